This design comes from an exercise in tuning for small area, a short achievable clock period and few clock cycles on the open sky130 flow, not from production work. Only simulation tests tie the RTL to the original design; equivalence was not proved. Order is by start time. A run may have started before the one above it ended, and the first run may already hold edits. Not every run is shown, and edits may drop behaviour that the tests do not exercise. Power is estimated from default activity; no workload was simulated.

$ cat run.sh
#!/bin/bash
# synth_recipe.tcl (not shown) runs the flow's synth.tcl, then flattens the netlist and writes it again
# the make line also repeats each setting of config.mk as NAME=value (left out here)
make -C /OpenROAD-flow-scripts/flow DESIGN_CONFIG=/design/flow/config.mk WORK_HOME=/design/flow/orfs CLKGATE_MAP_FILE= SYNTH_SCRIPT=/design/flow/synth_recipe.tcl finish
$ cat config.mk
export PLATFORM = sky130hd
export DESIGN_NAME = cache
export DESIGN_NICKNAME = cache
export VERILOG_FILES = /design/flow/design.v
export SDC_FILE = /design/flow/constraint.sdc
export NUM_CORES = 4
export LEC_CHECK = 0
export CAP_MARGIN = 20
export CORE_MARGIN = 2
export CORE_UTILIZATION = 40
export SLEW_MARGIN = 20
$ cat constraint.sdc
create_clock -name core_clock -period 8.0 [get_ports {clk}]
set_input_delay 1.6000 -clock core_clock [delete_from_list [all_inputs] [get_ports {clk}]]
set_output_delay 1.6000 -clock core_clock [all_outputs]
set_load 0.01 [all_outputs]
$ cat design.v
module Ram (
    input  wire        clka,
    input  wire        ena,
    input  wire [ 3:0] wea,
    input  wire [ 2:0] addra,
    input  wire [31:0] dina,
    output reg  [31:0] douta
);
reg [31:0] mem [0:7];
integer b;
always @(posedge clka) begin
    if (ena) begin
        for (b = 0; b < 4; b = b + 1) begin
            if (wea[b])
                mem[addra][b*8 +: 8] <= dina[b*8 +: 8];
        end
        douta <= {wea[3] ? dina[31:24] : mem[addra][31:24],
                  wea[2] ? dina[23:16] : mem[addra][23:16],
                  wea[1] ? dina[15: 8] : mem[addra][15: 8],
                  wea[0] ? dina[ 7: 0] : mem[addra][ 7: 0]};
    end
end
endmodule
module tagv_ram (
    input  wire        clka,
    input  wire        resetn,
    input  wire        ena,
    input  wire        wea,
    input  wire [ 2:0] addra,
    input  wire [25:0] dina,
    output reg  [25:0] douta
);
reg [24:0] tag_mem [0:7];
reg [ 7:0] v_mem;
always @(posedge clka) begin
    if (ena & wea)
        tag_mem[addra] <= dina[25:1];
end
always @(posedge clka) begin
    if (!resetn)
        v_mem <= 8'b0;
    else if (ena & wea)
        v_mem[addra] <= dina[0];
end
always @(posedge clka) begin
    if (ena)
        douta <= wea ? dina : {tag_mem[addra], v_mem[addra]};
end
endmodule
module cache(
    input  wire         clk,
    input  wire         resetn,
    input  wire         valid,
    input  wire         op,
    input  wire [ 2: 0] index,
    input  wire [24: 0] tag,
    input  wire [ 3: 0] offset,
    input  wire [ 3: 0] wstrb,
    input  wire [31: 0] wdata,
    output wire         addr_ok,
    output wire         data_ok,
    output wire [31: 0] rdata,
    output wire         rd_req,
    output wire [ 2: 0] rd_type,
    output wire [31: 0] rd_addr,
    input  wire         rd_rdy,
    input  wire         ret_valid,
    input  wire         ret_last,
    input  wire [31: 0] ret_data,
    output wire         wr_req,
    output wire [ 2: 0] wr_type,
    output wire [31: 0] wr_addr,
    output wire [ 3: 0] wr_wstrb,
    output wire [127:0] wr_data,
    input  wire         wr_rdy
);
parameter idle = 3'b000,lookup = 3'b001,miss = 3'b010,replace = 3'b011,refill = 3'b100;
reg op_reg; 
reg [ 2:0] index_reg;
reg [24:0] tag_reg;
reg [ 3:0] offset_reg;
reg [ 3:0] wstrb_reg;
reg [31:0] wdata_reg;
reg [2:0] state_main;
wire way0_hit;
wire way1_hit;
wire cache_hit;
wire [31:0] way0_load_word;
wire [31:0] way1_load_word;
wire load_res;
wire random; 
wire replace_data;
wire replace_tag;
wire replace_v;
wire replace_d;
reg [1:0] return_num;
reg w_way_reg;
reg [2:0] w_index_reg;
reg [3:0] w_offset_reg;
reg [3:0] w_wstrb_reg;
reg [31:0] w_data_reg;
wire [24:0] way0_tag;
wire way0_v;
wire wea_tagv0;
wire [2:0] addra_tagv0;
wire [25:0] dina_tagv0;
assign wea_tagv0 = ret_valid & ret_last & ~replace_way;
assign addra_tagv0 = ({3{state_main == lookup  || state_main == idle}} & index)
                 | ({3{state_main == miss || state_main == replace || state_main == refill}} & index_reg);
assign dina_tagv0 = {tag_reg,1'b1};                 
tagv_ram tagv_ram_way0 (
  .clka(clk),     
  .resetn(resetn),
  .ena(1'b1),       
  .wea(wea_tagv0),       
  .addra(addra_tagv0),   
  .dina(dina_tagv0),     
  .douta({way0_tag,way0_v})   
);
reg [7:0] way0_d_reg;
wire way0_d;
assign way0_d = way0_d_reg[index_reg];
always@(posedge clk)begin
    if(!resetn)
        way0_d_reg <= 8'b0;
    else if(wr_state & ~w_way_reg)
        way0_d_reg[w_index_reg] <= 1'b1;
    else if(state_main == refill & ret_valid & ret_last &~replace_way)
        way0_d_reg[index_reg] <= op_reg;    
end
wire [127:0] way0_data;
wire [2:0] addra_way0_bank0;
wire [3:0] wea_way0_bank0;
wire [31:0] dina_way0_bank0;
wire [2:0] addra_way0_bank1;
wire [3:0] wea_way0_bank1;
wire [31:0] dina_way0_bank1;
wire [2:0] addra_way0_bank3;
wire [3:0] wea_way0_bank3;
wire [31:0] dina_way0_bank3;
wire [2:0] addra_way0_bank2;
wire [3:0] wea_way0_bank2;
wire [31:0] dina_way0_bank2;
assign addra_way0_bank0 = (wr_state & ~w_offset_reg[3]&~w_offset_reg[2]) ? w_index_reg : 
                        addr_ok ? index : index_reg ;
assign wea_way0_bank0 = ({4{wr_state & ~w_offset_reg[3]&~w_offset_reg[2] & ~w_way_reg}} & w_wstrb_reg ) 
                     |({4{state_main == refill & (return_num == 2'd0) & ret_valid & ~replace_way}}); 
assign dina_way0_bank0 = ({32{wr_state}} & w_data_reg)  
                      | ({32{state_main == refill}})& (
                       ~offset_reg[3]&~offset_reg[2] & op_reg ? {
                                        wstrb_reg[3] ? wdata_reg[31:24] : ret_data[31:24],
                                        wstrb_reg[2] ? wdata_reg[23:16] : ret_data[23:16],
                                        wstrb_reg[1] ? wdata_reg[15: 8] : ret_data[15: 8],
                                        wstrb_reg[0] ? wdata_reg[ 7: 0] : ret_data[ 7: 0]
                                    } : ret_data);
Ram bank0_ram_way0 (  
  .clka(clk),     
  .ena(1'b1),       
  .wea(wea_way0_bank0),       
  .addra(addra_way0_bank0),   
  .dina(dina_way0_bank0),     
  .douta(way0_data[31:0])   
);
assign addra_way0_bank1 = (wr_state & ~w_offset_reg[3]&w_offset_reg[2]) ? w_index_reg : 
                        addr_ok ? index : index_reg ;
assign wea_way0_bank1 = ({4{wr_state & ~w_offset_reg[3]&w_offset_reg[2] & ~w_way_reg}} & w_wstrb_reg ) 
                     |({4{state_main == refill & (return_num == 2'd1) & ret_valid & ~replace_way}}); 
assign dina_way0_bank1 = ({32{wr_state}} & w_data_reg)  
                      | ({32{state_main == refill}})& (
                       ~offset_reg[3]& offset_reg[2] & op_reg ? {
                                        wstrb_reg[3] ? wdata_reg[31:24] : ret_data[31:24],
                                        wstrb_reg[2] ? wdata_reg[23:16] : ret_data[23:16],
                                        wstrb_reg[1] ? wdata_reg[15: 8] : ret_data[15: 8],
                                        wstrb_reg[0] ? wdata_reg[ 7: 0] : ret_data[ 7: 0]
                                    } : ret_data);
Ram bank1_ram_way0 (
  .clka(clk),     
  .ena(1'b1),       
  .wea(wea_way0_bank1),       
  .addra(addra_way0_bank1),   
  .dina(dina_way0_bank1),     
  .douta(way0_data[63:32])   
);
assign addra_way0_bank2 = (wr_state & w_offset_reg[3]&~w_offset_reg[2]) ? w_index_reg : 
                        addr_ok ? index : index_reg ;
assign wea_way0_bank2 = ({4{wr_state & w_offset_reg[3]&~w_offset_reg[2] & ~w_way_reg}} & w_wstrb_reg ) 
                     |({4{state_main == refill & (return_num == 2'd2) & ret_valid & ~replace_way}}); 
assign dina_way0_bank2 = ({32{wr_state}} & w_data_reg)  
                      | ({32{state_main == refill}})& (
                       offset_reg[3]&~offset_reg[2] & op_reg ? {
                                        wstrb_reg[3] ? wdata_reg[31:24] : ret_data[31:24],
                                        wstrb_reg[2] ? wdata_reg[23:16] : ret_data[23:16],
                                        wstrb_reg[1] ? wdata_reg[15: 8] : ret_data[15: 8],
                                        wstrb_reg[0] ? wdata_reg[ 7: 0] : ret_data[ 7: 0]
                                    } : ret_data);
Ram bank2_ram_way0 (
  .clka(clk),     
  .ena(1'b1),       
  .wea(wea_way0_bank2),       
  .addra(addra_way0_bank2),   
  .dina(dina_way0_bank2),     
  .douta(way0_data[95:64])   
);
assign addra_way0_bank3 = (wr_state & w_offset_reg[3]&w_offset_reg[2]) ? w_index_reg : 
                        addr_ok ? index : index_reg ;
assign wea_way0_bank3 = ({4{wr_state & w_offset_reg[3]&w_offset_reg[2] & ~w_way_reg}} & w_wstrb_reg ) 
                     |({4{state_main == refill & (return_num ==2'd3) & ret_valid & ~replace_way}}); 
assign dina_way0_bank3 = ({32{wr_state}} & w_data_reg)  
                      | (({32{state_main == refill}})& (
                       offset_reg[3]&offset_reg[2] & op_reg ? {
                                        wstrb_reg[3] ? wdata_reg[31:24] : ret_data[31:24],
                                        wstrb_reg[2] ? wdata_reg[23:16] : ret_data[23:16],
                                        wstrb_reg[1] ? wdata_reg[15: 8] : ret_data[15: 8],
                                        wstrb_reg[0] ? wdata_reg[ 7: 0] : ret_data[ 7: 0]
                                    } : ret_data));
Ram bank3_ram_way0 (
  .clka(clk),     
  .ena(1'b1),       
  .wea(wea_way0_bank3),       
  .addra(addra_way0_bank3),   
  .dina(dina_way0_bank3),     
  .douta(way0_data[127:96])   
);
wire [24:0] way1_tag;
wire way1_v;
wire wea_tagv1;
wire [2:0] addra_tagv1;
wire [25:0] dina_tagv1;
assign wea_tagv1 = ret_valid & ret_last & replace_way;
assign addra_tagv1 = ({3{state_main == lookup  || state_main == idle}} & index)
                 | ({3{state_main == miss || state_main == replace || state_main == refill}} & index_reg);
assign dina_tagv1 = {tag_reg,1'b1};                 
tagv_ram tagv_ram_way1 (
  .clka(clk),     
  .resetn(resetn),
  .ena(1'b1),       
  .wea(wea_tagv1),       
  .addra(addra_tagv1),   
  .dina(dina_tagv1),     
  .douta({way1_tag,way1_v})   
);
reg [7:0] way1_d_reg;
wire way1_d;
assign way1_d = way1_d_reg[index_reg];
always@(posedge clk)begin
    if(!resetn)
        way1_d_reg <= 8'b0;
    else if(wr_state & w_way_reg)
        way1_d_reg[w_index_reg] <= 1'b1;
    else if(state_main == refill & ret_valid & ret_last & replace_way)
        way1_d_reg[index_reg] <= op_reg;    
end
wire [127:0] way1_data;
wire [2:0] addra_way1_bank0;
wire [3:0] wea_way1_bank0;
wire [31:0] dina_way1_bank0;
wire [2:0] addra_way1_bank1;
wire [3:0] wea_way1_bank1;
wire [31:0] dina_way1_bank1;
wire [2:0] addra_way1_bank3;
wire [3:0] wea_way1_bank3;
wire [31:0] dina_way1_bank3;
wire [2:0] addra_way1_bank2;
wire [3:0] wea_way1_bank2;
wire [31:0] dina_way1_bank2;
assign addra_way1_bank0 = (wr_state & ~w_offset_reg[3]&~w_offset_reg[2]) ? w_index_reg : 
                        addr_ok ? index : index_reg ;
assign wea_way1_bank0 = ({4{wr_state & ~w_offset_reg[3]&~w_offset_reg[2] & w_way_reg}} & w_wstrb_reg ) 
                     |({4{state_main == refill & (return_num == 2'd0) & ret_valid & replace_way}}); 
assign dina_way1_bank0 = ({32{wr_state}} & w_data_reg)  
                      | ({32{state_main == refill}})& (
                       ~offset_reg[3]&~offset_reg[2] & op_reg ? {
                                        wstrb_reg[3] ? wdata_reg[31:24] : ret_data[31:24],
                                        wstrb_reg[2] ? wdata_reg[23:16] : ret_data[23:16],
                                        wstrb_reg[1] ? wdata_reg[15: 8] : ret_data[15: 8],
                                        wstrb_reg[0] ? wdata_reg[ 7: 0] : ret_data[ 7: 0]
                                    } : ret_data);
Ram bank0_ram_way1 (  
  .clka(clk),     
  .ena(1'b1),       
  .wea(wea_way1_bank0),       
  .addra(addra_way1_bank0),   
  .dina(dina_way1_bank0),     
  .douta(way1_data[31:0])   
);
assign addra_way1_bank1 = (wr_state & ~w_offset_reg[3]&w_offset_reg[2]) ? w_index_reg : 
                        addr_ok ? index : index_reg ;
assign wea_way1_bank1 = ({4{wr_state & ~w_offset_reg[3]&w_offset_reg[2] & w_way_reg}} & w_wstrb_reg ) 
                     |({4{state_main == refill & (return_num == 2'd1) & ret_valid & replace_way}}); 
assign dina_way1_bank1 = ({32{wr_state}} & w_data_reg)  
                      | ({32{state_main == refill}})& (
                       ~offset_reg[3]&offset_reg[2] & op_reg ? {
                                        wstrb_reg[3] ? wdata_reg[31:24] : ret_data[31:24],
                                        wstrb_reg[2] ? wdata_reg[23:16] : ret_data[23:16],
                                        wstrb_reg[1] ? wdata_reg[15: 8] : ret_data[15: 8],
                                        wstrb_reg[0] ? wdata_reg[ 7: 0] : ret_data[ 7: 0]
                                    } : ret_data);
Ram bank1_ram_way1 (
  .clka(clk),     
  .ena(1'b1),       
  .wea(wea_way1_bank1),       
  .addra(addra_way1_bank1),   
  .dina(dina_way1_bank1),     
  .douta(way1_data[63:32])   
);
assign addra_way1_bank2 = (wr_state & w_offset_reg[3]&~w_offset_reg[2]) ? w_index_reg : 
                        addr_ok ? index : index_reg ;
assign wea_way1_bank2 = ({4{wr_state & w_offset_reg[3]&~w_offset_reg[2] & w_way_reg}} & w_wstrb_reg ) 
                     |({4{state_main == refill & (return_num == 2'd2) & ret_valid & replace_way}}); 
assign dina_way1_bank2 = ({32{wr_state}} & w_data_reg)  
                      | ({32{state_main == refill}})& (
                       offset_reg[3]&~offset_reg[2] & op_reg ? {
                                        wstrb_reg[3] ? wdata_reg[31:24] : ret_data[31:24],
                                        wstrb_reg[2] ? wdata_reg[23:16] : ret_data[23:16],
                                        wstrb_reg[1] ? wdata_reg[15: 8] : ret_data[15: 8],
                                        wstrb_reg[0] ? wdata_reg[ 7: 0] : ret_data[ 7: 0]
                                    } : ret_data);
Ram bank2_ram_way1 (
  .clka(clk),     
  .ena(1'b1),       
  .wea(wea_way1_bank2),       
  .addra(addra_way1_bank2),   
  .dina(dina_way1_bank2),     
  .douta(way1_data[95:64])   
);
assign addra_way1_bank3 = (wr_state & w_offset_reg[3]&w_offset_reg[2]) ? w_index_reg : 
                        addr_ok ? index : index_reg ;
assign wea_way1_bank3 = ({4{wr_state & w_offset_reg[3]&w_offset_reg[2] & w_way_reg}} & w_wstrb_reg ) 
                     |({4{state_main == refill & (return_num == 2'd3) & ret_valid & replace_way}}); 
assign dina_way1_bank3 = ({32{wr_state}} & w_data_reg)  
                      | ({32{state_main == refill}})& (
                       (offset_reg[3]&offset_reg[2] & op_reg) ? {
                                        wstrb_reg[3] ? wdata_reg[31:24] : ret_data[31:24],
                                        wstrb_reg[2] ? wdata_reg[23:16] : ret_data[23:16],
                                        wstrb_reg[1] ? wdata_reg[15: 8] : ret_data[15: 8],
                                        wstrb_reg[0] ? wdata_reg[ 7: 0] : ret_data[ 7: 0]
                                    } : ret_data);
Ram bank3_ram_way1 (
  .clka(clk),     
  .ena(1'b1),       
  .wea(wea_way1_bank3),       
  .addra(addra_way1_bank3),   
  .dina(dina_way1_bank3),     
  .douta(way1_data[127:96])   
);
always@(posedge clk)begin
    if(!resetn)begin
        op_reg <= 1'b0; 
        index_reg <= 3'b0; 
        tag_reg <= 25'b0; 
        offset_reg <= 4'b0; 
        wstrb_reg <= 4'b0; 
        wdata_reg   <= 32'b0; 
    end
    else if((state_main == idle & valid & !hit_write_cf) |
            (state_main == lookup & (cache_hit & valid & (op | (!op & !hit_write_cf) ))))begin
        op_reg <= op; 
        index_reg <= index; 
        tag_reg <= tag; 
        offset_reg <= offset; 
        wstrb_reg <= wstrb; 
        wdata_reg   <= wdata;         
    end
end
assign way0_hit = way0_v && {way0_tag == tag_reg};
assign way1_hit = way1_v && {way1_tag == tag_reg};
assign cache_hit = way0_hit || way1_hit;
assign way0_load_word = way0_data[offset_reg[3:2]*32 +: 32];
assign way1_load_word = way1_data[offset_reg[3:2]*32 +: 32];
assign load_res = {32{way0_hit}} & way0_load_word
                | {32{way1_hit}} & way1_load_word
                | {32{~cache_hit}} & ret_data;
LFSR u_lfsr(
    .clk(clk),
    .reset(!resetn),
    .lfsr_bit(random)
);                
reg replace_way; 
always@(posedge clk)begin
    if(!resetn)begin
        replace_way <= 1'b0;
    end
    else if(state_main == miss & wr_rdy)begin
        replace_way <= random;
    end
end
always@(posedge clk)begin
    if(!resetn | (state_main == replace && rd_rdy))
        return_num <= 2'b0;
    else if(ret_valid)begin
        return_num <= return_num + 2'b1;
    end
end
always@(posedge clk)begin
    if(!resetn)begin
        state_main <= idle;
    end
    else if(state_main == idle)begin
        if(valid & !hit_write_cf)begin
            state_main <= lookup;       
        end
    end
    else if(state_main == lookup)begin
        if(cache_hit & (!valid | (valid & hit_write_cf)))begin
            state_main <= idle;
        end    
        else if(!cache_hit)begin
            state_main <= miss;
        end 
    end
    else if(state_main == miss)begin
        if(wr_rdy)begin
            state_main <= replace;
        end
    end
    else if(state_main == replace)begin
        if(rd_rdy)begin
            state_main <= refill;
        end
    end
    else if(state_main == refill)begin
        if(ret_valid & ret_last)begin
            state_main <= idle;
        end
    end
    else 
        state_main <= idle;
end
reg wr_state;
wire hit_write_sign;
wire hit_write_cf;
assign hit_write_sign = (state_main == lookup) & op_reg & cache_hit;
assign hit_write_cf = ( (state_main == lookup) & op_reg & (!op & valid) & ({tag,index,offset} == {tag_reg,index_reg,offset_reg}) ) 
                    | ( wr_state & (!op & valid) & (offset[3:2] == w_offset_reg[3:2]));
always@(posedge clk)begin
    if(!resetn)begin
        wr_state <= 1'b0;
        w_way_reg <= 1'b0;
        w_index_reg <= 3'b0;
        w_offset_reg <= 4'b0;
        w_wstrb_reg <= 4'b0;
        w_data_reg <= 32'b0;
    end
    else if(~wr_state)begin
        if(hit_write_sign)begin
            wr_state <= 1'b1;
            w_way_reg <= way1_hit;
            w_index_reg <= index_reg;
            w_offset_reg <= offset_reg;
            w_wstrb_reg <= wstrb_reg;
            w_data_reg <= wdata_reg; 
        end 
    end
    else if(wr_state)begin
        if(hit_write_sign)begin
            w_way_reg <= way1_hit;
            w_index_reg <= index_reg;
            w_offset_reg <= offset_reg;
            w_wstrb_reg <= wstrb_reg;
            w_data_reg <= wdata_reg; 
        end
        else begin
            wr_state <= 1'b0;
        end    
    end
    else 
        wr_state <= 1'b0;
end
assign addr_ok = ((state_main == idle) & !hit_write_cf) || 
                 (state_main == lookup & (cache_hit & valid & (op | (!op & !hit_write_cf) ))); 
assign data_ok = (state_main == lookup & (cache_hit)) ||
                 (state_main == refill && ret_valid && return_num == offset_reg[3:2]);
assign rdata = ({32{state_main == lookup & way0_hit}} & way0_load_word)
             | ({32{state_main == lookup & way1_hit}} & way1_load_word)
             | ({32{state_main == refill}} & ret_data);                  
assign rd_req = (state_main == replace);
assign rd_type = 3'b100;
assign rd_addr = {tag_reg,index_reg,4'd0};
reg wr_req_reg;
assign wr_req = wr_req_reg & 
            ((replace_way) ? (way1_d & way1_v) : (way0_d & way0_v));
assign wr_type = 3'b100;
assign wr_addr = {(replace_way ? way1_tag : way0_tag),index_reg,4'd0};
assign wr_wstrb = 4'b1111;
assign wr_data = replace_way ? way1_data : way0_data;
always@(posedge clk)begin
    if(!resetn)
        wr_req_reg <= 1'b0;
    else if(state_main == miss & wr_rdy)
        wr_req_reg <= 1'b1;
    else if(wr_rdy)
        wr_req_reg <= 1'b0;
end                 
endmodule
module LFSR (
    input wire clk,
    input wire reset,
    output reg lfsr_bit
);
    reg [7:0] lfsr;
    always @(posedge clk) begin
        if (reset) begin
            lfsr <= 8'h1;  
        end else begin
            lfsr <= {lfsr[6:0], lfsr[7] ^ lfsr[5]};  
        end
    end
    always @(posedge clk) begin
        if (reset) begin
            lfsr_bit <= 1'b0;
        end else begin
            lfsr_bit <= lfsr[0];  
        end
    end
endmodule
==> results of run 1 <==
==> metal layers <==
| layer | up-vias | GRT usage, % | wire length, microns |
|---|---|---|---|
| met2 | 2627 | 36.9 | 154000 |
| li1 | 25200 | - | - |
| met4 | 8 | 8.74 | 13700 |
| met5 | - | 0 | 53 |
| met1 | 31600 | 31.1 | 129000 |
| met3 | 466 | 4.56 | 26100 |
==> cell type report <==
| cell class | count | area [sq um] | area share (%) |
|---|---|---|---|
| clock inverter | 136 | 1240 | 0.967 |
| sequential | 2624 | 77100 | 60.3 |
| multi-input combinational | 2774 | 29900 | 23.4 |
| inverter | 27 | 114 | 0.0890 |
| clock buffer | 379 | 7830 | 6.12 |
| tap | 3570 | 4470 | 3.49 |
| timing repair buffer | 805 | 7140 | 5.58 |
| antenna | 18 | 45.0 | 0.0352 |
==> kinds of logic after synthesis <==
family	count (synthesis)	share of synthesized area (%)
other	2	0.00694
XOR/XNOR	65	0.526
buffers and inverters	419	1.66
AND/OR/NAND/NOR	816	3.64
AO/OA/AOI/OAI	466	2.81
flip-flops	2624	71.2
multiplexers	1395	20.0
adder cells (fa/ha/maj)	14	0.162
==> worst max-delay path: cells and delay by family, from the launching register on <==
kind	cells	cell delay (ps)
simple gates	2	1170
mux	2	890
xor+xnor	1	180
flops	1	630
compound gates	2	710
buf+inv	3	1550
==> path summary, 6_finish.rpt <==
check | startpoint | end | slack (ps) | cells after the start
max | flip-flop | rdata[4] | 280 | 10
min | u_lfsr.lfsr[2] | u_lfsr.lfsr[3] | 440 | 1
max reg2reg | flip-flop | bank3_ram_way0.mem[5][2] | 950 | 12
min reg2reg | u_lfsr.lfsr[2] | u_lfsr.lfsr[3] | 440 | 1
==> power by group <==
group / switching, uW / internal [uW] / leakage (uW)
Combinational: 4830 / 3560 / 0.0152
Sequential: 657 / 15100 / 0.0223
Clock: 5450 / 7420 / 0.00445
==> placed cells by master (no fill, tap or decap), types with 136 or more instances in the layout <==
cell / netlist / layout
sky130_fd_sc_hd__buf_4: 37 / 456
sky130_fd_sc_hd__clkdlybuf4s50_1: 0 / 327
sky130_fd_sc_hd__nand2_1: 138 / 136
sky130_fd_sc_hd__nor3_1: 289 / 281
sky130_fd_sc_hd__clkbuf_16: 0 / 296
sky130_fd_sc_hd__mux2i_1: 737 / 733
sky130_fd_sc_hd__mux4_2: 614 / 614
sky130_fd_sc_hd__nor2_1: 198 / 188
sky130_fd_sc_hd__edfxtp_1: 2448 / 2448
sky130_fd_sc_hd__dfxtp_1: 176 / 157
==> stage by stage <==
| step | cell area (sq um) | utilization (%) | worst slack [ps] |
|---|---|---|---|
| after floorplan | 108000 | - | 2450 |
| after global placement | 118000 | 43.8 | 395 |
| after detailed placement | 118000 | 43.8 | 850 |
| after CTS | 127000 | 47.2 | 5.23 |
| after global routing | 128000 | 47.3 | 93.0 |
| final | 128000 | 47.4 | 275 |
==> synthesized netlist by cell type, drive strengths merged, types with 6 or more instances <==
library cell and number:
a21o 34, a21oi 41, a222oi 12, a22o 23, a22oi 23, a31oi 11, and2 12, and3 15
buf 173, clkbuf 219, dfxtp 176, edfxtp 2448, ha 14, inv 24, mux2 44, mux2i 737
mux4 614, nand2 138, nand2b 13, nand3 29, nand4 53, nand4b 12, nor2 201, nor3 289
nor4 13, o211ai 37, o21ai 187, o21bai 8, o22ai 50, o31ai 11, or2 6, or3 17
xnor2 47, xor2 18
==> repair_timing <==
item / 4_1_cts / 5_1_grt
endpoints found under the setup margin: 4 / 8
resized for setup: 5 / 1
hold buffers: 0 / 0
buffers inserted: 0 / 3
==> impl_table.tex, run 1 <==
\begin{tabular}{lr}
\hline
Metric & Value \\
\hline
\multicolumn{2}{l}{\textbf{Synth}} \\
Post-synth ARST share & 0\% \\
Mean cell area of the mapped netlist & 18.7 sq um \\
Count of flip-flops with a built-in enable after synthesis & 2,448 \\
Post-synthesis cell area & 108,000 sq um \\
Area contributors post-synth & sky130\_fd\_sc\_hd\_\_edfxtp\_1 68\%, sky130\_fd\_sc\_hd\_\_mux4\_2 13\%, sky130\_fd\_sc\_hd\_\_mux2i\_1 6.8\% \\
Post-Synthesis Cells & 5,801 \\
Share of the synthesized area in the top cell type & 67.9\% \\
Yosys warns & 4 \\
Total of flip-flops plus latches after synthesis & 2,624 \\
Post-synthesis cell type with the largest combined area & sky130\_fd\_sc\_hd\_\_edfxtp\_1 \\
Primary FF master, synth & sky130\_fd\_sc\_hd\_\_edfxtp\_1 \\
Number of distinct library cells after synthesis & 69 \\
Share of synthesized area occupied by flip-flops and latches & 71.2\% \\
\multicolumn{2}{l}{\textbf{Detailed routing}} \\
Via density per instance & 5.79 \\
Violation count after the first detailed-route iteration & 6,863 \\
Number of nets still failing antenna checks after routing & 0 \\
Final wirelength & 323,000 microns \\
Total number of vias & 59,900 \\
Number of DRC violations after detailed routing & 0 \\
Number of detailed-routing iterations run before antenna repair & 9 \\
Routed wirelength normalized by instance count & 31.2 microns \\
\multicolumn{2}{l}{\textbf{Place}} \\
Port Buffer Count & 327 \\
Post-placement cell count & 9,791 \\
Global placer's final weighted congestion & 0.857 \\
Placed wire-length estimate & 224,000 microns \\
\multicolumn{2}{l}{\textbf{Global route}} \\
Global-route wire length before repair & 447,000 microns \\
Number of global-route vias before repair & 58,900 \\
GR Overflow Total & 0 \\
Initial antenna violation count & 24 \\
Pin count of the biggest net entering global routing & 94 \\
Overall routing resource usage & 23.0\% \\
\multicolumn{2}{l}{\textbf{Job}} \\
Max-cap check violation count & 0 \\
\multicolumn{2}{l}{\textbf{STA}} \\
Post-route setup TNS & 0 ps \\
Hold violation count in the final report & 0 \\
Shortest clock period the worst path allows after layout & 7720 ps \\
Slew at the pin closest to its max-slew limit & 1190 ps \\
F\_max & 129 MHz \\
Final Setup Violations & 0 \\
Slew headroom & 18.1\% \\
Clk\_skew & 71.7 ps \\
Setup repair after global routing missed its margin & no \\
Number of pins exceeding their max-slew limit in the final report & 0 \\
Worst hold-check slack & 437 ps \\
Final worst-path cycle share & 96.6\% \\
\multicolumn{2}{l}{\textbf{Power and ir drop}} \\
Leakage Power & 0.0419 uW \\
Pwr dens & 289 nW/um\^{}2 \\
Maximum ir drop on the vdd rail & 0.000252 V \\
Total design power & 37,000 uW \\
\multicolumn{2}{l}{\textbf{Critical path}} \\
Critical path arrival & 6120 ps \\
Crit path max-delay cell type & sky130\_fd\_sc\_hd\_\_nor4b\_2 \\
Required time worst endpoint & 6400 ps \\
Launching element type of the critical path & flip-flop \\
Type of the worst setup path & flip-flop to output pin \\
CP cell instances & buf\_4 -> mux4\_2 -> mux2\_2 -> xor2\_1 -> nor4b\_2 -> nand4\_4 -> buf\_4 -> o22ai\_1 -> a21o\_1 -> clkdlybuf4s50\_1 \\
Worst path most repeated cell & sky130\_fd\_sc\_hd\_\_buf\_4 \\
Category of the worst setup path capture point & output pin \\
Worst path max stage delay & 640 ps \\
Biggest fanout along the worst timing path & 26 \\
\multicolumn{2}{l}{\textbf{Floorplanning}} \\
Area enclosed by the die boundary & 275,000 sq um \\
Width of the chip & 524 microns \\
Vertical die dimension & 524 microns \\
Std cell rows & 191 \\
Number of placed I/O pins & 346 \\
Area of the core & 270,000 sq um \\
Starting utilization of the core area & 40.1\% \\
\multicolumn{2}{l}{\textbf{Clock tree}} \\
CTS tree & yes \\
Register clock-pin slew on the reported worst setup and hold paths & 60 ps \\
Buffer type at the clock tree root & sky130\_fd\_sc\_hd\_\_clkbuf\_16 \\
Sinks on the clock net & 2,624 \\
Clock latency at the later pin of the worst-skew pair & 900 ps \\
Largest buffer count on any clock path & 4 \\
TritonCTS Buffers & 287 \\
H-tree lvl count & 5 \\
\multicolumn{2}{l}{\textbf{Layout}} \\
Fraction of final layout cells with drive strength greater than 1 & 24.9\% \\
Fill cell count & 22,600 \\
Final non-filler cell total & 10,300 \\
Final nets & 6,641 \\
Layout-stage area growth over the synthesis result & 18.1\% \\
\multicolumn{2}{l}{\textbf{Hold path}} \\
Class of the worst hold path & flip-flop to flip-flop \\
\multicolumn{2}{l}{\textbf{Outcome}} \\
Result of the run & finished clean \\
\hline
\end{tabular}
Testbench counts, summed over its fixed seeds: cycles 141,471.
==> inputs of run 2 (changes only) <==
==> design.v (replaced) <==
module cache(
    input  wire         clk,
    input  wire         resetn,
    input  wire         valid,
    input  wire         op,
    input  wire [ 2: 0] index,
    input  wire [24: 0] tag,
    input  wire [ 3: 0] offset,
    input  wire [ 3: 0] wstrb,
    input  wire [31: 0] wdata,
    output wire         addr_ok,
    output wire         data_ok,
    output wire [31: 0] rdata,
    output wire         rd_req,
    output wire [ 2: 0] rd_type,
    output wire [31: 0] rd_addr,
    input  wire         rd_rdy,
    input  wire         ret_valid,
    input  wire         ret_last,
    input  wire [31: 0] ret_data,
    output wire         wr_req,
    output wire [ 2: 0] wr_type,
    output wire [31: 0] wr_addr,
    output wire [ 3: 0] wr_wstrb,
    output wire [127:0] wr_data,
    input  wire         wr_rdy
);
reg  [24:0] tag_mem  [0:15];
reg  [15:0] vld;
reg  [15:0] drt;
reg  [ 7:0] lru;                 
wire [31:0] data_mem [0:63];
reg        r_done;               
reg        r_wait;               
reg        r_onrf;               
reg        r_op;
reg [ 2:0] r_index;
reg [24:0] r_tag;
reg [ 1:0] r_word;
reg [ 3:0] r_wstrb;
reg [31:0] r_wdata;
reg        r_way;                
reg [31:0] rdata_q;
reg         pend;                
reg         p_wb;                
reg         wb_stale;            
reg         wrdy_q;              
reg [127:0] wb_buf;
reg [ 24:0] wb_tag;
reg         burst;               
reg         rf;                  
reg         f_way;
reg [  2:0] f_index;
reg [  1:0] f_cnt;               
reg [  1:0] a_cnt;               
reg         rq_valid;            
reg [ 31:0] rq_data;
wire st_now = r_done & r_op;     
wire [ 1:0] iw   = offset[3:2];
wire [ 2:0] sidx = pend ? r_index : index;       
wire [24:0] t0 = tag_mem[{1'b0, sidx}];
wire [24:0] t1 = tag_mem[{1'b1, sidx}];
wire v0 = vld[{1'b0, sidx}];
wire v1 = vld[{1'b1, sidx}];
wire m0 = v0 & (t0 == tag);
wire m1 = v1 & (t1 == tag);
wire hit = m0 | m1;
wire rf_set  = rf & (f_index == sidx);
wire onrf    = rf_set & hit & (m1 == f_way);
wire beat    = burst & ret_valid;
wire in_arr  = iw < f_cnt;
wire in_rq   = rq_valid & (iw == f_cnt);
wire arr_now = beat & (iw == a_cnt);
wire avail   = ~onrf | in_arr | in_rq | arr_now;
wire collide = op & ~onrf & beat & (a_cnt == iw);
wire l_done  = hit & avail & ~collide;
wire l_onrf  = hit & ~avail;
wire vsel   = rf_set ? ~f_way : (~v0 ? 1'b0 : (~v1 ? 1'b1 : lru[sidx]));
wire vdirty = vsel ? (v1 & drt[{1'b1, sidx}]) : (v0 & drt[{1'b0, sidx}]);
wire stale  = st_now & (r_index == sidx) & (r_way == vsel);
wire [127:0] line0 = {data_mem[{1'b0, sidx, 2'd3}], data_mem[{1'b0, sidx, 2'd2}],
                      data_mem[{1'b0, sidx, 2'd1}], data_mem[{1'b0, sidx, 2'd0}]};
wire [127:0] line1 = {data_mem[{1'b1, sidx, 2'd3}], data_mem[{1'b1, sidx, 2'd2}],
                      data_mem[{1'b1, sidx, 2'd1}], data_mem[{1'b1, sidx, 2'd0}]};
wire [31:0] a0 = line0[iw*32 +: 32];
wire [31:0] a1 = line1[iw*32 +: 32];
wire rqf0 = rq_valid & ~f_way & (f_index == sidx) & (f_cnt == iw);
wire rqf1 = rq_valid &  f_way & (f_index == sidx) & (f_cnt == iw);
wire stf0 = st_now & ~r_way & (r_index == sidx) & (r_word == iw);
wire stf1 = st_now &  r_way & (r_index == sidx) & (r_word == iw);
wire [31:0] b0 = rqf0 ? rq_data : a0;
wire [31:0] b1 = rqf1 ? rq_data : a1;
wire [31:0] s0, s1;
genvar gb;
generate
for (gb = 0; gb < 4; gb = gb + 1) begin : fwd
    assign s0[gb*8 +: 8] = (stf0 & r_wstrb[gb]) ? r_wdata[gb*8 +: 8] : b0[gb*8 +: 8];
    assign s1[gb*8 +: 8] = (stf1 & r_wstrb[gb]) ? r_wdata[gb*8 +: 8] : b1[gb*8 +: 8];
end
endgenerate
wire [31:0] l_rdata = (r_wait | onrf & arr_now) ? ret_data : (m1 ? s1 : s0);
wire r_beat = beat & (a_cnt == r_word);
wire w_done = r_onrf ? r_beat : (~pend & ~r_beat);      
wire acc = valid & ~r_wait;
assign addr_ok  = ~r_wait;
assign data_ok  = r_done;
assign rdata    = rdata_q;
assign wr_req   = pend & p_wb & ~wb_stale;
assign rd_req   = pend & ~burst & (~p_wb | (wrdy_q & ~wb_stale));
assign rd_type  = 3'b100;
assign rd_addr  = {r_tag, r_index, 4'd0};
assign wr_type  = 3'b100;
assign wr_wstrb = 4'b1111;
assign wr_addr  = {wb_tag, r_index, 4'd0};
assign wr_data  = wb_buf;
wire wb_take = wr_req & wr_rdy;
wire rd_take = rd_req & rd_rdy;
always @(posedge clk) begin
    if (!resetn) begin
        r_done <= 1'b0;
        r_wait <= 1'b0;
        r_onrf <= 1'b0;
    end else if (acc) begin
        r_done <= l_done;
        r_wait <= ~l_done;
        r_onrf <= l_onrf;
    end else if (r_wait) begin
        if (rd_take)
            r_onrf <= 1'b1;
        if (w_done) begin
            r_done <= 1'b1;
            r_wait <= 1'b0;
            r_onrf <= 1'b0;
        end
    end else begin
        r_done <= 1'b0;
    end
end
always @(posedge clk) begin
    if (acc) begin
        r_op    <= op;
        r_index <= index;
        r_tag   <= tag;
        r_word  <= iw;
        r_wstrb <= wstrb;
        r_wdata <= wdata;
        r_way   <= hit ? m1 : vsel;
    end
end
always @(posedge clk) begin
    rdata_q <= l_rdata;
end
always @(posedge clk) begin
    wb_buf <= (pend ? r_way : vsel) ? line1 : line0;
    wb_tag <= (pend ? r_way : vsel) ? t1 : t0;
    rq_data <= ret_data;
end
always @(posedge clk) begin
    if (!resetn) begin
        pend     <= 1'b0;
        p_wb     <= 1'b0;
        wb_stale <= 1'b0;
        wrdy_q   <= 1'b0;
        burst    <= 1'b0;
        rf       <= 1'b0;
        f_way    <= 1'b0;
        f_index  <= 3'd0;
        f_cnt    <= 2'd0;
        a_cnt    <= 2'd0;
        rq_valid <= 1'b0;
    end else begin
        wrdy_q   <= wr_rdy & ~wb_take;
        wb_stale <= acc & ~hit & stale;
        rq_valid <= beat;
        if (beat) begin
            a_cnt <= a_cnt + 2'd1;
            if (ret_last)
                burst <= 1'b0;
        end
        if (rq_valid) begin
            f_cnt <= f_cnt + 2'd1;
            if (f_cnt == 2'd3)
                rf <= 1'b0;
        end
        if (acc & ~hit) begin
            pend <= 1'b1;
            p_wb <= vdirty;
        end
        if (wb_take)
            p_wb <= 1'b0;
        if (rd_take) begin
            pend    <= 1'b0;
            burst   <= 1'b1;
            rf      <= 1'b1;
            f_way   <= r_way;
            f_index <= r_index;
            f_cnt   <= 2'd0;
            a_cnt   <= 2'd0;
        end
    end
end
always @(posedge clk) begin
    if (rd_take)
        tag_mem[{r_way, r_index}] <= r_tag;
end
always @(posedge clk) begin
    if (!resetn) begin
        vld <= 16'd0;
        lru <= 8'd0;
    end else begin
        if (rd_take)
            vld[{r_way, r_index}] <= 1'b1;
        if (acc)
            lru[index] <= hit ? ~m1 : ~vsel;
    end
end
always @(posedge clk) begin
    if (rd_take)
        drt[{r_way, r_index}] <= 1'b0;
    else if (acc & op & l_done)
        drt[{m1, index}] <= 1'b1;
    else if (r_wait & r_op & w_done)
        drt[{r_way, r_index}] <= 1'b1;
end
genvar gw, gs, gj;
generate
for (gj = 0; gj < 4; gj = gj + 1) begin : lane
    wire rq_here = rq_valid & (f_cnt == gj);
    wire st_here = st_now & (r_word == gj);
    wire [31:0] bus;
    for (gb = 0; gb < 4; gb = gb + 1) begin : bb
        assign bus[gb*8 +: 8] = (st_here & r_wstrb[gb]) ? r_wdata[gb*8 +: 8] : rq_data[gb*8 +: 8];
    end
    for (gw = 0; gw < 2; gw = gw + 1) begin : way
        for (gs = 0; gs < 8; gs = gs + 1) begin : set
            wire fill = rq_here & (f_way == gw) & (f_index == gs);
            wire st   = st_here & (r_way == gw) & (r_index == gs);
            reg [31:0] q;
            assign data_mem[gw*32 + gs*4 + gj] = q;
            for (gb = 0; gb < 4; gb = gb + 1) begin : bl
                always @(posedge clk) begin
                    if (fill | st & r_wstrb[gb])
                        q[gb*8 +: 8] <= bus[gb*8 +: 8];
                end
            end
        end
    end
end
endgenerate
endmodule
--- a/config.mk
+++ b/config.mk
@@ -9,3 +9,4 @@
 export CORE_MARGIN = 2
 export CORE_UTILIZATION = 40
+export SETUP_SLACK_MARGIN = 4.5
 export SLEW_MARGIN = 20
==> impl_table.tex, run 2 <==
\begin{tabular}{lr}
\hline
Metric & Value \\
\hline
\multicolumn{2}{l}{\textbf{Outcome}} \\
Result of the run & finished clean \\
\multicolumn{2}{l}{\textbf{Global route}} \\
Overall routing resource usage & 31.4\% \\
Global-route wire length before repair & 609,000 microns \\
Initial antenna violation count & 45 \\
Number of global-route vias before repair & 73,200 \\
Pin count of the biggest net entering global routing & 92 \\
GR Overflow Total & 0 \\
\multicolumn{2}{l}{\textbf{Layout}} \\
Top flop regs & lane.way.set.q (2048), tag\_mem (400), wb\_buf (128) \\
Fraction of final layout cells with drive strength greater than 1 & 25.4\% \\
Highest-count cells in the layout ignoring fill and taps & 2,532 x sky130\_fd\_sc\_hd\_\_edfxtp\_1, 606 x sky130\_fd\_sc\_hd\_\_a22oi\_1, 475 x sky130\_fd\_sc\_hd\_\_buf\_4 \\
Leading cell type in the layout, fill and taps excluded & sky130\_fd\_sc\_hd\_\_edfxtp\_1 \\
Fill cell count & 22,300 \\
Most flops, register & lane.way.set.q \\
Layout-stage area growth over the synthesis result & 26.7\% \\
Number of flip-flops under the largest register name & 2,048 \\
Post-route design area & 140,000 sq um \\
Final nets & 8,050 \\
\multicolumn{2}{l}{\textbf{Synth}} \\
Post-synthesis cell area & 111,000 sq um \\
Share of synthesized area occupied by flip-flops and latches & 73.4\% \\
Post-synthesis cell type with the largest combined area & sky130\_fd\_sc\_hd\_\_edfxtp\_1 \\
Mean cell area of the mapped netlist & 15.8 sq um \\
Total of flip-flops plus latches after synthesis & 2,791 \\
Library cell with the highest instance count after synthesis & sky130\_fd\_sc\_hd\_\_edfxtp\_1 \\
Share of the synthesized area in the top cell type & 68.7\% \\
Most instantiated cells after synthesis & 2,532 x sky130\_fd\_sc\_hd\_\_edfxtp\_1, 608 x sky130\_fd\_sc\_hd\_\_a22oi\_1, 294 x sky130\_fd\_sc\_hd\_\_nor2\_1, 292 x sky130\_fd\_sc\_hd\_\_o21ai\_0, 283 x sky130\_fd\_sc\_hd\_\_nand2\_1 \\
Area contributors post-synth & sky130\_fd\_sc\_hd\_\_edfxtp\_1 69\%, sky130\_fd\_sc\_hd\_\_dfxtp\_1 4.7\%, sky130\_fd\_sc\_hd\_\_a22oi\_1 4.1\% \\
Number of distinct library cells after synthesis & 91 \\
Primary FF master, synth & sky130\_fd\_sc\_hd\_\_edfxtp\_1 \\
Post-Synthesis Cells & 7,016 \\
Count of flip-flops with a built-in enable after synthesis & 2,532 \\
Yosys warns & 1 \\
Post-synth ARST share & 0\% \\
\multicolumn{2}{l}{\textbf{Power and ir drop}} \\
Total design power & 36,200 uW \\
Combinational group share of total power & 15.6\% \\
Maximum ir drop on the vdd rail & 0.000180 V \\
Portion of total power attributed to the clock network & 39.0\% \\
Leakage Power & 0.0470 uW \\
Net switching power of the design & 9560 uW \\
Internal power component & 26,600 uW \\
Seq pwr share & 45.4\% \\
Pwr dens & 258 nW/um\^{}2 \\
Switching power as a share of total power & 26.4\% \\
\multicolumn{2}{l}{\textbf{Floorplanning}} \\
Number of placed I/O pins & 346 \\
Area enclosed by the die boundary & 281,000 sq um \\
Vertical die dimension & 530 microns \\
Std cell rows & 193 \\
Area of the core & 276,000 sq um \\
Width of the chip & 530 microns \\
Starting utilization of the core area & 40.1\% \\
\multicolumn{2}{l}{\textbf{Hold path}} \\
Class of the worst hold path & flip-flop to flip-flop \\
\multicolumn{2}{l}{\textbf{STA}} \\
Slew headroom & 17.1\% \\
Worst Setup Slack, final & 3640 ps \\
F\_max & 229 MHz \\
Post-route setup TNS & 0 ps \\
Number of pins exceeding their max-slew limit in the final report & 0 \\
Clk\_skew & 74.3 ps \\
Slew at the pin closest to its max-slew limit & 1240 ps \\
Final worst-path cycle share & 54.5\% \\
Final Setup Violations & 0 \\
Shortest clock period the worst path allows after layout & 4360 ps \\
Setup repair after global routing missed its margin & yes \\
Hold violation count in the final report & 0 \\
\multicolumn{2}{l}{\textbf{Critical path}} \\
Category of the worst setup path capture point & flip-flop \\
Critical path arrival & 5160 ps \\
Worst Reg-to-Reg Cells & 17 \\
Number of buffer and inverter stages on the critical path & 7 \\
Crit path max-delay cell type & sky130\_fd\_sc\_hd\_\_nor4\_1 \\
End point of the critical path & rdata\_q[20] \\
Biggest fanout along the worst timing path & 10 \\
Launch point of the worst path & index[0] \\
Critical path's top delay family & simple AND/OR/NAND/NOR gates \\
Number of cells on the critical path & 18 \\
Required time worst endpoint & 8800 ps \\
FF-to-FF setup slack & 3660 ps \\
CP cell instances & buf\_16 -> nor3b\_4 -> nor2\_4 -> buf\_4 -> bufbuf\_16 -> o221ai\_1 -> o22a\_1 -> xnor2\_1 -> nor4\_1 -> nand4\_1 -> nor2\_4 -> a31oi\_4 -> buf\_12 -> buf\_12 -> clkbuf\_16 -> clkbuf\_16 -> nor2\_1 -> a21oi\_1 \\
Type of the worst setup path & input port to flip-flop \\
Launching element type of the critical path & input port \\
Worst path max stage delay & 350 ps \\
Endpoint of the worst-slack reg-to-reg timing path & rdata\_q[27] \\
Launch instance of the worst register-to-register path & pend \\
\multicolumn{2}{l}{\textbf{Detailed routing}} \\
Final wirelength & 462,000 microns \\
Number of nets still failing antenna checks after routing & 0 \\
Routed wirelength normalized by instance count & 38.8 microns \\
Violation count after the first detailed-route iteration & 14,000 \\
Via density per instance & 6.65 \\
Total number of vias & 79,200 \\
Number of DRC violations after detailed routing & 0 \\
Number of detailed-routing iterations run before antenna repair & 9 \\
\multicolumn{2}{l}{\textbf{Clock tree}} \\
Largest buffer count on any clock path & 4 \\
Sinks on the clock net & 2,791 \\
Clock latency at the later pin of the worst-skew pair & 950 ps \\
CTS tree & yes \\
H-tree lvl count & 5 \\
TritonCTS Buffers & 299 \\
Buffer type at the clock tree root & sky130\_fd\_sc\_hd\_\_clkbuf\_16 \\
Number of buffers inserted by hold repair at cts & 0 \\
Register clock-pin slew on the reported worst setup and hold paths & 60 ps \\
\multicolumn{2}{l}{\textbf{Place}} \\
Port Buffer Count & 325 \\
Placed wire-length estimate & 263,000 microns \\
Global placer's final weighted congestion & 0.976 \\
Placed cell areas & 119,000 sq um \\
Place WS & 1160 ps \\
\multicolumn{2}{l}{\textbf{Job}} \\
Max-cap check violation count & 0 \\
\hline
\end{tabular}
-- run 2: changes by cell type after synthesis, moves of 85 or more --
| cell | change |
|---|---|
| sky130_fd_sc_hd__o21ai_0 | +107 |
| sky130_fd_sc_hd__a222oi_1 | +85 |
| sky130_fd_sc_hd__a221oi_1 | +181 |
| sky130_fd_sc_hd__a22o_1 | +99 |
| sky130_fd_sc_hd__nor2_1 | +96 |
| sky130_fd_sc_hd__nor3_1 | -237 |
| sky130_fd_sc_hd__mux2_2 | +93 |
| sky130_fd_sc_hd__nand2_1 | +145 |
| sky130_fd_sc_hd__mux2i_1 | -522 |
| sky130_fd_sc_hd__buf_2 | +168 |
| sky130_fd_sc_hd__a22oi_1 | +585 |
| sky130_fd_sc_hd__mux4_2 | -554 |
| sky130_fd_sc_hd__a21oi_1 | +118 |
| sky130_fd_sc_hd__a21o_1 | +98 |
-- run 2: power groups by stage --
| stage | sequential [uW] | clock (uW) | combinational (uW) |
|---|---|---|---|
| after detailed placement | 16800 | 0 | 3950 |
| after global placement | 16700 | 0 | 3930 |
| after CTS | 16400 | 14100 | 5150 |
| final | 16400 | 14100 | 5660 |
| after floorplan | 16800 | 0 | 1840 |
| after global routing | 16400 | 14700 | 5740 |
-- run 2: worst register-to-register path, delay by kind of cell (launching register included) --
family	cells	cell delay [ps]
xor gates and xnor gates	1	190
AOI/OAI and AO/OA	4	1000
and+or+nand+nor	5	1200
DFF	1	510
buffers and inverters	6	1270
muxes	1	150
-- run 2: cells by family after synthesis --
| logic type | after synthesis | share of synthesized area, % |
|---|---|---|
| compound gates | 2129 | 14.2 |
| xor+xnor | 71 | 0.569 |
| simple gates | 1029 | 4.64 |
| mux | 413 | 4.57 |
| buf+inv | 564 | 2.42 |
| flops | 2791 | 73.4 |
| other cells | 2 | 0.00679 |
| fa+ha+maj | 17 | 0.192 |
-- run 2: area by class of cell --
class | count | area (sq um) | share of cell area (%)
Inverter | 36 | 171 | 0.122
Multi-Input combinational cell | 3686 | 31000 | 22.1
Timing Repair Buffer | 1111 | 13200 | 9.42
Clock inverter | 155 | 1620 | 1.15
Tap cell | 3705 | 4640 | 3.31
Clock buffer | 392 | 8260 | 5.89
Antenna cell | 33 | 82.6 | 0.0589
Sequential cell | 2791 | 81200 | 58.0
-- run 2: layer usage --
metal | track usage, % | vias up | wire length [microns]
met5 | 0 | - | 203
met4 | 15.5 | 30 | 27000
met3 | 10.3 | 1449 | 70500
met2 | 45.8 | 6971 | 197000
met1 | 42.0 | 40200 | 168000
li1 | - | 30600 | -
-- run 2: per-stage QoR --
step           util, %  hold WS [ps]  instances
2_1_floorplan        -           432       7032
3_3_place_gp      43.3           444      10900
3_5_place_dp      43.3           453      10900
4_1_cts           49.9           461      11800
5_1_grt           50.8           473      11900
6_report          50.8           461      11900
-- run 2: how the worst min path moves through the flow --
stage | from | end | depth (start not counted)
final | lru[2] | lru[2] | 2
after global routing | lru[6] | lru[6] | 2
after CTS | lru[2] | lru[2] | 2
after detailed placement | lru[2] | lru[2] | 2
after global placement | lru[6] | lru[6] | 2
after floorplan | lru[6] | lru[6] | 2
-- run 2: what timing repair did --
item | in CTS | in global routing
hold endpoints to repair | 0 | 0
pin swaps | 87 | 93
setup endpoints to repair | 1429 | 878
resized for setup | 784 | 319
buffers inserted | 308 | 77
gates cloned | 73 | 16
Testbench counts for the RTL of run 2, summed over its fixed seeds: cycles 96,078.
==> inputs of run 3 (changes only) <==
==> design.v (replaced) <==
module cache(
    input  wire         clk,
    input  wire         resetn,
    input  wire         valid,
    input  wire         op,
    input  wire [ 2: 0] index,
    input  wire [24: 0] tag,
    input  wire [ 3: 0] offset,
    input  wire [ 3: 0] wstrb,
    input  wire [31: 0] wdata,
    output wire         addr_ok,
    output wire         data_ok,
    output wire [31: 0] rdata,
    output wire         rd_req,
    output wire [ 2: 0] rd_type,
    output wire [31: 0] rd_addr,
    input  wire         rd_rdy,
    input  wire         ret_valid,
    input  wire         ret_last,
    input  wire [31: 0] ret_data,
    output wire         wr_req,
    output wire [ 2: 0] wr_type,
    output wire [31: 0] wr_addr,
    output wire [ 3: 0] wr_wstrb,
    output wire [127:0] wr_data,
    input  wire         wr_rdy
);
reg  [24:0] tag_mem  [0:15];
reg  [15:0] vld;
reg  [15:0] drt;
reg  [ 7:0] lru;                 
wire [31:0] data_mem [0:63];
reg        r_done;               
reg        r_wait;               
reg        r_free;               
reg        r_onrf;               
reg        r_op;
reg [ 2:0] r_index;
reg [ 7:0] r_set;                
reg [24:0] r_tag;
reg [ 1:0] r_word;
reg [ 3:0] r_lane;               
reg [ 3:0] r_wstrb;
reg [31:0] r_wdata;
reg        r_way;                
reg [31:0] rdata_q;
reg        st_now;               
reg         pend;                
reg         p_wb;                
reg         wrdy_q;              
reg         rd_req_q;
reg         wr_req_q;
reg [127:0] wb_buf;
reg [ 24:0] wb_tag;
reg         burst;               
reg         rf;                  
reg         f_way;
reg [  2:0] f_index;
reg [  7:0] f_set;               
reg [  1:0] f_cnt;               
reg [  1:0] a_cnt;               
reg         rq_valid;            
reg [  3:0] rq_lane;             
reg [ 31:0] rq_data;
reg  [7:0] vf_s;                 
reg  [7:0] vv_s;                 
wire [7:0] rf_s;                 
wire [7:0] vs_s;                 
wire [7:0] vd_s;                 
genvar gs;
generate
for (gs = 0; gs < 8; gs = gs + 1) begin : pset
    assign rf_s[gs] = rf & f_set[gs];
    assign vs_s[gs] = vf_s[gs] ? vv_s[gs] : lru[gs];
    assign vd_s[gs] = vs_s[gs] ? (vld[8+gs] & drt[8+gs]) : (vld[gs] & drt[gs]);
end
endgenerate
wire [ 1:0] iw = offset[3:2];
wire [24:0] t0 = tag_mem[{1'b0, index}];
wire [24:0] t1 = tag_mem[{1'b1, index}];
wire [15:0] eq;
genvar ge;
generate
for (ge = 0; ge < 16; ge = ge + 1) begin : cmp
    assign eq[ge] = vld[ge] & (tag_mem[ge] == tag);
end
endgenerate
wire m0 = eq[{1'b0, index}];
wire m1 = eq[{1'b1, index}];
wire hit = m0 | m1;
wire rf_set  = rf_s[index];
wire rf0     = rf_set & ~f_way;              
wire rf1     = rf_set &  f_way;
wire beat    = burst & ret_valid;
wire in_arr  = iw < f_cnt;
wire in_rq   = rq_lane[iw];
wire arr_now = beat & (iw == a_cnt);
wire w_avail = in_arr | in_rq | arr_now;     
wire lane_busy = op & beat & (a_cnt == iw);  
wire done0   = rf0 ? w_avail : ~lane_busy;
wire done1   = rf1 ? w_avail : ~lane_busy;
wire l_done  = m0 & done0 | m1 & done1;
wire l_onrf  = m0 & rf0 & ~w_avail | m1 & rf1 & ~w_avail;
wire same_r = st_now & r_set[index];         
wire vsel   = vs_s[index];
wire vdirty = vd_s[index] | same_r & (r_way == vsel);
wire stale  = same_r & (r_way == vsel);     
wire [127:0] line0 = {data_mem[{1'b0, index, 2'd3}], data_mem[{1'b0, index, 2'd2}],
                      data_mem[{1'b0, index, 2'd1}], data_mem[{1'b0, index, 2'd0}]};
wire [127:0] line1 = {data_mem[{1'b1, index, 2'd3}], data_mem[{1'b1, index, 2'd2}],
                      data_mem[{1'b1, index, 2'd1}], data_mem[{1'b1, index, 2'd0}]};
wire rqf  = rq_lane[iw] & f_set[index];
wire rqf0 = rqf & ~f_way;
wire rqf1 = rqf &  f_way;
wire stf  = st_now & r_set[index] & r_lane[iw];
wire stf0 = stf & ~r_way;
wire stf1 = stf &  r_way;
wire ret0 = r_wait | rf0 & arr_now;
wire ret1 = r_wait | rf1 & arr_now;
wire [3:0] iw1h = 4'd1 << iw;
wire [31:0] x0, x1;
genvar gb;
generate
for (gb = 0; gb < 4; gb = gb + 1) begin : fwd
    wire st0  = ~ret0 & stf0 & r_wstrb[gb];
    wire st1  = ~ret1 & stf1 & r_wstrb[gb];
    wire rq0  = ~ret0 & ~st0 & rqf0;
    wire rq1  = ~ret1 & ~st1 & rqf1;
    wire [3:0] ar0 = {4{~ret0 & ~st0 & ~rqf0}} & iw1h;
    wire [3:0] ar1 = {4{~ret1 & ~st1 & ~rqf1}} & iw1h;
    assign x0[gb*8 +: 8] = {8{ret0}} & ret_data[gb*8 +: 8]
                         | {8{st0}} & r_wdata[gb*8 +: 8]
                         | {8{rq0}} & rq_data[gb*8 +: 8]
                         | {8{ar0[0]}} & line0[  0 + gb*8 +: 8]
                         | {8{ar0[1]}} & line0[ 32 + gb*8 +: 8]
                         | {8{ar0[2]}} & line0[ 64 + gb*8 +: 8]
                         | {8{ar0[3]}} & line0[ 96 + gb*8 +: 8];
    assign x1[gb*8 +: 8] = {8{ret1}} & ret_data[gb*8 +: 8]
                         | {8{st1}} & r_wdata[gb*8 +: 8]
                         | {8{rq1}} & rq_data[gb*8 +: 8]
                         | {8{ar1[0]}} & line1[  0 + gb*8 +: 8]
                         | {8{ar1[1]}} & line1[ 32 + gb*8 +: 8]
                         | {8{ar1[2]}} & line1[ 64 + gb*8 +: 8]
                         | {8{ar1[3]}} & line1[ 96 + gb*8 +: 8];
end
endgenerate
wire [31:0] l_rdata = m1 ? x1 : x0;
wire [127:0] vline;
genvar gv;
generate
for (gv = 0; gv < 16; gv = gv + 1) begin : vmerge
    wire m  = stale & r_lane[gv / 4] & r_wstrb[gv % 4];
    wire u0 = ~m & ~vsel;
    wire u1 = ~m &  vsel;
    assign vline[gv*8 +: 8] = {8{m}} & r_wdata[(gv % 4)*8 +: 8]
                            | {8{u0}} & line0[gv*8 +: 8]
                            | {8{u1}} & line1[gv*8 +: 8];
end
endgenerate
wire r_beat = beat & (a_cnt == r_word);
wire w_done = r_onrf ? r_beat : (~pend & ~r_beat);      
wire acc = valid & r_free;
assign addr_ok  = r_free;
assign data_ok  = r_done;
assign rdata    = rdata_q;
assign wr_req   = wr_req_q;
assign rd_req   = rd_req_q;
assign rd_type  = 3'b100;
assign rd_addr  = {r_tag, r_index, 4'd0};
assign wr_type  = 3'b100;
assign wr_wstrb = 4'b1111;
assign wr_addr  = {wb_tag, r_index, 4'd0};
assign wr_data  = wb_buf;
wire wb_take = wr_req & wr_rdy;
wire rd_take = rd_req & rd_rdy;
wire miss_now = acc & ~hit;
wire pend_n   = ~rd_take & (pend | miss_now);
wire p_wb_n   = pend ? (p_wb & ~wb_take) : vdirty;
wire burst_n  = rd_take | burst & ~(beat & ret_last);
wire wrdy_n   = wr_rdy & ~wb_take;
wire        rf_n    = rd_take | rf & ~(rq_valid & (f_cnt == 2'd3));
wire [ 7:0] fset_n  = rd_take ? r_set : f_set;
wire        fway_n  = rd_take ? r_way : f_way;
wire [15:0] vld_n   = vld | {16{rd_take}} & (16'd1 << {r_way, r_index});
wire [ 7:0] rfs_n   = {8{rf_n}} & fset_n;
always @(posedge clk) begin
    if (!resetn) begin
        r_done <= 1'b0;
        r_wait <= 1'b0;
        r_free <= 1'b1;
        r_onrf <= 1'b0;
        st_now <= 1'b0;
    end else if (acc) begin
        r_done <= l_done;
        r_wait <= ~l_done;
        r_free <= l_done;
        r_onrf <= l_onrf;
        st_now <= op & l_done;
    end else if (r_wait) begin
        if (rd_take)
            r_onrf <= 1'b1;
        if (w_done) begin
            r_done <= 1'b1;
            r_wait <= 1'b0;
            r_free <= 1'b1;
            r_onrf <= 1'b0;
            st_now <= r_op;
        end
    end else begin
        r_done <= 1'b0;
        st_now <= 1'b0;
    end
end
always @(posedge clk) begin
    if (acc) begin
        r_op    <= op;
        r_index <= index;
        r_set   <= 8'd1 << index;
        r_tag   <= tag;
        r_word  <= iw;
        r_lane  <= 4'd1 << iw;
        r_wstrb <= wstrb;
        r_wdata <= wdata;
        r_way   <= m1 | ~m0 & vsel;
    end
end
always @(posedge clk) begin
    rdata_q <= l_rdata;
end
always @(posedge clk) begin
    if (!pend) begin
        wb_buf <= vline;
        wb_tag <= vsel ? t1 : t0;
    end
    rq_data <= ret_data;
end
always @(posedge clk) begin
    if (!resetn) begin
        pend     <= 1'b0;
        p_wb     <= 1'b0;
        wrdy_q   <= 1'b0;
        rd_req_q <= 1'b0;
        wr_req_q <= 1'b0;
        burst    <= 1'b0;
        rf       <= 1'b0;
        f_way    <= 1'b0;
        f_index  <= 3'd0;
        f_set    <= 8'd0;
        f_cnt    <= 2'd0;
        a_cnt    <= 2'd0;
        rq_valid <= 1'b0;
        rq_lane  <= 4'd0;
        vf_s     <= 8'hff;
        vv_s     <= 8'h00;
    end else begin
        vf_s     <= rfs_n | ~vld_n[7:0] | ~vld_n[15:8];
        vv_s     <= (rfs_n & {8{~fway_n}}) | (~rfs_n & vld_n[7:0]);
        wrdy_q   <= wrdy_n;
        rd_req_q <= pend_n & ~burst_n & (~p_wb_n | wrdy_n);
        wr_req_q <= pend_n & p_wb_n;
        rq_valid <= beat;
        rq_lane  <= {4{beat}} & (4'd1 << a_cnt);
        if (beat) begin
            a_cnt <= a_cnt + 2'd1;
            if (ret_last)
                burst <= 1'b0;
        end
        if (rq_valid) begin
            f_cnt <= f_cnt + 2'd1;
            if (f_cnt == 2'd3)
                rf <= 1'b0;
        end
        if (acc & ~hit) begin
            pend <= 1'b1;
            p_wb <= vdirty;
        end
        if (wb_take)
            p_wb <= 1'b0;
        if (rd_take) begin
            pend    <= 1'b0;
            burst   <= 1'b1;
            rf      <= 1'b1;
            f_way   <= r_way;
            f_index <= r_index;
            f_set   <= r_set;
            f_cnt   <= 2'd0;
            a_cnt   <= 2'd0;
        end
    end
end
always @(posedge clk) begin
    if (rd_take)
        tag_mem[{r_way, r_index}] <= r_tag;
end
always @(posedge clk) begin
    if (!resetn) begin
        vld <= 16'd0;
        lru <= 8'd0;
    end else begin
        if (rd_take)
            vld[{r_way, r_index}] <= 1'b1;
        if (acc)
            lru[index] <= ~(m1 | ~m0 & vsel);
    end
end
always @(posedge clk) begin
    if (rd_take)
        drt[{r_way, r_index}] <= 1'b0;
    else if (st_now)
        drt[{r_way, r_index}] <= 1'b1;
end
genvar gw, gj;
generate
for (gj = 0; gj < 4; gj = gj + 1) begin : lane
    wire st_here = st_now & r_lane[gj];
    wire [31:0] bus;
    for (gb = 0; gb < 4; gb = gb + 1) begin : bb
        assign bus[gb*8 +: 8] = (st_here & r_wstrb[gb]) ? r_wdata[gb*8 +: 8] : rq_data[gb*8 +: 8];
    end
    for (gw = 0; gw < 2; gw = gw + 1) begin : way
        for (gs = 0; gs < 8; gs = gs + 1) begin : set
            wire fill = rq_lane[gj] & (f_way == gw) & f_set[gs];
            wire st   = st_here & (r_way == gw) & r_set[gs];
            reg [31:0] q;
            assign data_mem[gw*32 + gs*4 + gj] = q;
            for (gb = 0; gb < 4; gb = gb + 1) begin : bl
                always @(posedge clk) begin
                    if (fill | st & r_wstrb[gb])
                        q[gb*8 +: 8] <= bus[gb*8 +: 8];
                end
            end
        end
    end
end
endgenerate
endmodule
==> flow/run.sh (new file) <==
#!/bin/bash
# Standard layout, with the port buffers built from buf_4 instead of the
# smallest buffer ORFS picks (a delay cell that the resizer leaves in place).
cp standard.sh standard_sh_copy.log
export BUFFER_PORTS_ARGS="-buffer_cell sky130_fd_sc_hd__buf_4"
bash standard.sh > standard.log 2>&1
==> standard.sh (new file) <==
#!/bin/bash
# synth_recipe.tcl (not shown) runs the flow's synth.tcl, then flattens the netlist and writes it again
# the make line also repeats each setting of config.mk as NAME=value (left out here)
make -C /OpenROAD-flow-scripts/flow DESIGN_CONFIG=/design/flow/config.mk WORK_HOME=/design/flow/orfs CLKGATE_MAP_FILE= SYNTH_SCRIPT=/design/flow/synth_recipe.tcl "${@:-finish}"
--- a/config.mk
+++ b/config.mk
@@ -8,5 +8,9 @@
 export CAP_MARGIN = 20
 export CORE_MARGIN = 2
-export CORE_UTILIZATION = 40
-export SETUP_SLACK_MARGIN = 4.5
+export CORE_UTILIZATION = 50
+export CTS_CLUSTER_DIAMETER = 60
+export CTS_CLUSTER_SIZE = 20
+export PLACE_DENSITY = 0.6
+export SETUP_SLACK_MARGIN = 4.0
 export SLEW_MARGIN = 20
+export TNS_END_PERCENT = 5
removed: run.sh
==> impl_table.tex, run 3 <==
\begin{tabular}{lr}
\hline
Metric & Value \\
\hline
\multicolumn{2}{l}{\textbf{Synth}} \\
Post-synth ARST share & 0\% \\
Post-synthesis cell area & 117,000 sq um \\
Library cell with the highest instance count after synthesis & sky130\_fd\_sc\_hd\_\_edfxtp\_1 \\
Post-synthesis cell type with the largest combined area & sky130\_fd\_sc\_hd\_\_edfxtp\_1 \\
Total of flip-flops plus latches after synthesis & 2,830 \\
Share of the synthesized area in the top cell type & 69.1\% \\
Post-Synthesis Cells & 7,487 \\
Yosys warns & 1 \\
Primary FF master, synth & sky130\_fd\_sc\_hd\_\_edfxtp\_1 \\
Mean cell area of the mapped netlist & 15.6 sq um \\
Count of flip-flops with a built-in enable after synthesis & 2,697 \\
Area contributors post-synth & sky130\_fd\_sc\_hd\_\_edfxtp\_1 69\%, sky130\_fd\_sc\_hd\_\_a222oi\_1 4.3\%, sky130\_fd\_sc\_hd\_\_mux4\_2 3.4\% \\
Share of synthesized area occupied by flip-flops and latches & 71.4\% \\
Most instantiated cells after synthesis & 2,697 x sky130\_fd\_sc\_hd\_\_edfxtp\_1, 499 x sky130\_fd\_sc\_hd\_\_a222oi\_1, 480 x sky130\_fd\_sc\_hd\_\_nor2\_1, 337 x sky130\_fd\_sc\_hd\_\_nand2\_1, 327 x sky130\_fd\_sc\_hd\_\_clkbuf\_1 \\
Number of distinct library cells after synthesis & 76 \\
\multicolumn{2}{l}{\textbf{STA}} \\
Slew headroom & 18.2\% \\
Clk\_skew & 52.9 ps \\
Hold violation count in the final report & 0 \\
F\_max & 232 MHz \\
Setup repair after global routing missed its margin & yes \\
Number of pins exceeding their max-slew limit in the final report & 0 \\
Shortest clock period the worst path allows after layout & 4310 ps \\
Post-route setup TNS & 0 ps \\
Slew at the pin closest to its max-slew limit & 1230 ps \\
Final Setup Violations & 0 \\
Final worst-path cycle share & 53.8\% \\
\multicolumn{2}{l}{\textbf{Floorplanning}} \\
Std cell rows & 177 \\
Width of the chip & 488 microns \\
Area of the core & 233,000 sq um \\
Vertical die dimension & 488 microns \\
Area enclosed by the die boundary & 238,000 sq um \\
Number of placed I/O pins & 346 \\
Starting utilization of the core area & 50.3\% \\
\multicolumn{2}{l}{\textbf{Clock tree}} \\
H-tree lvl count & 4 \\
Clock latency at the later pin of the worst-skew pair & 890 ps \\
Largest buffer count on any clock path & 3 \\
Buffer type at the clock tree root & sky130\_fd\_sc\_hd\_\_clkbuf\_16 \\
Sinks on the clock net & 2,830 \\
Number of buffers inserted by hold repair at cts & 0 \\
TritonCTS Buffers & 193 \\
Register clock-pin slew on the reported worst setup and hold paths & 80 ps \\
CTS tree & yes \\
\multicolumn{2}{l}{\textbf{Detailed routing}} \\
Number of detailed-routing iterations run before antenna repair & 13 \\
Total number of vias & 78,700 \\
Violation count after the first detailed-route iteration & 16,100 \\
Number of DRC violations after detailed routing & 0 \\
Final wirelength & 448,000 microns \\
Via density per instance & 7.09 \\
Number of nets still failing antenna checks after routing & 0 \\
Routed wirelength normalized by instance count & 40.4 microns \\
\multicolumn{2}{l}{\textbf{Layout}} \\
Most flops, register & lane.way.set.q \\
Final non-filler cell total & 11,100 \\
Highest-count cells in the layout ignoring fill and taps & 2,697 x sky130\_fd\_sc\_hd\_\_edfxtp\_1, 646 x sky130\_fd\_sc\_hd\_\_buf\_4, 499 x sky130\_fd\_sc\_hd\_\_a222oi\_1 \\
Final nets & 7,927 \\
Fill cell count & 18,100 \\
Layout-stage area growth over the synthesis result & 13.1\% \\
Leading cell type in the layout, fill and taps excluded & sky130\_fd\_sc\_hd\_\_edfxtp\_1 \\
Number of flip-flops under the largest register name & 2,048 \\
Post-route design area & 133,000 sq um \\
Fraction of final layout cells with drive strength greater than 1 & 21.3\% \\
Top flop regs & lane.way.set.q (2048), tag\_mem (400), wb\_buf (128) \\
\multicolumn{2}{l}{\textbf{Critical path}} \\
Biggest fanout along the worst timing path & 19 \\
Required time worst endpoint & 8750 ps \\
CP cell instances & clkbuf\_16 -> clkinv\_8 -> ha\_4 -> ha\_4 -> or4\_4 -> buf\_12 -> nor3\_2 -> a31o\_2 -> mux4\_2 -> nor2\_1 -> or3\_1 -> a21oi\_1 -> nor3\_1 \\
End point of the critical path & rdata\_q[7] \\
Worst path most repeated cell & sky130\_fd\_sc\_hd\_\_ha\_4 \\
Category of the worst setup path capture point & flip-flop \\
Endpoint of the worst-slack reg-to-reg timing path & rdata\_q[29] \\
Critical path's top delay family & simple AND/OR/NAND/NOR gates \\
Crit path max-delay cell type & sky130\_fd\_sc\_hd\_\_nor3\_2 \\
Critical path arrival & 5060 ps \\
Number of cells on the critical path & 13 \\
FF-to-FF setup slack & 4090 ps \\
Launch instance of the worst register-to-register path & r\_set[6] \\
Worst path max stage delay & 610 ps \\
Number of buffer and inverter stages on the critical path & 3 \\
Launch point of the worst path & index[0] \\
Worst Reg-to-Reg Cells & 10 \\
Type of the worst setup path & input port to flip-flop \\
Launching element type of the critical path & input port \\
\multicolumn{2}{l}{\textbf{Place}} \\
Port Buffer Count & 325 \\
Post-placement cell count & 10,600 \\
Placed wire-length estimate & 290,000 microns \\
Placed cell areas & 124,000 sq um \\
Global placer's final weighted congestion & 1.00 \\
\multicolumn{2}{l}{\textbf{Hold path}} \\
Class of the worst hold path & flip-flop to flip-flop \\
\multicolumn{2}{l}{\textbf{Global route}} \\
GR Overflow Total & 0 \\
Initial antenna violation count & 43 \\
Number of global-route vias before repair & 72,100 \\
Global-route wire length before repair & 602,000 microns \\
Overall routing resource usage & 36.7\% \\
Pin count of the biggest net entering global routing & 123 \\
\multicolumn{2}{l}{\textbf{Job}} \\
Max-cap check violation count & 0 \\
\multicolumn{2}{l}{\textbf{Power and ir drop}} \\
Leakage Power & 0.0434 uW \\
Pwr dens & 232 nW/um\^{}2 \\
Portion of total power attributed to the clock network & 34.5\% \\
Maximum ir drop on the vdd rail & 0.000215 V \\
Net switching power of the design & 7910 uW \\
Combinational group share of total power & 10.8\% \\
Internal power component & 22,800 uW \\
Seq pwr share & 54.7\% \\
Switching power as a share of total power & 25.7\% \\
\multicolumn{2}{l}{\textbf{Outcome}} \\
Result of the run & finished clean \\
\hline
\end{tabular}
run 3: cell types whose count changed in the layout (fill, tap and decap cells not counted), sizes merged, moves of 165 or more:
cell / before / now
xnor2: 37 / 235
a22oi: 608 / 65
edfxtp: 2532 / 2697
a222oi: 97 / 499
clkbuf: 405 / 233
nor2: 296 / 480
clkdlybuf4s50: 281 / 0
run 3: logic make-up after synthesis:
family,synth area share (%)
AOI/OAI and AO/OA,11.9
xor gates and xnor gates,3.05
adders and majority gates,0.224
buffers and inverters,2.52
DFF,71.4
muxes,5.84
other,0.00641
and+or+nand+nor,5.02
run 3: worst min-delay path by stage:
stage | from | to | slack [ps] | depth (start not counted)
after floorplan | lru[2] | lru[2] | 440 | 2
after global placement | lru[6] | lru[6] | 480 | 2
after detailed placement | lru[6] | lru[6] | 470 | 2
after CTS | lru[6] | lru[6] | 490 | 2
after global routing | lru[6] | lru[6] | 520 | 2
final | lru[6] | lru[6] | 490 | 2
run 3: worst register-to-register path, cell delays in order, from the launching register on:
cell	delay, ps
sky130_fd_sc_hd__edfxtp_1	760
sky130_fd_sc_hd__mux4_2	360
sky130_fd_sc_hd__mux2_2	220
sky130_fd_sc_hd__o211ai_2	100
sky130_fd_sc_hd__nor3_2	520
sky130_fd_sc_hd__buf_4	330
sky130_fd_sc_hd__and3_1	610
sky130_fd_sc_hd__nor3_2	260
sky130_fd_sc_hd__a222oi_1	340
sky130_fd_sc_hd__o211ai_1	150
sky130_fd_sc_hd__o21a_1	150
run 3: power groups by stage:
stage	clock [uW]	sequential (uW)	combinational, uW
3_3_place_gp	0	17100	2950
2_1_floorplan	0	17100	1580
3_5_place_dp	0	17100	2970
5_1_grt	11200	16800	3390
4_1_cts	10700	16800	3140
6_report	10600	16800	3310
run 3: layer usage:
| metal | global-route usage [%] | wire length [microns] |
|---|---|---|
| met5 | 0.449 | 531 |
| met1 | 51.5 | 168000 |
| met3 | 13.0 | 69000 |
| met4 | 15.1 | 21600 |
| met2 | 52.0 | 189000 |
run 3: layout make-up:
cell class	count	area, sq um	area share, %
diodes	26	65.1	0.0491
clock buffers	226	5100	3.85
clock inverters	110	1400	1.06
inverters	23	145	0.110
multi-input cells	4024	31700	23.9
flip-flops and latches	2830	83700	63.1
well taps	3132	3920	2.96
repair buffers	724	6470	4.88
repair inverters	2	32.5	0.0246
run 3: stage by stage:
step                util (%)  setup slack [ps]  power, uW  hold WS [ps]
finish                  56.9              3690      30700           491
floorplan                  -              3580      18600           442
detailed placement      53.1              1600      20100           467
CTS                     56.7              3950      30600           487
global placement        53.1              1630      20100           475
global route            56.9              3770      31400           517
run 3: repair_timing:
item / CTS / global route
gates cloned: 23 / 3
endpoints found under the setup margin: 195 / 144
pin swaps: 11 / 6
setup buffers: 47 / 15
resized for setup: 147 / 47
Testbench counts for the RTL of run 3, summed over its fixed seeds: cycles 96,078.
==> inputs of run 4 (changes only) <==
==> run.sh (new file) <==
#!/bin/bash
# synth_recipe.tcl (not shown) runs the flow's synth.tcl, then flattens the netlist and writes it again
# the make line also repeats each setting of config.mk as NAME=value (left out here)
make -C /OpenROAD-flow-scripts/flow DESIGN_CONFIG=/design/flow/config.mk WORK_HOME=/design/flow/orfs CLKGATE_MAP_FILE= SYNTH_SCRIPT=/design/flow/synth_recipe.tcl finish
removed: flow/run.sh
removed: standard.sh
==> impl_table.tex, run 4 <==
\begin{tabular}{lr}
\hline
Metric & Value \\
\hline
\multicolumn{2}{l}{\textbf{Outcome}} \\
Result of the run & finished clean \\
\multicolumn{2}{l}{\textbf{STA}} \\
Slew at the pin closest to its max-slew limit & 1250 ps \\
Shortest clock period the worst path allows after layout & 4100 ps \\
Clk\_skew & 44.1 ps \\
Post-route setup TNS & 0 ps \\
Hold violation count in the final report & 0 \\
Slew headroom & 16.8\% \\
F\_max & 244 MHz \\
Number of pins exceeding their max-slew limit in the final report & 0 \\
Final Setup Violations & 0 \\
Worst Setup Slack, final & 3900 ps \\
Final worst-path cycle share & 51.2\% \\
Setup repair after global routing missed its margin & yes \\
\multicolumn{2}{l}{\textbf{Critical path}} \\
Biggest fanout along the worst timing path & 34 \\
CP cell instances & clkdlybuf4s50\_1 -> nand2\_1 -> nor3\_1 -> buf\_4 -> a41o\_2 -> buf\_4 -> nand2b\_4 -> a21oi\_4 -> nor2b\_1 -> a221o\_1 -> a221o\_1 \\
Critical path's top delay family & buffers and inverters \\
Category of the worst setup path capture point & flip-flop \\
Required time worst endpoint & 8780 ps \\
Critical path arrival & 4880 ps \\
Number of buffer and inverter stages on the critical path & 3 \\
Worst path max stage delay & 580 ps \\
Crit path max-delay cell type & sky130\_fd\_sc\_hd\_\_buf\_4 \\
Launching element type of the critical path & input port \\
Type of the worst setup path & input port to flip-flop \\
\multicolumn{2}{l}{\textbf{Layout}} \\
Final nets & 7,970 \\
Fraction of final layout cells with drive strength greater than 1 & 18.6\% \\
Leading cell type in the layout, fill and taps excluded & sky130\_fd\_sc\_hd\_\_edfxtp\_1 \\
Layout-stage area growth over the synthesis result & 14.6\% \\
Top flop regs & lane.way.set.q (2048), tag\_mem (400), wb\_buf (128) \\
Highest-count cells in the layout ignoring fill and taps & 2,697 x sky130\_fd\_sc\_hd\_\_edfxtp\_1, 499 x sky130\_fd\_sc\_hd\_\_a222oi\_1, 477 x sky130\_fd\_sc\_hd\_\_nor2\_1 \\
Final non-filler cell total & 11,100 \\
Post-route design area & 134,000 sq um \\
Fraction of the core area covered by cells at the end of the flow & 57.7\% \\
Number of flip-flops under the largest register name & 2,048 \\
Most flops, register & lane.way.set.q \\
\multicolumn{2}{l}{\textbf{Place}} \\
Placed wire-length estimate & 291,000 microns \\
Post-placement cell count & 10,700 \\
Place WS & 1700 ps \\
Port Buffer Count & 325 \\
Global placer's final weighted congestion & 0.987 \\
Placed cell areas & 125,000 sq um \\
\multicolumn{2}{l}{\textbf{Power and ir drop}} \\
Portion of total power attributed to the clock network & 33.9\% \\
Net switching power of the design & 7950 uW \\
Combinational group share of total power & 11.2\% \\
Seq pwr share & 54.8\% \\
Pwr dens & 228 nW/um\^{}2 \\
Switching power as a share of total power & 25.9\% \\
Maximum ir drop on the vdd rail & 0.000218 V \\
Leakage Power & 0.0435 uW \\
Internal power component & 22,700 uW \\
\multicolumn{2}{l}{\textbf{Synth}} \\
Mean cell area of the mapped netlist & 15.6 sq um \\
Post-Synthesis Cells & 7,487 \\
Primary FF master, synth & sky130\_fd\_sc\_hd\_\_edfxtp\_1 \\
Library cell with the highest instance count after synthesis & sky130\_fd\_sc\_hd\_\_edfxtp\_1 \\
Most instantiated cells after synthesis & 2,697 x sky130\_fd\_sc\_hd\_\_edfxtp\_1, 499 x sky130\_fd\_sc\_hd\_\_a222oi\_1, 480 x sky130\_fd\_sc\_hd\_\_nor2\_1, 337 x sky130\_fd\_sc\_hd\_\_nand2\_1, 327 x sky130\_fd\_sc\_hd\_\_clkbuf\_1 \\
Post-synthesis cell area & 117,000 sq um \\
Share of synthesized area occupied by flip-flops and latches & 71.4\% \\
Area contributors post-synth & sky130\_fd\_sc\_hd\_\_edfxtp\_1 69\%, sky130\_fd\_sc\_hd\_\_a222oi\_1 4.3\%, sky130\_fd\_sc\_hd\_\_mux4\_2 3.4\% \\
Share of the synthesized area in the top cell type & 69.1\% \\
Yosys warns & 1 \\
Count of flip-flops with a built-in enable after synthesis & 2,697 \\
Post-synth ARST share & 0\% \\
Number of distinct library cells after synthesis & 76 \\
Post-synthesis cell type with the largest combined area & sky130\_fd\_sc\_hd\_\_edfxtp\_1 \\
Total of flip-flops plus latches after synthesis & 2,830 \\
\multicolumn{2}{l}{\textbf{Detailed routing}} \\
Final wirelength & 447,000 microns \\
Number of nets still failing antenna checks after routing & 0 \\
Total number of vias & 78,500 \\
Number of detailed-routing iterations run before antenna repair & 10 \\
Routed wirelength normalized by instance count & 40.1 microns \\
Via density per instance & 7.05 \\
Violation count after the first detailed-route iteration & 15,300 \\
Number of DRC violations after detailed routing & 0 \\
\multicolumn{2}{l}{\textbf{Global route}} \\
Pin count of the biggest net entering global routing & 126 \\
GR Overflow Total & 0 \\
Global-route wire length before repair & 597,000 microns \\
Initial antenna violation count & 37 \\
Number of global-route vias before repair & 72,600 \\
Overall routing resource usage & 36.4\% \\
\multicolumn{2}{l}{\textbf{Clock tree}} \\
CTS tree & yes \\
H-tree lvl count & 4 \\
Sinks on the clock net & 2,830 \\
TritonCTS Buffers & 194 \\
Largest buffer count on any clock path & 3 \\
Register clock-pin slew on the reported worst setup and hold paths & 90 ps \\
Buffer type at the clock tree root & sky130\_fd\_sc\_hd\_\_clkbuf\_16 \\
Number of buffers inserted by hold repair at cts & 0 \\
Clock latency at the later pin of the worst-skew pair & 900 ps \\
\multicolumn{2}{l}{\textbf{Hold path}} \\
Class of the worst hold path & flip-flop to flip-flop \\
\multicolumn{2}{l}{\textbf{Floorplanning}} \\
Std cell rows & 177 \\
Width of the chip & 488 microns \\
Number of placed I/O pins & 346 \\
Area of the core & 233,000 sq um \\
Area enclosed by the die boundary & 238,000 sq um \\
Starting utilization of the core area & 50.3\% \\
Vertical die dimension & 488 microns \\
\multicolumn{2}{l}{\textbf{Job}} \\
Max-cap check violation count & 0 \\
\hline
\end{tabular}
run 4: repair_timing:
action,CTS,global route
setup buffers,58,23
resized for setup,215,152
cloned,15,8
hold endpoints to repair,0,0
setup endpoints to repair,182,159
pin swaps,18,32
run 4: metrics by stage:
step	total power (uW)	hold slack, ps
2_1_floorplan	18600	442
5_1_grt	31300	514
6_report	30600	494
4_1_cts	30500	494
3_5_place_dp	20200	483
3_3_place_gp	20200	473
run 4: path summary, 6_finish.rpt:
| path | startpoint | to | slack (ps) | cells after the start |
|---|---|---|---|---|
| worst max-delay path | ret_valid | rdata_q[20] | 3900 | 11 |
| worst min register to register | lru[5] | lru[5] | 490 | 2 |
| worst max register to register | r_lane[3] | lane[3].way[1].set[0].q[27] | 4040 | 4 |
| worst min-delay path | lru[5] | lru[5] | 490 | 2 |
run 4: metal layers:
metal,track usage [%],up-vias,share of wire [%]
met3,12.8,1004,15
met1,50.2,40100,37
met4,16.0,20,5.2
met5,0.531,-,0.057
li1,-,31100,-
met2,52.2,6289,43
run 4: final cells by class:
class / count / area [sq um]
diodes: 27 / 67.6
clock buffers: 230 / 5150
clock inverters: 109 / 1180
fillers: 18000 / 98500
inverters: 23 / 145
multi-input cells: 4022 / 32300
flip-flops and latches: 2830 / 83700
well taps: 3132 / 3920
repair buffers: 769 / 7830
repair inverters: 1 / 11.3
run 4: power by group through the flow:
stage / Clock [uW] / Sequential, uW / Combinational, uW
finish: 10400 / 16800 / 3440
global route: 11000 / 16800 / 3530
CTS: 10400 / 16800 / 3240
detailed placement: 0 / 17100 / 3080
global placement: 0 / 17100 / 3060
floorplan: 0 / 17100 / 1580
run 4: cells by family after synthesis:
family | after synthesis | synth area share [%]
flops | 2830 | 71.4
compound gates | 1848 | 11.9
simple gates | 1282 | 5.02
buf+inv | 657 | 2.52
mux | 439 | 5.84
xor+xnor | 408 | 3.05
fa+ha+maj | 21 | 0.224
other cells | 2 | 0.00641
run 4: worst min-delay path, stage by stage (launching register included):
cell	delay (ps)
sky130_fd_sc_hd__dfxtp_1	330
sky130_fd_sc_hd__nand3_1	70
sky130_fd_sc_hd__o31ai_1	60
==> inputs of run 5 (changes only) <==
--- a/design.v
+++ b/design.v
@@ -35,4 +35,5 @@
 reg        r_free;               
 reg        r_onrf;               
+reg        rw_rd;                
 reg        r_op;
 reg [ 2:0] r_index;
@@ -116,6 +117,6 @@
 wire stf0 = stf & ~r_way;
 wire stf1 = stf &  r_way;
-wire ret0 = r_wait | rf0 & arr_now;
-wire ret1 = r_wait | rf1 & arr_now;
+wire ret0 = rf0 & arr_now;
+wire ret1 = rf1 & arr_now;
 wire [3:0] iw1h = 4'd1 << iw;
 wire [31:0] x0, x1;
@@ -160,8 +161,10 @@
 wire r_beat = beat & (a_cnt == r_word);
 wire w_done = r_onrf ? r_beat : (~pend & ~r_beat);      
-wire acc = valid & r_free;
-assign addr_ok  = r_free;
-assign data_ok  = r_done;
-assign rdata    = rdata_q;
+wire armed = rw_rd & burst & (a_cnt == r_word);         
+wire early = armed & ret_valid;
+wire acc = valid & (r_free | early);
+assign addr_ok  = r_free | early;
+assign data_ok  = r_done | early;
+assign rdata    = rw_rd ? ret_data : rdata_q;
 assign wr_req   = wr_req_q;
 assign rd_req   = rd_req_q;
@@ -190,4 +193,5 @@
         r_free <= 1'b1;
         r_onrf <= 1'b0;
+        rw_rd  <= 1'b0;
         st_now <= 1'b0;
     end else if (acc) begin
@@ -196,8 +200,18 @@
         r_free <= l_done;
         r_onrf <= l_onrf;
+        rw_rd  <= l_onrf & ~op;
         st_now <= op & l_done;
+    end else if (early) begin
+        r_done <= 1'b0;
+        r_wait <= 1'b0;
+        r_free <= 1'b1;
+        r_onrf <= 1'b0;
+        rw_rd  <= 1'b0;
+        st_now <= 1'b0;
     end else if (r_wait) begin
-        if (rd_take)
+        if (rd_take) begin
             r_onrf <= 1'b1;
+            rw_rd  <= ~r_op;
+        end
         if (w_done) begin
             r_done <= 1'b1;
@@ -205,4 +219,5 @@
             r_free <= 1'b1;
             r_onrf <= 1'b0;
+            rw_rd  <= 1'b0;
             st_now <= r_op;
         end
==> flow/run.sh (new file) <==
#!/bin/bash
# Standard layout, with the port buffers built from buf_4 instead of the
# smallest buffer ORFS picks (a delay cell that the resizer leaves in place).
cp standard.sh standard_sh_copy.log
export BUFFER_PORTS_ARGS="-buffer_cell sky130_fd_sc_hd__buf_4"
bash standard.sh > standard.log 2>&1
==> standard.sh (new file) <==
#!/bin/bash
# synth_recipe.tcl (not shown) runs the flow's synth.tcl, then flattens the netlist and writes it again
# the make line also repeats each setting of config.mk as NAME=value (left out here)
make -C /OpenROAD-flow-scripts/flow DESIGN_CONFIG=/design/flow/config.mk WORK_HOME=/design/flow/orfs CLKGATE_MAP_FILE= SYNTH_SCRIPT=/design/flow/synth_recipe.tcl "${@:-finish}"
removed: run.sh
==> impl_table.tex, run 5 <==
\begin{tabular}{lr}
\hline
Metric & Value \\
\hline
\multicolumn{2}{l}{\textbf{Outcome}} \\
Result of the run & finished clean \\
\multicolumn{2}{l}{\textbf{STA}} \\
Hold violation count in the final report & 0 \\
Slew at the pin closest to its max-slew limit & 1270 ps \\
Shortest clock period the worst path allows after layout & 4320 ps \\
Slew headroom & 14.8\% \\
Setup repair after global routing missed its margin & yes \\
Post-route setup TNS & 0 ps \\
Number of pins exceeding their max-slew limit in the final report & 0 \\
Clk\_skew & 54.2 ps \\
Final Setup Violations & 0 \\
Worst Setup Slack, final & 3680 ps \\
Final worst-path cycle share & 54.0\% \\
F\_max & 231 MHz \\
\multicolumn{2}{l}{\textbf{Synth}} \\
Share of the synthesized area in the top cell type & 68.4\% \\
Total of flip-flops plus latches after synthesis & 2,831 \\
Area contributors post-synth & sky130\_fd\_sc\_hd\_\_edfxtp\_1 68\%, sky130\_fd\_sc\_hd\_\_mux2\_2 4.2\%, sky130\_fd\_sc\_hd\_\_mux4\_2 2.9\% \\
Share of synthesized area occupied by flip-flops and latches & 70.6\% \\
Most instantiated cells after synthesis & 2,697 x sky130\_fd\_sc\_hd\_\_edfxtp\_1, 619 x sky130\_fd\_sc\_hd\_\_nand2\_1, 442 x sky130\_fd\_sc\_hd\_\_mux2\_2, 411 x sky130\_fd\_sc\_hd\_\_nor2\_1, 360 x sky130\_fd\_sc\_hd\_\_clkbuf\_1 \\
Post-synthesis cell type with the largest combined area & sky130\_fd\_sc\_hd\_\_edfxtp\_1 \\
Count of flip-flops with a built-in enable after synthesis & 2,697 \\
Yosys warns & 1 \\
Post-Synthesis Cells & 7,762 \\
Library cell with the highest instance count after synthesis & sky130\_fd\_sc\_hd\_\_edfxtp\_1 \\
Number of distinct library cells after synthesis & 76 \\
Post-synthesis cell area & 118,000 sq um \\
Primary FF master, synth & sky130\_fd\_sc\_hd\_\_edfxtp\_1 \\
Mean cell area of the mapped netlist & 15.3 sq um \\
Post-synth ARST share & 0\% \\
\multicolumn{2}{l}{\textbf{Floorplanning}} \\
Area enclosed by the die boundary & 241,000 sq um \\
Number of placed I/O pins & 346 \\
Area of the core & 235,000 sq um \\
Starting utilization of the core area & 50.3\% \\
Std cell rows & 178 \\
Width of the chip & 491 microns \\
Vertical die dimension & 491 microns \\
\multicolumn{2}{l}{\textbf{Layout}} \\
Top flop regs & lane.way.set.q (2048), tag\_mem (400), wb\_buf (128) \\
Layout-stage area growth over the synthesis result & 14.2\% \\
Leading cell type in the layout, fill and taps excluded & sky130\_fd\_sc\_hd\_\_edfxtp\_1 \\
Final nets & 8,340 \\
Number of flip-flops under the largest register name & 2,048 \\
Highest-count cells in the layout ignoring fill and taps & 2,697 x sky130\_fd\_sc\_hd\_\_edfxtp\_1, 731 x sky130\_fd\_sc\_hd\_\_buf\_4, 616 x sky130\_fd\_sc\_hd\_\_nand2\_1 \\
Fill cell count & 18,400 \\
Most flops, register & lane.way.set.q \\
Fraction of final layout cells with drive strength greater than 1 & 23.6\% \\
\multicolumn{2}{l}{\textbf{Critical path}} \\
FF-to-FF setup slack & 4050 ps \\
Critical path arrival & 5080 ps \\
Number of buffer and inverter stages on the critical path & 4 \\
Worst Reg-to-Reg Cells & 4 \\
Biggest fanout along the worst timing path & 27 \\
Launching element type of the critical path & input port \\
Worst path max stage delay & 500 ps \\
Endpoint of the worst-slack reg-to-reg timing path & lane[3].way[0].set[3].q[22] \\
Type of the worst setup path & input port to flip-flop \\
Required time worst endpoint & 8760 ps \\
Category of the worst setup path capture point & flip-flop \\
CP cell instances & buf\_16 -> buf\_4 -> mux4\_2 -> mux2\_2 -> and4\_2 -> buf\_4 -> buf\_6 -> nor2b\_2 -> nor2b\_2 -> nand2\_1 -> a31oi\_1 \\
Crit path max-delay cell type & sky130\_fd\_sc\_hd\_\_mux4\_2 \\
Launch instance of the worst register-to-register path & r\_lane[3] \\
Critical path's top delay family & simple AND/OR/NAND/NOR gates \\
\multicolumn{2}{l}{\textbf{Detailed routing}} \\
Final wirelength & 449,000 microns \\
Via density per instance & 6.91 \\
Number of DRC violations after detailed routing & 0 \\
Violation count after the first detailed-route iteration & 14,000 \\
Total number of vias & 79,700 \\
Number of detailed-routing iterations run before antenna repair & 9 \\
Number of nets still failing antenna checks after routing & 0 \\
Routed wirelength normalized by instance count & 38.9 microns \\
\multicolumn{2}{l}{\textbf{Hold path}} \\
Class of the worst hold path & flip-flop to flip-flop \\
Number of cells on the worst hold path & 2 \\
Beginning of the worst hold path & lru[6] \\
Endpoint with the worst hold slack & lru[6] \\
\multicolumn{2}{l}{\textbf{Clock tree}} \\
Buffer type at the clock tree root & sky130\_fd\_sc\_hd\_\_clkbuf\_16 \\
TritonCTS Buffers & 193 \\
Sinks on the clock net & 2,831 \\
Register clock-pin slew on the reported worst setup and hold paths & 80 ps \\
Largest buffer count on any clock path & 3 \\
Clock latency at the later pin of the worst-skew pair & 900 ps \\
H-tree lvl count & 4 \\
Number of buffers inserted by hold repair at cts & 0 \\
CTS tree & yes \\
\multicolumn{2}{l}{\textbf{Power and ir drop}} \\
Leakage Power & 0.0440 uW \\
Total design power & 30,800 uW \\
Maximum ir drop on the vdd rail & 0.000261 V \\
Pwr dens & 228 nW/um\^{}2 \\
\multicolumn{2}{l}{\textbf{Global route}} \\
Number of global-route vias before repair & 74,500 \\
GR Overflow Total & 0 \\
Pin count of the biggest net entering global routing & 115 \\
Global-route wire length before repair & 604,000 microns \\
Overall routing resource usage & 36.0\% \\
Initial antenna violation count & 28 \\
\multicolumn{2}{l}{\textbf{Job}} \\
Max-cap check violation count & 0 \\
\multicolumn{2}{l}{\textbf{Place}} \\
Placed wire-length estimate & 293,000 microns \\
Place WS & 1500 ps \\
Port Buffer Count & 325 \\
Global placer's final weighted congestion & 0.986 \\
\hline
\end{tabular}
-- run 5: cell count changes after synthesis, sizes merged, moves of 119 or more --
cell,before,now
a22oi,65,294
o22ai,124,5
a222oi,499,251
mux2,186,442
nand2,337,619
a41oi,1,165
a221oi,215,22
-- run 5: through the flow --
stage               hold slack (ps)  utilization [%]  area (sq um)  instances
floorplan                       442                -        119000       7778
global placement                486             53.4        126000      11000
detailed placement              509             53.5        126000      11000
CTS                             521             57.2        135000      11500
global route                    542             57.5        135000      11500
finish                          519             57.5        135000      11500
-- run 5: worst reg2reg max path, delay by kind of cell (launching register included) --
kind                   cells  cell delay [ps]
AO/OA/AOI/OAI              1             1040
buffers and inverters      1              290
flip-flops                 1             1130
AND/OR/NAND/NOR            2             1070
-- run 5: timing repair --
item	CTS	global route
resized for setup	200	35
setup buffers	91	18
hold endpoints to repair	0	0
endpoints found under the setup margin	257	403
pin swaps	30	10
gates cloned	14	8
-- run 5: power breakdown --
| group | internal (uW) | leakage (uW) | switching (uW) |
|---|---|---|---|
| sequential | 16500 | 0.0257 | 295 |
| combinational | 1100 | 0.0152 | 2140 |
| clock | 5330 | 0.00318 | 5410 |
-- run 5: logic make-up (layout without fill, tap and decap cells) --
kind of cell,count (synthesis),count (layout),synth area share (%)
AOI/OAI and AO/OA,1696,1696,10.3
xor gates and xnor gates,406,406,3.00
adders and majority gates,20,20,0.211
buffers and inverters,620,1197,2.18
DFF,2831,2831,70.6
muxes,723,723,8.20
other,2,43,0.00634
and+or+nand+nor,1464,1471,5.46
-- run 5: worst max path at each step --
stage               startpoint          end  slack (ps)  cells past startpoint
finish                index[1]  rdata_q[28]        3680                     11
global route          index[1]   wb_buf[94]        3770                     11
CTS                   index[1]  rdata_q[13]        3840                     12
detailed placement    index[1]  rdata_q[25]        1500                     14
global placement      index[1]  rdata_q[25]        1510                     14
floorplan             index[0]   rdata_q[9]        3380                     16
-- run 5: layout make-up --
type	count	area (sq um)	area share [%]
Multi-Input combinational cell	4334	33600	24.8
Tap cell	3150	3940	2.91
Clock buffer	220	5090	3.76
Timing Repair inverter	1	5.00	0.00370
Antenna cell	25	62.6	0.0462
Inverter	34	184	0.136
Sequential cell	2831	83700	61.8
Clock inverter	125	1510	1.11
Timing Repair Buffer	817	7290	5.39
-- run 5: per-layer routing --
metal,GRT usage (%),up-vias,wire [microns],share of wire (%)
met5,0,-,54,0.012
met4,17.7,8,27500,6.1
met3,9.79,1145,57400,13
met2,54.2,6162,199000,44
met1,48.6,40700,165000,37
li1,-,31800,-,-
Testbench counts for the RTL of run 5, summed over its fixed seeds: cycles 92,404.
==> inputs of run 6 (changes only) <==
--- a/config.mk
+++ b/config.mk
@@ -9,6 +9,4 @@
 export CORE_MARGIN = 2
 export CORE_UTILIZATION = 50
-export CTS_CLUSTER_DIAMETER = 60
-export CTS_CLUSTER_SIZE = 20
 export PLACE_DENSITY = 0.6
 export SETUP_SLACK_MARGIN = 4.0
==> impl_table.tex, run 6 <==
\begin{tabular}{lr}
\hline
Metric & Value \\
\hline
\multicolumn{2}{l}{\textbf{Global route}} \\
Number of global-route vias before repair & 75,700 \\
Global-route wire length before repair & 611,000 microns \\
GR Overflow Total & 0 \\
Pin count of the biggest net entering global routing & 115 \\
Overall routing resource usage & 36.4\% \\
Initial antenna violation count & 33 \\
\multicolumn{2}{l}{\textbf{Layout}} \\
Final non-filler cell total & 11,700 \\
Leading cell type in the layout, fill and taps excluded & sky130\_fd\_sc\_hd\_\_edfxtp\_1 \\
Final nets & 8,455 \\
Fill cell count & 18,100 \\
Number of flip-flops under the largest register name & 2,048 \\
Highest-count cells in the layout ignoring fill and taps & 2,697 x sky130\_fd\_sc\_hd\_\_edfxtp\_1, 731 x sky130\_fd\_sc\_hd\_\_buf\_4, 616 x sky130\_fd\_sc\_hd\_\_nand2\_1 \\
Most flops, register & lane.way.set.q \\
Layout-stage area growth over the synthesis result & 16.5\% \\
Fraction of the core area covered by cells at the end of the flow & 58.6\% \\
Fraction of final layout cells with drive strength greater than 1 & 24.1\% \\
Top flop regs & lane.way.set.q (2048), tag\_mem (400), wb\_buf (128) \\
\multicolumn{2}{l}{\textbf{Power and ir drop}} \\
Switching power as a share of total power & 24.3\% \\
Combinational group share of total power & 9.6\% \\
Seq pwr share & 49.9\% \\
Leakage Power & 0.0454 uW \\
Internal power component & 25,500 uW \\
Portion of total power attributed to the clock network & 40.5\% \\
Pwr dens & 245 nW/um\^{}2 \\
Maximum ir drop on the vdd rail & 0.000168 V \\
Net switching power of the design & 8220 uW \\
\multicolumn{2}{l}{\textbf{Detailed routing}} \\
Violation count after the first detailed-route iteration & 14,000 \\
Via density per instance & 6.86 \\
Routed wirelength normalized by instance count & 38.4 microns \\
Number of DRC violations after detailed routing & 0 \\
Total number of vias & 80,400 \\
Number of nets still failing antenna checks after routing & 0 \\
Final wirelength & 450,000 microns \\
Number of detailed-routing iterations run before antenna repair & 9 \\
\multicolumn{2}{l}{\textbf{Synth}} \\
Primary FF master, synth & sky130\_fd\_sc\_hd\_\_edfxtp\_1 \\
Yosys warns & 1 \\
Area contributors post-synth & sky130\_fd\_sc\_hd\_\_edfxtp\_1 68\%, sky130\_fd\_sc\_hd\_\_mux2\_2 4.2\%, sky130\_fd\_sc\_hd\_\_mux4\_2 2.9\% \\
Total of flip-flops plus latches after synthesis & 2,831 \\
Post-synth ARST share & 0\% \\
Share of synthesized area occupied by flip-flops and latches & 70.6\% \\
Library cell with the highest instance count after synthesis & sky130\_fd\_sc\_hd\_\_edfxtp\_1 \\
Post-synthesis cell type with the largest combined area & sky130\_fd\_sc\_hd\_\_edfxtp\_1 \\
Most instantiated cells after synthesis & 2,697 x sky130\_fd\_sc\_hd\_\_edfxtp\_1, 619 x sky130\_fd\_sc\_hd\_\_nand2\_1, 442 x sky130\_fd\_sc\_hd\_\_mux2\_2, 411 x sky130\_fd\_sc\_hd\_\_nor2\_1, 360 x sky130\_fd\_sc\_hd\_\_clkbuf\_1 \\
Post-Synthesis Cells & 7,762 \\
Number of distinct library cells after synthesis & 76 \\
Share of the synthesized area in the top cell type & 68.4\% \\
Count of flip-flops with a built-in enable after synthesis & 2,697 \\
Mean cell area of the mapped netlist & 15.3 sq um \\
Post-synthesis cell area & 118,000 sq um \\
\multicolumn{2}{l}{\textbf{Outcome}} \\
Result of the run & finished clean \\
\multicolumn{2}{l}{\textbf{Floorplanning}} \\
Area of the core & 235,000 sq um \\
Number of placed I/O pins & 346 \\
Area enclosed by the die boundary & 241,000 sq um \\
Starting utilization of the core area & 50.3\% \\
Width of the chip & 491 microns \\
Vertical die dimension & 491 microns \\
Std cell rows & 178 \\
\multicolumn{2}{l}{\textbf{Clock tree}} \\
Largest buffer count on any clock path & 4 \\
Register clock-pin slew on the reported worst setup and hold paths & 60 ps \\
Number of buffers inserted by hold repair at cts & 0 \\
TritonCTS Buffers & 312 \\
Sinks on the clock net & 2,831 \\
H-tree lvl count & 5 \\
Buffer type at the clock tree root & sky130\_fd\_sc\_hd\_\_clkbuf\_16 \\
Clock latency at the later pin of the worst-skew pair & 960 ps \\
CTS tree & yes \\
\multicolumn{2}{l}{\textbf{Critical path}} \\
Biggest fanout along the worst timing path & 16 \\
Required time worst endpoint & 8670 ps \\
Type of the worst setup path & input port to flip-flop \\
Critical path arrival & 4910 ps \\
Launching element type of the critical path & input port \\
Category of the worst setup path capture point & flip-flop \\
Worst Reg-to-Reg Cells & 9 \\
\multicolumn{2}{l}{\textbf{STA}} \\
Hold violation count in the final report & 0 \\
Final worst-path cycle share & 53.0\% \\
Shortest clock period the worst path allows after layout & 4240 ps \\
Setup repair after global routing missed its margin & yes \\
F\_max & 236 MHz \\
Final Setup Violations & 0 \\
Slew at the pin closest to its max-slew limit & 1300 ps \\
Clk\_skew & 49.5 ps \\
Number of pins exceeding their max-slew limit in the final report & 0 \\
Slew headroom & 13.5\% \\
Post-route setup TNS & 0 ps \\
\multicolumn{2}{l}{\textbf{Hold path}} \\
Number of cells on the worst hold path & 2 \\
Class of the worst hold path & flip-flop to flip-flop \\
\multicolumn{2}{l}{\textbf{Place}} \\
Global placer's final weighted congestion & 0.986 \\
Post-placement cell count & 11,000 \\
Port Buffer Count & 325 \\
Placed wire-length estimate & 293,000 microns \\
\multicolumn{2}{l}{\textbf{Job}} \\
Max-cap check violation count & 0 \\
\hline
\end{tabular}
-- run 6: cell count changes in the layout (fill, tap and decap cells not counted), sizes merged --
cell,change
diode,-1
or2,+1
clkbuf,+159
buf,+3
inv,-33
clkinv,+67
clkinvlp,-14
-- run 6: worst max-delay path, stage by stage --
cell                        delay (ps)
sky130_fd_sc_hd__buf_16            130
sky130_fd_sc_hd__clkinv_16          70
sky130_fd_sc_hd__buf_12            110
sky130_fd_sc_hd__mux4_2            530
sky130_fd_sc_hd__nand2_1           330
sky130_fd_sc_hd__and2_4            260
sky130_fd_sc_hd__xnor2_1           110
sky130_fd_sc_hd__and3_1            430
sky130_fd_sc_hd__buf_4             360
sky130_fd_sc_hd__nand3_2           410
sky130_fd_sc_hd__a31oi_1           550
-- run 6: cells by family after synthesis --
kind of cell,Yosys count,synth area share [%]
compound gates,1696,10.3
mux,723,8.20
xor+xnor,406,3.00
fa+ha+maj,20,0.211
other cells,2,0.00634
flops,2831,70.6
buf+inv,620,2.18
simple gates,1464,5.46
-- run 6: per-stage QoR --
step                instance area, sq um  total power (uW)  hold WS (ps)  worst slack [ps]
detailed placement                126000             20100           509              1500
global placement                  126000             20000           486              1510
global route                      138000             34400           540              3800
floorplan                         119000             18500           442              3380
CTS                               138000             33700           518              3810
finish                            138000             33700           512              3760
-- run 6: cell type report --
type / instances / area (sq um) / share of cell area [%]
sequential: 2831 / 83700 / 60.6
multi-input combinational: 4335 / 33600 / 24.3
clock buffer: 387 / 8240 / 5.97
timing repair buffer: 812 / 7090 / 5.14
tap: 3150 / 3940 / 2.86
clock inverter: 145 / 1190 / 0.860
inverter: 34 / 213 / 0.154
antenna: 24 / 60.1 / 0.0435
timing repair inverter: 1 / 5.00 / 0.00363
-- run 6: worst paths after layout --
path	start	endpoint	slack, ps
max	index[1]	wb_buf[29]	3760
min	lru[1]	lru[1]	510
max reg2reg	r_lane[3]	rdata_q[24]	4100
min reg2reg	lru[1]	lru[1]	510
-- run 6: timing repair --
action / 4_1_cts / 5_1_grt
gates cloned: 16 / 1
pin swaps: 32 / 9
buffers inserted: 94 / 18
setup endpoints to repair: 257 / 353
gates resized for setup: 199 / 33
-- run 6: layer usage --
metal	GRT usage [%]	routed length, microns
met5	0.218	225
met4	19.0	28500
met3	9.69	56100
met2	54.7	199000
met1	48.8	166000
-- run 6: power by group through the flow --
| stage | Sequential [uW] | Combinational [uW] | Clock, uW |
|---|---|---|---|
| after floorplan | 17000 | 1490 | 0 |
| after global placement | 17100 | 2900 | 0 |
| after detailed placement | 17100 | 2920 | 0 |
| after CTS | 16800 | 3110 | 13700 |
| after global routing | 16900 | 3300 | 14300 |
| final | 16900 | 3230 | 13700 |

[static timing again, ports no longer ideal]
The results above use ideal ports. As a check the final layouts listed here were re-extracted and re-timed, cells and wires unchanged.
Step 1: set_driving_cell puts a clkbuf_16 on clk and a buf_2 on each other input, an assumption about the parent block.
Step 2 moves the port delays by t, midway between the first and last clock arrival at a register: inputs arrive t later, outputs are due t later. That takes back most of the time a late clock gives input paths.
a / b / c = no drivers / after step 1 / after step 2; a / b = the first two.
| run | t, ns | setup slack, ns | worst setup path after step 2 | worst slew at a driven data input, ns | pins driven straight from the clock port |
|---|---|---|---|---|---|
| run 1 | 0.971 | 0.275 / 0.172 / 0.809 | input to register | 0.35 | 1 |
| run 2 | 1.023 | 3.643 / 3.407 / 2.383 | input to register | 0.38 | 1 |
| run 3 | 0.959 | 3.695 / 3.501 / 2.543 | input to register | 0.28 | 1 |
| run 4 | 0.985 | 3.904 / 3.773 / 2.788 | input to register | 0.27 | 1 |
| run 5 | 0.969 | 3.680 / 3.570 / 2.601 | input to register | 0.22 | 1 |
| run 6 | 1.024 | 3.756 / 3.661 / 2.636 | input to register | 0.21 | 1 |
After both steps setup and hold are still met in every run listed. For run 2, which loses most, drivers alone change the setup slack by -0.236 ns; drivers and shift together by -1.260 ns.
